Context: an optimization exercise on an open-source flow, tuned for small area. The choices shown serve that exercise and are no tape-out recipe.
At most, simulation tests tie the RTL to the original design; equivalence was not proved.
Runs are listed by start time; runs that overlapped did not see each other's results, and the first one shown may already differ from the original design.
Not every run is shown, and edits may drop behaviour that the tests do not exercise.
No functional check of the RTL was part of run 1.
Power is estimated from default activity; no workload was simulated.

==> design/flow/design.v <==
module aib_bert_chk #(
parameter [0:0] BERT_BUF_MODE_EN = 1   
)
(
input            clk,                   
input            rstn,                  
input            rx_rst_pulse,          
input            rx_start_pulse,        
input            seed_in_en,            
input      [1:0] rx_sft_nb,             
input      [7:0]   rx_bert_data_in,     
input      [2:0]   rx_ptrn_sel,         
output reg [127:0] rx_bert_data_ff,     
output reg         rbert_running_ff,    
output reg [15:0]  rbert_biterr_cnt_ff  
);
localparam [1:0] NBIT1 = 2'b00;  
localparam [1:0] NBIT2 = 2'b01;  
localparam [1:0] NBIT4 = 2'b10;  
localparam [1:0] NBIT8 = 2'b11;  
localparam [2:0] PRBS7   = 3'b000;  
localparam [2:0] PRBS15  = 3'b001;  
localparam [2:0] PRBS23  = 3'b010;  
localparam [2:0] PRBS31  = 3'b011;  
localparam [2:0] PTRN127 = 3'b100;  
localparam [2:0] PTRN128 = 3'b101;  
integer i;  
reg  [127:0] lfsr_buf_ff;       
reg  [127:0] seed_data_in;      
reg  [127:0] lfsr_buf_next;     
reg  [  7:0] bit_err;           
reg  [  3:0] rxbert_inc_val;    
reg          co2_nc;            
wire [15:0] rbert_biterr_cnt_in;  
wire [15:0] rbert_biterr_nxt;     
wire        co1_cnt;              
wire [7:0] lfsr7_sft1;  
wire [7:0] lfsr7_sft2;  
wire [7:0] lfsr7_sft3;  
wire [7:0] lfsr7_sft4;  
wire [7:0] lfsr7_sft5;  
wire [7:0] lfsr7_sft6;  
wire [7:0] lfsr7_sft7;  
wire [7:0] lfsr7_sft8;  
wire [14:0] lfsr15_sft1;  
wire [14:0] lfsr15_sft2;  
wire [14:0] lfsr15_sft3;  
wire [14:0] lfsr15_sft4;  
wire [14:0] lfsr15_sft5;  
wire [14:0] lfsr15_sft6;  
wire [14:0] lfsr15_sft7;  
wire [14:0] lfsr15_sft8;  
wire [22:0] lfsr23_sft1;  
wire [22:0] lfsr23_sft2;  
wire [22:0] lfsr23_sft3;  
wire [22:0] lfsr23_sft4;  
wire [22:0] lfsr23_sft5;  
wire [22:0] lfsr23_sft6;  
wire [22:0] lfsr23_sft7;  
wire [22:0] lfsr23_sft8;  
wire [30:0] lfsr31_sft1;  
wire [30:0] lfsr31_sft2;  
wire [30:0] lfsr31_sft3;  
wire [30:0] lfsr31_sft4;  
wire [30:0] lfsr31_sft5;  
wire [30:0] lfsr31_sft6;  
wire [30:0] lfsr31_sft7;  
wire [30:0] lfsr31_sft8;  
always @(posedge clk or negedge rstn)
  begin: rbert_running_register
    if(!rstn)  
      begin
        rbert_running_ff <= 1'h0;
      end
    else if(rx_rst_pulse)
      begin
        rbert_running_ff <= 1'h0;
      end
    else if(rx_start_pulse)
      begin
        rbert_running_ff <= 1'b1;
      end
  end  
always @(*)
  begin: seed_data_in_logic
    case(rx_sft_nb[1:0])
      NBIT1:  
        begin
          seed_data_in[127:0] = {rx_bert_data_in[0],
                                 lfsr_buf_ff[127:1]};
        end
      NBIT2:  
        begin
          seed_data_in[127:0] = {rx_bert_data_in[1:0],
                                 lfsr_buf_ff[127:2]};
        end
      NBIT4:  
        begin
          seed_data_in[127:0] = {rx_bert_data_in[3:0],
                                 lfsr_buf_ff[127:4]};
        end
      NBIT8:  
        begin
          seed_data_in[127:0] = {rx_bert_data_in[7:0],
                                 lfsr_buf_ff[127:8]};
        end
    endcase
  end  
assign lfsr7_sft1[7:0] = {(lfsr_buf_ff[121] ^ lfsr_buf_ff[122]),
                           lfsr_buf_ff[127:121]};
assign lfsr7_sft2[7:0] = {(lfsr7_sft1[1] ^ lfsr7_sft1[2]),lfsr7_sft1[7:1]};
assign lfsr7_sft3[7:0] = {(lfsr7_sft2[1] ^ lfsr7_sft2[2]),lfsr7_sft2[7:1]};
assign lfsr7_sft4[7:0] = {(lfsr7_sft3[1] ^ lfsr7_sft3[2]),lfsr7_sft3[7:1]};
assign lfsr7_sft5[7:0] = {(lfsr7_sft4[1] ^ lfsr7_sft4[2]),lfsr7_sft4[7:1]};
assign lfsr7_sft6[7:0] = {(lfsr7_sft5[1] ^ lfsr7_sft5[2]),lfsr7_sft5[7:1]};
assign lfsr7_sft7[7:0] = {(lfsr7_sft6[1] ^ lfsr7_sft6[2]),lfsr7_sft6[7:1]};
assign lfsr7_sft8[7:0] = {(lfsr7_sft7[1] ^ lfsr7_sft7[2]),lfsr7_sft7[7:1]};
assign lfsr15_sft1[14:0] = {(lfsr_buf_ff[113] ^ lfsr_buf_ff[114]),
                             lfsr_buf_ff[127:114]};
assign lfsr15_sft2[14:0] = {(lfsr15_sft1[0] ^ lfsr15_sft1[1]),lfsr15_sft1[14:1]};
assign lfsr15_sft3[14:0] = {(lfsr15_sft2[0] ^ lfsr15_sft2[1]),lfsr15_sft2[14:1]};
assign lfsr15_sft4[14:0] = {(lfsr15_sft3[0] ^ lfsr15_sft3[1]),lfsr15_sft3[14:1]};
assign lfsr15_sft5[14:0] = {(lfsr15_sft4[0] ^ lfsr15_sft4[1]),lfsr15_sft4[14:1]};
assign lfsr15_sft6[14:0] = {(lfsr15_sft5[0] ^ lfsr15_sft5[1]),lfsr15_sft5[14:1]};
assign lfsr15_sft7[14:0] = {(lfsr15_sft6[0] ^ lfsr15_sft6[1]),lfsr15_sft6[14:1]};
assign lfsr15_sft8[14:0] = {(lfsr15_sft7[0] ^ lfsr15_sft7[1]),lfsr15_sft7[14:1]};
assign lfsr23_sft1[22:0] = {(lfsr_buf_ff[105] ^ lfsr_buf_ff[110]),
                             lfsr_buf_ff[127:106]};
assign lfsr23_sft2[22:0] = {(lfsr23_sft1[0] ^ lfsr23_sft1[5]),lfsr23_sft1[22:1]};
assign lfsr23_sft3[22:0] = {(lfsr23_sft2[0] ^ lfsr23_sft2[5]),lfsr23_sft2[22:1]};
assign lfsr23_sft4[22:0] = {(lfsr23_sft3[0] ^ lfsr23_sft3[5]),lfsr23_sft3[22:1]};
assign lfsr23_sft5[22:0] = {(lfsr23_sft4[0] ^ lfsr23_sft4[5]),lfsr23_sft4[22:1]};
assign lfsr23_sft6[22:0] = {(lfsr23_sft5[0] ^ lfsr23_sft5[5]),lfsr23_sft5[22:1]};
assign lfsr23_sft7[22:0] = {(lfsr23_sft6[0] ^ lfsr23_sft6[5]),lfsr23_sft6[22:1]};
assign lfsr23_sft8[22:0] = {(lfsr23_sft7[0] ^ lfsr23_sft7[5]),lfsr23_sft7[22:1]};
assign lfsr31_sft1[30:0] = {(lfsr_buf_ff[97] ^ lfsr_buf_ff[100]),
                             lfsr_buf_ff[127:98]};
assign lfsr31_sft2[30:0] = {(lfsr31_sft1[0] ^ lfsr31_sft1[3]),lfsr31_sft1[30:1]};
assign lfsr31_sft3[30:0] = {(lfsr31_sft2[0] ^ lfsr31_sft2[3]),lfsr31_sft2[30:1]};
assign lfsr31_sft4[30:0] = {(lfsr31_sft3[0] ^ lfsr31_sft3[3]),lfsr31_sft3[30:1]};
assign lfsr31_sft5[30:0] = {(lfsr31_sft4[0] ^ lfsr31_sft4[3]),lfsr31_sft4[30:1]};
assign lfsr31_sft6[30:0] = {(lfsr31_sft5[0] ^ lfsr31_sft5[3]),lfsr31_sft5[30:1]};
assign lfsr31_sft7[30:0] = {(lfsr31_sft6[0] ^ lfsr31_sft6[3]),lfsr31_sft6[30:1]};
assign lfsr31_sft8[30:0] = {(lfsr31_sft7[0] ^ lfsr31_sft7[3]),lfsr31_sft7[30:1]};
always @(*)
  begin: lfsr_buf_next_logic
    lfsr_buf_next[127:0] = lfsr_buf_ff[127:0];
    case(rx_ptrn_sel[2:0])
      PRBS7:  
        begin
          case(rx_sft_nb[1:0])
            NBIT1:  
              begin
                lfsr_buf_next[127:120] = lfsr7_sft1[7:0];
              end
            NBIT2:  
              begin
                lfsr_buf_next[127:120] = lfsr7_sft2[7:0];
              end
            NBIT4:  
              begin
                lfsr_buf_next[127:120] = lfsr7_sft4[7:0];
              end
            NBIT8:  
              begin
                lfsr_buf_next[127:120] = lfsr7_sft8[7:0];
              end
          endcase
        end
      PRBS15:  
        begin
          case(rx_sft_nb[1:0])
            NBIT1:  
              begin
                lfsr_buf_next[127:113] = lfsr15_sft1[14:0];
              end
            NBIT2:  
              begin
                lfsr_buf_next[127:113] = lfsr15_sft2[14:0];
              end
            NBIT4:  
              begin
                lfsr_buf_next[127:113] = lfsr15_sft4[14:0];
              end
            NBIT8:  
              begin
                lfsr_buf_next[127:113] = lfsr15_sft8[14:0];
              end
          endcase
        end
      PRBS23:  
        begin
          case(rx_sft_nb[1:0])
            NBIT1:  
              begin
                lfsr_buf_next[127:105] = lfsr23_sft1[22:0];
              end
            NBIT2:  
              begin
                lfsr_buf_next[127:105] = lfsr23_sft2[22:0];
              end
            NBIT4:  
              begin
                lfsr_buf_next[127:105] = lfsr23_sft4[22:0];
              end
            NBIT8:  
              begin
                lfsr_buf_next[127:105] = lfsr23_sft8[22:0];
              end
          endcase
        end 
      PRBS31:   
        begin
          case(rx_sft_nb[1:0])
            NBIT1:  
              begin
                lfsr_buf_next[127:97] = lfsr31_sft1[30:0];
              end
            NBIT2:  
              begin
                lfsr_buf_next[127:97] = lfsr31_sft2[30:0];
              end
            NBIT4:  
              begin
                lfsr_buf_next[127:97] = lfsr31_sft4[30:0];
              end
            NBIT8:  
              begin
                lfsr_buf_next[127:97] = lfsr31_sft8[30:0];
              end
          endcase
        end
      PTRN127:  
        begin
          case(rx_sft_nb[1:0])
            NBIT1:  
              begin
                lfsr_buf_next[127:1] = { lfsr_buf_ff[1],
                                         lfsr_buf_ff[127:2]  };
              end
            NBIT2:  
              begin
                lfsr_buf_next[127:1] = { lfsr_buf_ff[2:1],
                                         lfsr_buf_ff[127:3] };
              end
            NBIT4:  
              begin
                lfsr_buf_next[127:1] = { lfsr_buf_ff[4:1],
                                         lfsr_buf_ff[127:5] };
              end
            NBIT8:  
              begin
                lfsr_buf_next[127:1] = { lfsr_buf_ff[8:1],
                                         lfsr_buf_ff[127:9] };
              end
          endcase
        end
      PTRN128:  
        begin
          case(rx_sft_nb[1:0])
            NBIT1:  
              begin
                lfsr_buf_next[127:0] = { lfsr_buf_ff[0],
                                         lfsr_buf_ff[127:1]  };
              end
            NBIT2:  
              begin
                lfsr_buf_next[127:0] = { lfsr_buf_ff[1:0],
                                         lfsr_buf_ff[127:2] };
              end
            NBIT4:  
              begin
                lfsr_buf_next[127:0] = { lfsr_buf_ff[3:0],
                                         lfsr_buf_ff[127:4] };
              end
            NBIT8:  
              begin
                lfsr_buf_next[127:0] = { lfsr_buf_ff[7:0],
                                         lfsr_buf_ff[127:8] };
              end
          endcase
        end
      default:  
        begin
          lfsr_buf_next[127:0] = lfsr_buf_ff[127:0];
        end
    endcase
  end  
always @(posedge clk or negedge rstn)
  begin: lfsr_buf_register
    if(!rstn)  
      begin
        lfsr_buf_ff[127:0] <= 128'h0000_0000_0000_0000_0000_0000_0000_0000;
      end
    else if(rx_rst_pulse)
      begin
        lfsr_buf_ff[127:0] <= 128'h0000_0000_0000_0000_0000_0000_0000_0000;
      end
    else if(rbert_running_ff  | rx_start_pulse)
      begin
        lfsr_buf_ff[127:0] <= lfsr_buf_next[127:0] &
                              {31'h7fff_ffff,{97{BERT_BUF_MODE_EN}}};
      end
    else if(seed_in_en)
      begin
        lfsr_buf_ff[127:0] <= seed_data_in[127:0] &
                              {31'h7fff_ffff,{97{BERT_BUF_MODE_EN}}};
      end
  end  
always @(posedge clk or negedge rstn)
  begin: rx_bert_data_register
    if(!rstn)  
      begin
        rx_bert_data_ff[127:0] <= 128'h0000_0000_0000_0000_0000_0000_0000_0000;
      end
    else if(rx_rst_pulse)
      begin
        rx_bert_data_ff[127:0] <= 128'h0000_0000_0000_0000_0000_0000_0000_0000;
      end
    else if(rbert_running_ff  | rx_start_pulse)
      begin
        rx_bert_data_ff[127:0] <= seed_data_in[127:0];
      end
  end  
always @(*)
  begin: bit_err_logic
    bit_err[7:0]     = 8'b00;
    case(rx_sft_nb[1:0])
      NBIT1:  
        begin
          if(rbert_running_ff)
            bit_err[0] = lfsr_buf_ff[127] ^ rx_bert_data_ff[127];
        end
      NBIT2:  
        begin
          if(rbert_running_ff)
            bit_err[1:0] = lfsr_buf_ff[127:126] ^ rx_bert_data_ff[127:126];
        end
      NBIT4:  
        begin
          if(rbert_running_ff)
            bit_err[3:0] = lfsr_buf_ff[127:124] ^ rx_bert_data_ff[127:124];
        end
      NBIT8:  
        begin
          if(rbert_running_ff)
            bit_err[7:0] = lfsr_buf_ff[127:120] ^ rx_bert_data_ff[127:120];
        end
    endcase
  end  
always @(*)
  begin: rxbert_inc_val_logic
    rxbert_inc_val[3:0] = 4'h0;
    for(i=0;i<8;i=i+1)
      begin
        rxbert_inc_val[3:0] = rxbert_inc_val[3:0] + {3'h0,bit_err[i]};
      end
  end  
assign {co1_cnt,rbert_biterr_nxt[15:0]}  = rbert_biterr_cnt_ff[15:0] +
                                          {12'h0,rxbert_inc_val[3:0]};
assign rbert_biterr_cnt_in[15:0] = co1_cnt ? 16'hffff : rbert_biterr_nxt[15:0];
always @(posedge clk or negedge rstn)
  begin: rbert_biterr_cnt_register
    if(!rstn)  
      begin
        rbert_biterr_cnt_ff[15:0] <= {16{1'b0}};
      end
    else if(rx_rst_pulse)
      begin
        rbert_biterr_cnt_ff[15:0] <= {16{1'b0}};
      end
    else if(rbert_running_ff)
      begin
        rbert_biterr_cnt_ff[15:0] <= rbert_biterr_cnt_in[15:0];
      end
  end  
endmodule  
module aib_rx_bert #(
parameter [0:0] BERT_BUF_MODE_EN = 1   
)
(
input         clk,               
input         rstn,              
input [  3:0] rx_rst_pulse,      
input [  3:0] rx_start_pulse,    
input [  3:0] seed_in_en,        
input [  5:0] chk3_lane_sel_ff,  
input [  5:0] chk2_lane_sel_ff,  
input [  5:0] chk1_lane_sel_ff,  
input [  5:0] chk0_lane_sel_ff,  
input [  2:0] chk3_ptrn_sel_ff,  
input [  2:0] chk2_ptrn_sel_ff,  
input [  2:0] chk1_ptrn_sel_ff,  
input [  2:0] chk0_ptrn_sel_ff,  
input [319:0] rx_bert_data_i,    
input         sdr_mode,          
input   [1:0] r_fifo_mode,       
input         m_gen2_mode,       
output reg [ 48:0] rbert_bit_cnt_ff,  
output     [ 15:0] biterr_cnt_chk3,   
output     [ 15:0] biterr_cnt_chk2,   
output     [ 15:0] biterr_cnt_chk1,   
output     [ 15:0] biterr_cnt_chk0,   
output     [127:0] rx_bert3_data,     
output     [127:0] rx_bert2_data,     
output     [127:0] rx_bert1_data,     
output     [127:0] rx_bert0_data,     
output     [  3:0] rbert_running_ff   
);
localparam   FIFO_1X   = 2'b00;        
localparam   FIFO_2X   = 2'b01;        
localparam   FIFO_4X   = 2'b10;        
localparam [1:0] NBIT1 = 2'b00;  
localparam [1:0] NBIT2 = 2'b01;  
localparam [1:0] NBIT4 = 2'b10;  
localparam [1:0] NBIT8 = 2'b11;  
integer i;  
reg [39:0][7:0] rx_bert_lanes;    
reg [ 1:0] rx_sft_nb;             
reg [ 7:0] rx_bert_data_chk0_ff;   
reg [ 7:0] rx_bert_data_chk1_ff;   
reg [ 7:0] rx_bert_data_chk2_ff;   
reg [ 7:0] rx_bert_data_chk3_ff;   
reg [48:0] rbert_bit_cnt_in;
reg        co1_nc;
wire [7:0] rx_bert_data_chk0;    
wire [7:0] rx_bert_data_chk1;    
wire [7:0] rx_bert_data_chk2;    
wire [7:0] rx_bert_data_chk3;    
always @(*)
  begin: rx_sft_nb_logic
    case(r_fifo_mode)
      FIFO_1X:  
        begin
          if(sdr_mode)
            rx_sft_nb[1:0] = 2'b00;  
          else
            rx_sft_nb[1:0] = 2'b01;  
        end
      FIFO_2X:  
        begin
          if(sdr_mode)
            rx_sft_nb[1:0] = 2'b01;  
          else
            rx_sft_nb[1:0] = 2'b10;  
        end
      FIFO_4X:  
        begin
          if(sdr_mode)
            rx_sft_nb[1:0] = 2'b10;  
          else
            rx_sft_nb[1:0] = 2'b11;  
        end
      default:  
        begin
          if(sdr_mode)
            rx_sft_nb[1:0] = 2'b00;  
          else
            rx_sft_nb[1:0] = 2'b01;  
        end
    endcase
  end  
always @(*)
  begin: rx_bert_lanes_logic
    if(m_gen2_mode)  
      begin: rx_bert_lanes_gen2
        for(i=0;i<40;i=i+1)
          begin
            rx_bert_lanes[i] = { rx_bert_data_i[(2*i)+241],
                                 rx_bert_data_i[(2*i)+240],
                                 rx_bert_data_i[(2*i)+161],
                                 rx_bert_data_i[(2*i)+160],
                                 rx_bert_data_i[(2*i)+81],
                                 rx_bert_data_i[(2*i)+80],
                                 rx_bert_data_i[(2*i)+1],
                                 rx_bert_data_i[2*i] };
          end
      end  
    else  
      begin: rx_bert_lanes_gen1
        for(i=0;i<20;i=i+1)
          begin
            if(sdr_mode)  
              begin
                rx_bert_lanes[i] = { rx_bert_data_i[(2*i)+241],  
                                     rx_bert_data_i[(2*i)+240],  
                                     rx_bert_data_i[(2*i)+161],  
                                     rx_bert_data_i[(2*i)+160],  
                                     rx_bert_data_i[(2*i)+81],   
                                     rx_bert_data_i[(2*i)+80],   
                                     rx_bert_data_i[(2*i)+40],
                                     rx_bert_data_i[2*i] };
              end  
            else  
              begin
                rx_bert_lanes[i] = { rx_bert_data_i[(2*i)+241],  
                                     rx_bert_data_i[(2*i)+240],  
                                     rx_bert_data_i[(2*i)+161],  
                                     rx_bert_data_i[(2*i)+160],  
                                     rx_bert_data_i[(2*i)+41],
                                     rx_bert_data_i[(2*i)+40],
                                     rx_bert_data_i[(2*i)+1],
                                     rx_bert_data_i[2*i] };
              end  
          end
        for(i=20;i<40;i=i+1)
          begin
            rx_bert_lanes[i] = { rx_bert_data_i[(2*i)+241],  
                                 rx_bert_data_i[(2*i)+240],  
                                 rx_bert_data_i[(2*i)+161],  
                                 rx_bert_data_i[(2*i)+160],  
                                 rx_bert_data_i[(2*i)+81],   
                                 rx_bert_data_i[(2*i)+80],   
                                 rx_bert_data_i[(2*i)+1],    
                                 rx_bert_data_i[2*i] };      
          end
      end  
  end  
assign rx_bert_data_chk0[7:0] = (chk0_lane_sel_ff[5:0] < 6'd40)      ?
                                 rx_bert_lanes[chk0_lane_sel_ff[5:0] ] :
                                 8'h00;
assign rx_bert_data_chk1[7:0] = (chk1_lane_sel_ff[5:0] < 6'd40)      ?
                                 rx_bert_lanes[chk1_lane_sel_ff[5:0]] :
                                 8'h00;
assign rx_bert_data_chk2[7:0] = (chk2_lane_sel_ff[5:0] < 6'd40)      ?
                                 rx_bert_lanes[chk2_lane_sel_ff[5:0]] :
                                 8'h00;
assign rx_bert_data_chk3[7:0] = (chk3_lane_sel_ff[5:0] < 6'd40)      ?
                                 rx_bert_lanes[chk3_lane_sel_ff[5:0]] :
                                 8'h00;
always @(posedge clk or negedge rstn)
  begin: rx_bert_data_register
    if(!rstn)
      begin
        rx_bert_data_chk0_ff[7:0] <= 8'h0;
        rx_bert_data_chk1_ff[7:0] <= 8'h0;
        rx_bert_data_chk2_ff[7:0] <= 8'h0;
        rx_bert_data_chk3_ff[7:0] <= 8'h0;
      end
    else
      begin
        rx_bert_data_chk0_ff[7:0] <= rx_bert_data_chk0[7:0];
        rx_bert_data_chk1_ff[7:0] <= rx_bert_data_chk1[7:0];
        rx_bert_data_chk2_ff[7:0] <= rx_bert_data_chk2[7:0];
        rx_bert_data_chk3_ff[7:0] <= rx_bert_data_chk3[7:0];
      end
  end  
always @(*)
  begin: rbert_bit_cnt_in_logic
    case(rx_sft_nb[1:0])
      NBIT1:  
        begin
          {co1_nc,rbert_bit_cnt_in[48:0]} = rbert_bit_cnt_ff[48:0] + 49'd1;
        end
      NBIT2:  
        begin
          {co1_nc,rbert_bit_cnt_in[48:0]} = rbert_bit_cnt_ff[48:0] + 49'd2;
        end
      NBIT4:  
        begin
          {co1_nc,rbert_bit_cnt_in[48:0]} = rbert_bit_cnt_ff[48:0] + 49'd4;
        end
      NBIT8:  
        begin
          {co1_nc,rbert_bit_cnt_in[48:0]} = rbert_bit_cnt_ff[48:0] + 49'd8;
        end
    endcase
  end  
always @(posedge clk or negedge rstn)
  begin: rbert_bit_cnt_register
    if(!rstn)  
      begin
        rbert_bit_cnt_ff[48:0] <= {49{1'b0}};
      end
    else if(rx_rst_pulse[3:0] != 4'h0)
      begin
        rbert_bit_cnt_ff[48:0] <= {49{1'b0}};
      end
    else if(rbert_running_ff[3:0] != 4'h0)
      begin
        rbert_bit_cnt_ff[48:0] <= rbert_bit_cnt_in[48:0];
      end
  end  
aib_bert_chk #(.BERT_BUF_MODE_EN (BERT_BUF_MODE_EN))
aib_bert_chk0(
.clk             (clk),            
.rstn            (rstn),           
.rx_rst_pulse    (rx_rst_pulse[0]),   
.rx_start_pulse  (rx_start_pulse[0]), 
.seed_in_en      (seed_in_en[0]),     
.rx_sft_nb       (rx_sft_nb[1:0]), 
.rx_bert_data_in (rx_bert_data_chk0_ff[7:0]),  
.rx_ptrn_sel     (chk0_ptrn_sel_ff[2:0]),      
.rx_bert_data_ff     (rx_bert0_data[127:0]), 
.rbert_running_ff    (rbert_running_ff[0]),     
.rbert_biterr_cnt_ff (biterr_cnt_chk0[15:0])
);
aib_bert_chk #(.BERT_BUF_MODE_EN (BERT_BUF_MODE_EN))
aib_bert_chk1(
.clk             (clk),            
.rstn            (rstn),           
.rx_rst_pulse    (rx_rst_pulse[1]),   
.rx_start_pulse  (rx_start_pulse[1]), 
.seed_in_en      (seed_in_en[1]),     
.rx_sft_nb       (rx_sft_nb[1:0]), 
.rx_bert_data_in (rx_bert_data_chk1_ff[7:0]),  
.rx_ptrn_sel     (chk1_ptrn_sel_ff[2:0]),      
.rx_bert_data_ff     (rx_bert1_data[127:0]), 
.rbert_running_ff    (rbert_running_ff[1]),     
.rbert_biterr_cnt_ff (biterr_cnt_chk1[15:0])
);
aib_bert_chk #(.BERT_BUF_MODE_EN (BERT_BUF_MODE_EN))
aib_bert_chk2(
.clk             (clk),            
.rstn            (rstn),           
.rx_rst_pulse    (rx_rst_pulse[2]),   
.rx_start_pulse  (rx_start_pulse[2]), 
.seed_in_en      (seed_in_en[2]),     
.rx_sft_nb       (rx_sft_nb[1:0]), 
.rx_bert_data_in (rx_bert_data_chk2_ff[7:0]),  
.rx_ptrn_sel     (chk2_ptrn_sel_ff[2:0]),      
.rx_bert_data_ff     (rx_bert2_data[127:0]), 
.rbert_running_ff    (rbert_running_ff[2]),     
.rbert_biterr_cnt_ff (biterr_cnt_chk2[15:0])
);
aib_bert_chk #(.BERT_BUF_MODE_EN (BERT_BUF_MODE_EN))
aib_bert_chk3(
.clk             (clk),            
.rstn            (rstn),           
.rx_rst_pulse    (rx_rst_pulse[3]),   
.rx_start_pulse  (rx_start_pulse[3]), 
.seed_in_en      (seed_in_en[3]),     
.rx_sft_nb       (rx_sft_nb[1:0]), 
.rx_bert_data_in (rx_bert_data_chk3_ff[7:0]),  
.rx_ptrn_sel     (chk3_ptrn_sel_ff[2:0]),      
.rx_bert_data_ff     (rx_bert3_data[127:0]), 
.rbert_running_ff    (rbert_running_ff[3]),     
.rbert_biterr_cnt_ff (biterr_cnt_chk3[15:0])
);
endmodule  
==> design/flow/run.sh <==
#!/bin/bash
# synth_recipe.tcl (not shown) runs the flow's synth.tcl, then flattens the netlist and writes it again
# the make line also repeats each setting of config.mk as NAME=value (left out here)
make -C /OpenROAD-flow-scripts/flow DESIGN_CONFIG=/design/flow/config.mk WORK_HOME=/design/flow/orfs CLKGATE_MAP_FILE= SYNTH_SCRIPT=/design/flow/synth_recipe.tcl finish
==> design/flow/config.mk <==
export PLATFORM = sky130hd
export DESIGN_NAME = aib_rx_bert
export DESIGN_NICKNAME = aib_rx_bert
export VERILOG_FILES = /design/flow/design.v
export SDC_FILE = /design/flow/constraint.sdc
export NUM_CORES = 4
export LEC_CHECK = 0
export CAP_MARGIN = 20
export CORE_MARGIN = 2
export CORE_UTILIZATION = 40
export SLEW_MARGIN = 20
==> design/flow/constraint.sdc <==
create_clock -name core_clock -period 7.5 [get_ports {clk}]
set_input_delay 1.5000 -clock core_clock [delete_from_list [all_inputs] [get_ports {clk}]]
set_output_delay 1.5000 -clock core_clock [all_outputs]
set_load 0.01 [all_outputs]
==> results of run 1 <==
-- sequential cells by signal, indices dropped and copies added (netlist names), 8 cells and up --
name	flops
aib_bert_chk2.rx_bert_data_ff	128
aib_bert_chk0.lfsr_buf_ff	128
rx_bert_data_chk1_ff	8
aib_bert_chk2.lfsr_buf_ff	128
aib_bert_chk3.lfsr_buf_ff	128
rx_bert_data_chk0_ff	8
aib_bert_chk2.rbert_biterr_cnt_ff	16
aib_bert_chk3.rx_bert_data_ff	128
aib_bert_chk0.rbert_biterr_cnt_ff	16
rx_bert_data_chk2_ff	8
rx_bert_data_chk3_ff	8
aib_bert_chk1.lfsr_buf_ff	128
aib_bert_chk1.rbert_biterr_cnt_ff	16
aib_bert_chk1.rx_bert_data_ff	128
rbert_bit_cnt_ff	49
aib_bert_chk3.rbert_biterr_cnt_ff	16
aib_bert_chk0.rx_bert_data_ff	128
-- cells in the final DEF, fill, tap and decap left out, types with 44 or more instances in the layout --
master | Yosys | layout
a211oi_1 | 456 | 456
a21oi_1 | 212 | 211
a31oi_1 | 73 | 73
buf_4 | 19 | 195
clkbuf_16 | 0 | 144
clkdlybuf4s50_1 | 0 | 985
dfrtp_1 | 1173 | 1173
diode_2 | 0 | 44
inv_1 | 84 | 84
mux2_2 | 794 | 794
mux2i_1 | 533 | 533
mux4_2 | 375 | 375
nand2_1 | 776 | 774
nand3_1 | 95 | 95
nand4_1 | 46 | 46
nor2_1 | 343 | 337
nor3_1 | 105 | 105
o21ai_0 | 229 | 226
o22ai_1 | 487 | 487
xnor2_1 | 107 | 107
xor2_1 | 88 | 88
-- power by group through the flow --
stage	logic, mW	clock network (mW)	registers [mW]
2_1_floorplan	3.76	0	8.14
3_3_place_gp	6.27	0	8.54
3_5_place_dp	6.32	0	8.55
4_1_cts	6.35	7.13	8.45
5_1_grt	6.79	7.38	8.59
6_report	6.37	7.00	8.48
-- per-layer routing --
metal / routed length (microns) / vias to the layer above / GRT usage
met3: 23500 / 679 / 0.0519
li1: - / 29800 / -
met5: 81 / - / 0
met1: 119000 / 34900 / 0.381
met2: 150000 / 3544 / 0.498
met4: 20400 / 12 / 0.180
-- Yosys cell counts, drive strengths merged (15+ instances only) --
library cell | n | area share
dfrtp | 1173 | 0.38
mux2 | 794 | 0.11
nand2 | 777 | 0.037
mux2i | 533 | 0.068
clkbuf | 508 | 0.024
o22ai | 487 | 0.039
a211oi | 458 | 0.044
mux4 | 375 | 0.11
nor2 | 346 | 0.017
buf | 295 | 0.018
o21ai | 234 | 0.015
a21oi | 214 | 0.014
nor3 | 109 | 0.0072
xnor2 | 107 | 0.012
nand3 | 97 | 0.0063
xor2 | 88 | 0.0099
inv | 84 | 0.0040
a31oi | 74 | 0.0060
nand4 | 48 | 0.0040
a311oi | 43 | 0.0048
o221ai | 42 | 0.0047
a221oi | 40 | 0.0045
and3 | 40 | 0.0032
o211ai | 38 | 0.0036
a22oi | 36 | 0.0035
ha | 34 | 0.0054
nor2b | 34 | 0.0027
o31ai | 25 | 0.0024
nor4 | 23 | 0.0019
a22o | 22 | 0.0025
nand2b | 21 | 0.0017
a211o | 20 | 0.0022
a21o | 20 | 0.0019
and2 | 20 | 0.0016
fa | 20 | 0.0051
or3 | 19 | 0.0016
a2111oi | 16 | 0.0018
o21a | 15 | 0.0014
-- through the flow --
stage               std cells  TNS (ns)  setup WS [ns]  hold slack [ns]
finish                  10700         0          0.603            0.464
global route            10700         0          0.230            0.490
CTS                     10700         0          0.623            0.470
detailed placement      10400     -4.72         -0.254            0.457
global placement        10400     -2.73         -0.134            0.450
floorplan                7503         0        0.00286            0.507
-- worst paths after layout --
path                                              startpoint                                    end  slack, ns  cells after the start
max in group asynchronous                               rstn      aib_bert_chk0.rx_bert_data_ff[63]       5.29                      2
min in group asynchronous                               rstn                   rbert_bit_cnt_ff[39]       0.76                      1
min reg2reg                aib_bert_chk0.rx_bert_data_ff[63]      aib_bert_chk0.rx_bert_data_ff[63]       0.46                      2
max reg2reg                   aib_bert_chk3.lfsr_buf_ff[126]  aib_bert_chk3.rbert_biterr_cnt_ff[10]       1.37                     19
max                                           r_fifo_mode[0]  aib_bert_chk3.rbert_biterr_cnt_ff[10]       0.60                     24
min                        aib_bert_chk0.rx_bert_data_ff[63]      aib_bert_chk0.rx_bert_data_ff[63]       0.46                      2
-- logic make-up (layout without fill, tap and decap cells) --
family,after synthesis,after routing,share of synthesized area
AO/OA/AOI/OAI,1889,1889,0.164
buffers and inverters,889,1534,0.0470
AND/OR/NAND/NOR,1600,1600,0.0910
adder cells (fa/ha/maj),55,55,0.0107
multiplexers,1702,1702,0.291
other,0,44,0
flip-flops,1173,1173,0.375
XOR/XNOR,195,195,0.0218
-- layout make-up --
type                    instances  area, sq um
well taps                    2542         3180
inverters                      86          323
clock inverters                39          573
diodes                         44          110
flip-flops and latches       1173        29400
clock buffers                 205         4090
repair buffers               1204        11700
fillers                     17800        99900
multi-input cells            5441        45400
-- worst reg2reg max path, cell delays in order, from the launching register on --
cell	delay (ns)
dfrtp_1	0.57
xnor2_1	0.75
o22ai_1	0.15
a211oi_1	0.23
a211oi_1	0.09
ha_1	0.35
inv_1	0.06
fa_1	0.54
inv_1	0.06
fa_1	0.50
fa_1	0.44
inv_1	0.08
fa_1	0.45
fa_1	0.44
nor2b_1	0.12
o21ai_0	0.10
a21boi_0	0.28
nand3_1	0.27
buf_4	0.23
a311oi_1	0.30
==> results.py, run 1 <==
metrics = {
    "yosys": {
        "syn_avg_cell_area_sq_um": 10.4,
        "ys_types": 97,
        "syn_inst": 7503,
        "ys_warn_count": 2,
        "netlist_area_sq_um": 78200,
        "synth_nets": 7931,
        "yosysSeqAreaShare": 0.375,
        "synthFlopType": "dfrtp_1",
        "ys_ff_latch": 1173,
        "synth_edf_count": 0,
        "synthArstFlopShare": 1.00,
    },
    "setup_path": {
        "path_max_fanout": 9,
        "cp-start-kind": "input pin",
        "endpoint_kind": "flip-flop",
        "cp_num_buf_inv": 7,
        "critPathTopFamily": "adder cells",
        "crit_top_cell": "fa_1",
        "path_cells": "clkdlybuf4s50_1 > inv_1 > ha_2 > buf_4 > nor2b_1 > o21ai_4 > o22ai_1 > a211oi_1 > a211oi_1 > ha_1 > inv_1 > fa_1 > inv_1 > fa_1 > fa_1 > inv_1 > fa_1 > fa_1 > nor2b_1 > o21ai_0 > a21boi_0 > nand3_1 > buf_4 > a311oi_1",
        "crit_slowest_cell": "fa_1",
        "required_ns": 8.18,
        "critPathArrivalTime_ns": 7.58,
        "crit_type": "in2reg",
        "critPathMaxStageDelay_ns": 0.54,
    },
    "power_and_ir_drop": {
        "switchingPower_mw": 7.48,
        "clkPwrFrac": 0.320,
        "ir_worst_vdd_mv": 0.257,
        "p_seq_frac": 0.388,
        "p_leak_nw": 38.8,
        "p_int_mw": 14.4,
        "sw_frac_of_total": 0.342,
        "comb_power_share": 0.292,
        "finalPower_mw": 21.9,
        "power.density_nw_per_um2": 231,
    },
    "die": {
        "dieHeight_microns": 446,
        "core_sq_um": 195000,
        "die_x_microns": 446,
        "io_pins": 1003,
        "start_util": 0.402,
        "num_rows": 162,
        "design.die.area_sq_um": 199000,
    },
    "clocking": {
        "cts_max_path_buffers": 3,
        "cts_sinks": 1173,
        "cts_buffers": 138,
        "clkTransAtPathRegs_ns": 0.06,
        "ctsRootBufferMaster": "clkbuf_16",
        "cts_setup_buffers": 0,
        "cts_tree": "yes",
        "post_cts_resized": 0,
        "clk_latency_ns": 0.80,
        "cts_hold_buffers": 0,
        "cts_max_level": 4,
    },
    "global_route": {
        "grt_pass1_wl_microns": 461000,
        "grt_max_degree": 166,
        "overflow": 0,
        "grt_pass1_vias": 67100,
        "groute.usage.overall": 0.305,
        "antenna_found_initial": 66,
    },
    "timing": {
        "finalMaxSlewViolations": 0,
        "setup_viol": 0,
        "finalClockSkew_ns": 0.0478,
        "min_period_ns": 6.90,
        "rsz0062_at_grt": "no",
        "fmax_ghz": 0.145,
        "slew_headroom": 0.214,
        "tightestPinTransition_ns": 1.18,
        "hold_viol_final": 0,
        "finalCritPeriodShare": 0.920,
    },
    "worst_hold_path": {
        "hp-class": "reg2reg",
    },
    "placement": {
        "port_buffers": 1002,
        "place_hpwl_microns": 227000,
        "gp_congestion": 0.961,
        "place_area_sq_um": 89900,
    },
    "layout": {
        "fin_util": 0.487,
        "nNetsFinal": 8472,
        "final_area_sq_um": 94700,
        "area_delta_synth_final_pct": 21.1,
        "drive_above_1_share": 0.205,
    },
    "drt": {
        "dr.pass1.iters": 9,
        "first_iter_violations": 6999,
        "wirelength_microns": 313000,
        "drc_errors": 0,
        "via_per_inst": 6.42,
        "ant_nets": 0,
        "wl_per_cell_microns": 29.1,
        "num_vias": 68900,
    },
    "run": {
        "max-cap-violations": 0,
    },
    "outcome": {
        "status": "finished clean",
    },
}
==> run 2: changes to the inputs <==
==> design/flow/design.v (replaced) <==
module aib_bert_chk #(
parameter [0:0] BERT_BUF_MODE_EN = 1   
)
(
input            clk,                   
input            rstn,                  
input            rx_rst_pulse,          
input            rx_start_pulse,        
input            seed_in_en,            
input      [1:0] rx_sft_nb,             
input      [7:0] rx_bert_data_in,       
input      [2:0] rx_ptrn_sel,           
output reg [127:0] rx_bert_data_ff,     
output reg         rbert_running_ff,    
output reg [15:0]  rbert_biterr_cnt_ff  
);
localparam [1:0] NBIT1 = 2'b00;
localparam [1:0] NBIT2 = 2'b01;
localparam [1:0] NBIT4 = 2'b10;
localparam [1:0] NBIT8 = 2'b11;
localparam [2:0] PRBS7   = 3'b000;
localparam [2:0] PRBS15  = 3'b001;
localparam [2:0] PRBS23  = 3'b010;
localparam [2:0] PRBS31  = 3'b011;
localparam [2:0] PTRN127 = 3'b100;
localparam [2:0] PTRN128 = 3'b101;
integer i;
reg  [127:0] lfsr_buf_ff;
reg  [127:0] seed_data_in;
reg  [  7:0] top_next;       
reg  [  7:0] bit_err;
reg  [  3:0] rxbert_inc_val;
wire [7:0] d = rx_bert_data_in;
wire [127:0] L = lfsr_buf_ff;
wire en  = rbert_running_ff | rx_start_pulse;   
wire rst = rx_rst_pulse;
always @(posedge clk or negedge rstn)
  if(!rstn)             rbert_running_ff <= 1'b0;
  else if(rst)          rbert_running_ff <= 1'b0;
  else if(rx_start_pulse) rbert_running_ff <= 1'b1;
always @(*)
  case(rx_sft_nb)
    NBIT1: seed_data_in = {d[0],   L[127:1]};
    NBIT2: seed_data_in = {d[1:0], L[127:2]};
    NBIT4: seed_data_in = {d[3:0], L[127:4]};
    default: seed_data_in = {d[7:0], L[127:8]};
  endcase
wire [7:0]  p7_1  = {L[121]^L[122], L[127:121]};
wire [7:0]  p7_2  = {p7_1[1]^p7_1[2], p7_1[7:1]};
wire [7:0]  p7_3  = {p7_2[1]^p7_2[2], p7_2[7:1]};
wire [7:0]  p7_4  = {p7_3[1]^p7_3[2], p7_3[7:1]};
wire [7:0]  p7_5  = {p7_4[1]^p7_4[2], p7_4[7:1]};
wire [7:0]  p7_6  = {p7_5[1]^p7_5[2], p7_5[7:1]};
wire [7:0]  p7_7  = {p7_6[1]^p7_6[2], p7_6[7:1]};
wire [7:0]  p7_8  = {p7_7[1]^p7_7[2], p7_7[7:1]};
wire [14:0] p15_1 = {L[113]^L[114], L[127:114]};
wire [14:0] p15_2 = {p15_1[0]^p15_1[1], p15_1[14:1]};
wire [14:0] p15_3 = {p15_2[0]^p15_2[1], p15_2[14:1]};
wire [14:0] p15_4 = {p15_3[0]^p15_3[1], p15_3[14:1]};
wire [14:0] p15_5 = {p15_4[0]^p15_4[1], p15_4[14:1]};
wire [14:0] p15_6 = {p15_5[0]^p15_5[1], p15_5[14:1]};
wire [14:0] p15_7 = {p15_6[0]^p15_6[1], p15_6[14:1]};
wire [14:0] p15_8 = {p15_7[0]^p15_7[1], p15_7[14:1]};
wire [22:0] p23_1 = {L[105]^L[110], L[127:106]};
wire [22:0] p23_2 = {p23_1[0]^p23_1[5], p23_1[22:1]};
wire [22:0] p23_3 = {p23_2[0]^p23_2[5], p23_2[22:1]};
wire [22:0] p23_4 = {p23_3[0]^p23_3[5], p23_3[22:1]};
wire [22:0] p23_5 = {p23_4[0]^p23_4[5], p23_4[22:1]};
wire [22:0] p23_6 = {p23_5[0]^p23_5[5], p23_5[22:1]};
wire [22:0] p23_7 = {p23_6[0]^p23_6[5], p23_6[22:1]};
wire [22:0] p23_8 = {p23_7[0]^p23_7[5], p23_7[22:1]};
wire [30:0] p31_1 = {L[97]^L[100], L[127:98]};
wire [30:0] p31_2 = {p31_1[0]^p31_1[3], p31_1[30:1]};
wire [30:0] p31_3 = {p31_2[0]^p31_2[3], p31_2[30:1]};
wire [30:0] p31_4 = {p31_3[0]^p31_3[3], p31_3[30:1]};
wire [30:0] p31_5 = {p31_4[0]^p31_4[3], p31_4[30:1]};
wire [30:0] p31_6 = {p31_5[0]^p31_5[3], p31_5[30:1]};
wire [30:0] p31_7 = {p31_6[0]^p31_6[3], p31_6[30:1]};
wire [30:0] p31_8 = {p31_7[0]^p31_7[3], p31_7[30:1]};
wire [7:0] r127_1 = {L[1],     L[127:121]};
wire [7:0] r127_2 = {L[2:1],   L[127:122]};
wire [7:0] r127_4 = {L[4:1],   L[127:124]};
wire [7:0] r127_8 = L[8:1];
wire [7:0] r128_1 = {L[0],     L[127:121]};
wire [7:0] r128_2 = {L[1:0],   L[127:122]};
wire [7:0] r128_4 = {L[3:0],   L[127:124]};
wire [7:0] r128_8 = L[7:0];
always @(*)
  begin
    top_next = L[127:120];
    case(rx_ptrn_sel)
      PRBS7:
        case(rx_sft_nb)
          NBIT1: top_next = p7_1;
          NBIT2: top_next = p7_2;
          NBIT4: top_next = p7_4;
          default: top_next = p7_8;
        endcase
      PRBS15:
        case(rx_sft_nb)
          NBIT1: top_next = p15_1[14:7];
          NBIT2: top_next = p15_2[14:7];
          NBIT4: top_next = p15_4[14:7];
          default: top_next = p15_8[14:7];
        endcase
      PRBS23:
        case(rx_sft_nb)
          NBIT1: top_next = p23_1[22:15];
          NBIT2: top_next = p23_2[22:15];
          NBIT4: top_next = p23_4[22:15];
          default: top_next = p23_8[22:15];
        endcase
      PRBS31:
        case(rx_sft_nb)
          NBIT1: top_next = p31_1[30:23];
          NBIT2: top_next = p31_2[30:23];
          NBIT4: top_next = p31_4[30:23];
          default: top_next = p31_8[30:23];
        endcase
      PTRN127:
        case(rx_sft_nb)
          NBIT1: top_next = r127_1;
          NBIT2: top_next = r127_2;
          NBIT4: top_next = r127_4;
          default: top_next = r127_8;
        endcase
      PTRN128:
        case(rx_sft_nb)
          NBIT1: top_next = r128_1;
          NBIT2: top_next = r128_2;
          NBIT4: top_next = r128_4;
          default: top_next = r128_8;
        endcase
      default: top_next = L[127:120];
    endcase
  end
wire sh0   = (rx_ptrn_sel == PTRN128);
wire sh1   = (rx_ptrn_sel == PTRN127) | sh0;
wire sh97  = (rx_ptrn_sel == PRBS31)  | sh1;
wire sh105 = (rx_ptrn_sel == PRBS23)  | sh97;
wire sh113 = (rx_ptrn_sel == PRBS15)  | sh105;
wire seed_ld = ~en & seed_in_en;
wire ld0   = (en & sh0)   | seed_ld;
wire ld1   = (en & sh1)   | seed_ld;
wire ld97  = (en & sh97)  | seed_ld;
wire ld105 = (en & sh105) | seed_ld;
wire ld113 = (en & sh113) | seed_ld;
wire [4:0] f1 = {ld113, ld105, ld97, ld1, ld0} & {5{~rst}};
wire [4:0] f0 = ~{ld113, ld105, ld97, ld1, ld0} & {5{~rst}};
wire e1 = en & ~rst;
wire e0 = ~en & ~rst;
wire [119:0] lo_lfsr_d;
wire [119:0] lo_rx_d;
genvar g;
generate
  for(g=0;g<120;g=g+1)
    begin: g_bit
      localparam integer GRP = (g == 0) ? 0 : (g < 97) ? 1 : (g < 105) ? 2 :
                               (g < 113) ? 3 : 4;
      aib_bert_bit #(.MASK ((g > 96) | BERT_BUF_MODE_EN)) u_bit (
        .l1 (L[g+1]), .l2 (L[g+2]), .l4 (L[g+4]), .l8 (L[g+8]),
        .lq (L[g]), .xq (rx_bert_data_ff[g]), .k (rx_sft_nb),
        .e1 (e1), .e0 (e0), .f1 (f1[GRP]), .f0 (f0[GRP]),
        .xd (lo_rx_d[g]), .ld (lo_lfsr_d[g]));
    end
endgenerate
always @(posedge clk or negedge rstn)
  if(!rstn)
    lfsr_buf_ff <= 128'h0;
  else
    begin
      lfsr_buf_ff[119:0]   <= lo_lfsr_d;
      lfsr_buf_ff[127:120] <= rst ? 8'h0 :
                              en  ? top_next :
                              seed_in_en ? seed_data_in[127:120] :
                              lfsr_buf_ff[127:120];
    end
always @(posedge clk or negedge rstn)
  if(!rstn)
    rx_bert_data_ff <= 128'h0;
  else
    begin
      rx_bert_data_ff[119:0]   <= lo_rx_d;
      rx_bert_data_ff[127:120] <= rst ? 8'h0 :
                                  en  ? seed_data_in[127:120] :
                                  rx_bert_data_ff[127:120];
    end
always @(*)
  begin
    bit_err = 8'h0;
    if(rbert_running_ff)
      case(rx_sft_nb)
        NBIT1: bit_err[0]   = L[127]     ^ rx_bert_data_ff[127];
        NBIT2: bit_err[1:0] = L[127:126] ^ rx_bert_data_ff[127:126];
        NBIT4: bit_err[3:0] = L[127:124] ^ rx_bert_data_ff[127:124];
        default: bit_err[7:0] = L[127:120] ^ rx_bert_data_ff[127:120];
      endcase
  end
always @(*)
  begin
    rxbert_inc_val = 4'h0;
    for(i=0;i<8;i=i+1)
      rxbert_inc_val = rxbert_inc_val + {3'h0,bit_err[i]};
  end
wire [16:0] err_sum = {1'b0,rbert_biterr_cnt_ff} + {13'h0,rxbert_inc_val};
always @(posedge clk or negedge rstn)
  if(!rstn)
    rbert_biterr_cnt_ff <= 16'h0;
  else if(rst)
    rbert_biterr_cnt_ff <= 16'h0;
  else if(rbert_running_ff)
    rbert_biterr_cnt_ff <= err_sum[16] ? 16'hffff : err_sum[15:0];
endmodule  
module aib_bert_bit #(parameter [0:0] MASK = 1) (
input       l1, l2, l4, l8,    
input       lq, xq,            
input [1:0] k,                 
input       e1, e0,            
input       f1, f0,            
output      xd, ld
);
reg s;
always @(*)
  case(k)
    2'b00: s = l1;
    2'b01: s = l2;
    2'b10: s = l4;
    default: s = l8;
  endcase
assign xd = (s & e1) | (xq & e0);
assign ld = (s & MASK & f1) | (lq & f0);
endmodule
module aib_rx_bert #(
parameter [0:0] BERT_BUF_MODE_EN = 1   
)
(
input         clk,
input         rstn,
input [  3:0] rx_rst_pulse,
input [  3:0] rx_start_pulse,
input [  3:0] seed_in_en,
input [  5:0] chk3_lane_sel_ff,
input [  5:0] chk2_lane_sel_ff,
input [  5:0] chk1_lane_sel_ff,
input [  5:0] chk0_lane_sel_ff,
input [  2:0] chk3_ptrn_sel_ff,
input [  2:0] chk2_ptrn_sel_ff,
input [  2:0] chk1_ptrn_sel_ff,
input [  2:0] chk0_ptrn_sel_ff,
input [319:0] rx_bert_data_i,
input         sdr_mode,
input   [1:0] r_fifo_mode,
input         m_gen2_mode,
output reg [ 48:0] rbert_bit_cnt_ff,
output     [ 15:0] biterr_cnt_chk3,
output     [ 15:0] biterr_cnt_chk2,
output     [ 15:0] biterr_cnt_chk1,
output     [ 15:0] biterr_cnt_chk0,
output     [127:0] rx_bert3_data,
output     [127:0] rx_bert2_data,
output     [127:0] rx_bert1_data,
output     [127:0] rx_bert0_data,
output     [  3:0] rbert_running_ff
);
integer i;
reg [1:0] rx_sft_nb;
always @(*)
  case(r_fifo_mode)
    2'b01:   rx_sft_nb = sdr_mode ? 2'b01 : 2'b10;
    2'b10:   rx_sft_nb = sdr_mode ? 2'b10 : 2'b11;
    default: rx_sft_nb = sdr_mode ? 2'b00 : 2'b01;
  endcase
reg [319:0] lanes;
always @(*)
  for(i=0;i<40;i=i+1)
    begin
      lanes[8*i+0] = rx_bert_data_i[2*i];
      lanes[8*i+1] = (!m_gen2_mode && i<20 && sdr_mode)  ? rx_bert_data_i[2*i+40] :
                                                           rx_bert_data_i[2*i+1];
      lanes[8*i+2] = (!m_gen2_mode && i<20 && !sdr_mode) ? rx_bert_data_i[2*i+40] :
                                                           rx_bert_data_i[2*i+80];
      lanes[8*i+3] = (!m_gen2_mode && i<20 && !sdr_mode) ? rx_bert_data_i[2*i+41] :
                                                           rx_bert_data_i[2*i+81];
      lanes[8*i+4] = rx_bert_data_i[2*i+160];
      lanes[8*i+5] = rx_bert_data_i[2*i+161];
      lanes[8*i+6] = rx_bert_data_i[2*i+240];
      lanes[8*i+7] = rx_bert_data_i[2*i+241];
    end
wire [39:0] oh0, oh1, oh2, oh3;
aib_lane_dec u_dec0 (.sel (chk0_lane_sel_ff), .oh (oh0));
aib_lane_dec u_dec1 (.sel (chk1_lane_sel_ff), .oh (oh1));
aib_lane_dec u_dec2 (.sel (chk2_lane_sel_ff), .oh (oh2));
aib_lane_dec u_dec3 (.sel (chk3_lane_sel_ff), .oh (oh3));
reg [319:0] lanes_t;
always @(*)
  for(i=0;i<320;i=i+1)
    lanes_t[40*(i%8)+(i/8)] = lanes[i];
wire [7:0] pick0, pick1, pick2, pick3;
genvar g;
generate
  for(g=0;g<8;g=g+1)
    begin: g_pick
      aib_lane_pick u_p0 (.d (lanes_t[40*g +: 40]), .oh (oh0), .y (pick0[g]));
      aib_lane_pick u_p1 (.d (lanes_t[40*g +: 40]), .oh (oh1), .y (pick1[g]));
      aib_lane_pick u_p2 (.d (lanes_t[40*g +: 40]), .oh (oh2), .y (pick2[g]));
      aib_lane_pick u_p3 (.d (lanes_t[40*g +: 40]), .oh (oh3), .y (pick3[g]));
    end
endgenerate
reg [7:0] rx_bert_data_chk0_ff;
reg [7:0] rx_bert_data_chk1_ff;
reg [7:0] rx_bert_data_chk2_ff;
reg [7:0] rx_bert_data_chk3_ff;
always @(posedge clk or negedge rstn)
  if(!rstn)
    begin
      rx_bert_data_chk0_ff <= 8'h0;
      rx_bert_data_chk1_ff <= 8'h0;
      rx_bert_data_chk2_ff <= 8'h0;
      rx_bert_data_chk3_ff <= 8'h0;
    end
  else
    begin
      rx_bert_data_chk0_ff <= pick0;
      rx_bert_data_chk1_ff <= pick1;
      rx_bert_data_chk2_ff <= pick2;
      rx_bert_data_chk3_ff <= pick3;
    end
wire [3:0] cnt_inc = 4'd1 << rx_sft_nb;
always @(posedge clk or negedge rstn)
  if(!rstn)
    rbert_bit_cnt_ff <= 49'h0;
  else if(rx_rst_pulse != 4'h0)
    rbert_bit_cnt_ff <= 49'h0;
  else if(rbert_running_ff != 4'h0)
    rbert_bit_cnt_ff <= rbert_bit_cnt_ff + {45'h0, cnt_inc};
aib_bert_chk #(.BERT_BUF_MODE_EN (BERT_BUF_MODE_EN))
aib_bert_chk0(
.clk             (clk),
.rstn            (rstn),
.rx_rst_pulse    (rx_rst_pulse[0]),
.rx_start_pulse  (rx_start_pulse[0]),
.seed_in_en      (seed_in_en[0]),
.rx_sft_nb       (rx_sft_nb),
.rx_bert_data_in (rx_bert_data_chk0_ff),
.rx_ptrn_sel     (chk0_ptrn_sel_ff),
.rx_bert_data_ff     (rx_bert0_data),
.rbert_running_ff    (rbert_running_ff[0]),
.rbert_biterr_cnt_ff (biterr_cnt_chk0)
);
aib_bert_chk #(.BERT_BUF_MODE_EN (BERT_BUF_MODE_EN))
aib_bert_chk1(
.clk             (clk),
.rstn            (rstn),
.rx_rst_pulse    (rx_rst_pulse[1]),
.rx_start_pulse  (rx_start_pulse[1]),
.seed_in_en      (seed_in_en[1]),
.rx_sft_nb       (rx_sft_nb),
.rx_bert_data_in (rx_bert_data_chk1_ff),
.rx_ptrn_sel     (chk1_ptrn_sel_ff),
.rx_bert_data_ff     (rx_bert1_data),
.rbert_running_ff    (rbert_running_ff[1]),
.rbert_biterr_cnt_ff (biterr_cnt_chk1)
);
aib_bert_chk #(.BERT_BUF_MODE_EN (BERT_BUF_MODE_EN))
aib_bert_chk2(
.clk             (clk),
.rstn            (rstn),
.rx_rst_pulse    (rx_rst_pulse[2]),
.rx_start_pulse  (rx_start_pulse[2]),
.seed_in_en      (seed_in_en[2]),
.rx_sft_nb       (rx_sft_nb),
.rx_bert_data_in (rx_bert_data_chk2_ff),
.rx_ptrn_sel     (chk2_ptrn_sel_ff),
.rx_bert_data_ff     (rx_bert2_data),
.rbert_running_ff    (rbert_running_ff[2]),
.rbert_biterr_cnt_ff (biterr_cnt_chk2)
);
aib_bert_chk #(.BERT_BUF_MODE_EN (BERT_BUF_MODE_EN))
aib_bert_chk3(
.clk             (clk),
.rstn            (rstn),
.rx_rst_pulse    (rx_rst_pulse[3]),
.rx_start_pulse  (rx_start_pulse[3]),
.seed_in_en      (seed_in_en[3]),
.rx_sft_nb       (rx_sft_nb),
.rx_bert_data_in (rx_bert_data_chk3_ff),
.rx_ptrn_sel     (chk3_ptrn_sel_ff),
.rx_bert_data_ff     (rx_bert3_data),
.rbert_running_ff    (rbert_running_ff[3]),
.rbert_biterr_cnt_ff (biterr_cnt_chk3)
);
endmodule  
module aib_lane_dec (
input  [5:0]  sel,
output [39:0] oh
);
genvar g;
generate
  for(g=0;g<40;g=g+1)
    begin: g_oh
      assign oh[g] = (sel == g);
    end
endgenerate
endmodule
module aib_lane_pick (
input  [39:0] d,
input  [39:0] oh,
output        y
);
assign y = |(d & oh);
endmodule
--- a/design/flow/config.mk
+++ b/design/flow/config.mk
@@ -10,2 +10,4 @@
 export CORE_UTILIZATION = 40
 export SLEW_MARGIN = 20
+export SYNTH_HIERARCHICAL = 1
+export SYNTH_MINIMUM_KEEP_SIZE = 0
==> results.py, run 2 <==
metrics = {
    "outcome": {
        "status": "finished clean",
    },
    "timing": {
        "min_period_ns": 6.43,
        "finalMaxSlewViolations": 0,
        "setup_viol": 0,
        "finalClockSkew_ns": 0.0486,
        "fmax_ghz": 0.155,
        "finalCritPeriodShare": 0.858,
        "tightestPinTransition_ns": 1.29,
        "slew_headroom": 0.137,
        "hold_viol_final": 0,
        "rsz0062_at_grt": "no",
        "fin_setup_tns_ns": 0,
    },
    "drt": {
        "drc_errors": 0,
        "num_vias": 62900,
        "via_per_inst": 6.84,
        "wirelength_microns": 315000,
        "wl_per_cell_microns": 34.2,
        "first_iter_violations": 8115,
        "dr.pass1.iters": 7,
        "ant_nets": 0,
    },
    "power_and_ir_drop": {
        "ir_worst_vdd_mv": 0.193,
        "p_leak_nw": 35.0,
        "power.density_nw_per_um2": 179,
    },
    "worst_hold_path": {
        "hold_path_depth": 1,
        "hp-class": "reg2reg",
        "min_from": "aib_bert_chk3.rx_bert_data_ff[53]",
        "hold_end": "aib_bert_chk3.rx_bert_data_ff[53]",
    },
    "yosys": {
        "yosys.area.top_type": "dfrtp_1",
        "synth_xor_xnor_area_share": 0.0244,
        "synthArstFlopShare": 1.00,
        "synth.top_cell.area_share": 0.420,
        "synth_nets": 6067,
        "ys_types": 86,
        "synth_compound_area_frac": 0.248,
        "syn_inst": 5641,
        "yosysSeqAreaShare": 0.420,
        "synthFlopType": "dfrtp_1",
        "ys_warn_count": 9,
        "synthTopCellsByArea": "dfrtp_1 42%, mux4_2 17%, a22o_1 12%",
        "syn_avg_cell_area_sq_um": 12.4,
        "netlist_area_sq_um": 69900,
        "synthSimpleGateAreaFrac": 0.0895,
        "synthTopCellsByCount": "1173 x dfrtp_1, 996 x a22o_1, 568 x a22oi_1",
        "ys_ff_latch": 1173,
        "synthAdderAreaFrac": 0.0116,
        "yosysMostFrequentCell": "dfrtp_1",
        "synth_top_family_by_area": "compound AO/OA/AOI/OAI gates",
        "synth_edf_count": 0,
        "synthMuxAreaShare": 0.189,
    },
    "setup_path": {
        "required_ns": 8.19,
        "critPathTopFamily": "adder cells",
        "endpoint_kind": "flip-flop",
        "crit_top_cell": "fa_1",
        "crit_slowest_cell": "clkdlybuf4s50_1",
        "timing.rr.start": "aib_bert_chk0.lfsr_buf_ff[127]",
        "path_max_fanout": 12,
        "cp_num_buf_inv": 7,
        "path_cells": "clkdlybuf4s50_1 > inv_6 > ha_4 > nor2_1 > o22ai_4 > buf_4 > mux4_2 > and2_4 > fa_1 > inv_1 > fa_1 > inv_1 > fa_1 > inv_2 > fa_2 > inv_2 > fa_2 > a21o_1 > a21o_1 > and3_2 > o21ai_1 > a221oi_2",
        "reg2reg_slack_ns": 2.29,
        "critPathArrivalTime_ns": 7.12,
        "crit_type": "in2reg",
        "cp-start-kind": "input pin",
        "r2r_end": "aib_bert_chk0.rbert_biterr_cnt_ff[5]",
        "startpoint": "r_fifo_mode[0]",
        "r2r_cells": 17,
        "critPathMaxStageDelay_ns": 0.59,
    },
    "layout": {
        "multi_input_area_sq_um": 39700,
        "final_common_cell": "dfrtp_1",
        "final_area_sq_um": 88000,
        "area_delta_synth_final_pct": 25.9,
        "register_area_sq_um": 29400,
        "fillers": 15500,
        "final_cell_mix": "1171 x dfrtp_1, 997 x clkdlybuf4s50_1, 996 x a22o_1",
        "drive_above_1_share": 0.164,
        "nNetsFinal": 7147,
    },
    "die": {
        "design.die.area_sq_um": 178000,
        "num_rows": 153,
        "core_sq_um": 174000,
        "die_x_microns": 422,
        "dieHeight_microns": 422,
        "start_util": 0.402,
        "io_pins": 1003,
    },
    "placement": {
        "gp_congestion": 1.04,
        "place_area_sq_um": 83300,
        "port_buffers": 1002,
        "place_hpwl_microns": 232000,
    },
    "clocking": {
        "cts_hold_buffers": 0,
        "clkTransAtPathRegs_ns": 0.06,
        "ctsRootBufferMaster": "clkbuf_16",
        "cts_tree": "yes",
        "cts_sinks": 1173,
        "cts_setup_buffers": 0,
        "cts_max_level": 4,
        "cts_buffers": 136,
        "cts_max_path_buffers": 3,
        "post_cts_resized": 0,
        "clk_latency_ns": 0.78,
    },
    "global_route": {
        "overflow": 0,
        "grt_pass1_wl_microns": 456000,
        "grt_pass1_vias": 62000,
        "groute.usage.overall": 0.345,
        "antenna_found_initial": 76,
        "grt_max_degree": 165,
    },
    "run": {
        "max-cap-violations": 0,
    },
}
## run 2: cell count changes after synthesis, moves of 182 or more
cell	before	now
o22ai_1	487	21
mux2i_1	533	44
a22o_1	22	996
a211oi_1	456	70
nand2_1	776	137
a22oi_1	36	568
mux2_2	794	76
o21ai_0	229	47
clkbuf_1	507	79
## run 2: per-module statistics from Yosys, one instance, submodules excluded, excerpt
| module | area (sq um) | copies in the design | flops+latches | cells inside |
|---|---|---|---|---|
| aib_lane_pick | 195 | 32 | 0 | 26 |
| aib_rx_bert | 4410 | 1 | 81 | 421 |
| aib_lane_dec | 285 | 4 | 0 | 57 |
## run 2: stage by stage
stage	std cells	utilization	power [mW]	worst slack, ns	hold slack [ns]
2_1_floorplan	5641	-	8.09	-12.91	0.512
3_3_place_gp	8907	0.479	9.05	0.400	0.493
3_5_place_dp	8907	0.479	9.05	0.323	0.496
4_1_cts	9144	0.505	15.9	1.15	0.510
5_1_grt	9188	0.506	16.3	0.878	0.518
6_report	9198	0.506	15.8	1.07	0.504
## run 2: cell families (layout without fill, tap and decap cells)
logic type	Yosys count	in the layout
AOI/OAI and AO/OA	2141	2141
muxes	648	648
buffers and inverters	247	1426
DFF	1173	1173
xor gates and xnor gates	195	195
adders and majority gates	52	52
other	0	53
and+or+nand+nor	1185	1185
## run 2: final cells by class
type	count	share of cell area
Antenna cell	53	0.00151
Clock buffer	191	0.0452
Clock inverter	46	0.00629
Inverter	74	0.00321
Multi-Input combinational cell	4221	0.451
Sequential cell	1173	0.334
Tap cell	2325	0.0331
Timing Repair Buffer	1115	0.126
## run 2: worst reg2reg max path: stages, from the launching register on
cell and delay [ns]:
dfrtp_1 0.75, xor2_1 0.27, mux4_2 0.52, and2_4 0.18, fa_1 0.52, inv_1 0.05
fa_1 0.49, inv_1 0.05, fa_1 0.49, inv_2 0.04, fa_2 0.37, inv_2 0.07
fa_2 0.21, a21o_1 0.11, a21o_1 0.28, and3_2 0.31, o21ai_1 0.09, a221oi_2 0.31
## run 2: worst max-delay path by stage
stage	end	cells after the start
detailed placement	aib_bert_chk0.rbert_biterr_cnt_ff[5]	22
floorplan	aib_bert_chk0.rbert_biterr_cnt_ff[12]	22
finish	aib_bert_chk0.rbert_biterr_cnt_ff[5]	22
global placement	aib_bert_chk0.rbert_biterr_cnt_ff[12]	22
CTS	aib_bert_chk0.rbert_biterr_cnt_ff[5]	22
global route	aib_bert_chk0.rbert_biterr_cnt_ff[14]	22
## run 2: per-layer routing
| layer | track usage | vias to the layer above | wire [microns] |
|---|---|---|---|
| li1 | - | 26000 | - |
| met1 | 0.423 | 32400 | 116000 |
| met2 | 0.539 | 3704 | 146000 |
| met3 | 0.0694 | 876 | 24200 |
| met4 | 0.262 | 24 | 28600 |
| met5 | 0 | - | 144 |
## run 2: report_power, final
part,total [mW],switching (mW),internal [mW]
clock,6.78,2.85,3.93
combinational,2.39,1.51,0.875
sequential,6.59,0.177,6.41
total,15.8,4.54,11.2
==> run 3: changes to the inputs <==
==> design/flow/design.v (replaced) <==
module aib_bert_chk #(
parameter [0:0] BERT_BUF_MODE_EN = 1   
)
(
input            clk,                   
input            rstn,                  
input            rx_rst_pulse,          
input            rx_start_pulse,        
input            seed_in_en,            
input      [1:0] rx_sft_nb,             
input      [7:0] rx_bert_data_in,       
input      [2:0] rx_ptrn_sel,           
output reg [127:0] rx_bert_data_ff,     
output reg         rbert_running_ff,    
output reg [15:0]  rbert_biterr_cnt_ff  
);
localparam [2:0] PRBS7   = 3'b000;
localparam [2:0] PRBS15  = 3'b001;
localparam [2:0] PRBS23  = 3'b010;
localparam [2:0] PRBS31  = 3'b011;
localparam [2:0] PTRN127 = 3'b100;
localparam [2:0] PTRN128 = 3'b101;
reg  [127:0] lfsr_buf_ff;
wire [127:0] L = lfsr_buf_ff;
wire [7:0]   d = rx_bert_data_in;
wire en  = rbert_running_ff | rx_start_pulse;   
wire rst = rx_rst_pulse;
always @(posedge clk or negedge rstn)
  if(!rstn)               rbert_running_ff <= 1'b0;
  else if(rst)            rbert_running_ff <= 1'b0;
  else if(rx_start_pulse) rbert_running_ff <= 1'b1;
wire [7:0] n7, n15, n23, n31;
wire s8 = L[121] ^ L[122];
assign n7  = {L[121] ^ L[123], L[127] ^ s8, L[127:122] ^ L[126:121]};
assign n15 = L[120:113] ^ L[121:114];
assign n23 = L[112:105] ^ L[117:110];
assign n31 = L[104:97]  ^ L[107:100];
wire [6:0] isel = {~en,
                   {6{en}} & {(rx_ptrn_sel == PTRN128), (rx_ptrn_sel == PTRN127),
                              (rx_ptrn_sel == PRBS31),  (rx_ptrn_sel == PRBS23),
                              (rx_ptrn_sel == PRBS15),  (rx_ptrn_sel == PRBS7)}};
wire [7:0] inc;
genvar g;
generate
  for(g=0;g<8;g=g+1)
    begin: g_inc
      wire na, nb;
      aib_aoi222 u_a (.a1 (n7[g]),  .a2 (isel[0]), .b1 (n15[g]),  .b2 (isel[1]),
                      .c1 (n23[g]), .c2 (isel[2]), .y (na));
      aib_aoi222 u_b (.a1 (n31[g]), .a2 (isel[3]), .b1 (L[g+1]),  .b2 (isel[4]),
                      .c1 (L[g]),   .c2 (isel[5]), .y (nb));
      aib_inc_or u_o (.na (na), .nb (nb), .d (d[g]), .dsel (isel[6]), .y (inc[g]));
    end
endgenerate
wire ptrn_ok = ~(rx_ptrn_sel[2] & rx_ptrn_sel[1]);            
wire sh0   = (rx_ptrn_sel == PTRN128);
wire sh1   = (rx_ptrn_sel == PTRN127) | sh0;
wire sh97  = (rx_ptrn_sel == PRBS31)  | sh1;
wire sh105 = (rx_ptrn_sel == PRBS23)  | sh97;
wire sh113 = (rx_ptrn_sel == PRBS15)  | sh105;
wire seed_ld = ~en & seed_in_en;
wire [5:0] ld = {(en & ptrn_ok), (en & sh113), (en & sh105), (en & sh97),
                 (en & sh1), (en & sh0)} | {6{seed_ld}};
wire [5:0] f1 = ld & {6{~rst}};
wire [5:0] f0 = ~ld & {6{~rst}};
wire e1 = en & ~rst;
wire e0 = ~en & ~rst;
function integer grp;
  input integer b;
  grp = (b == 0) ? 0 : (b < 97) ? 1 : (b < 105) ? 2 : (b < 113) ? 3 :
        (b < 120) ? 4 : 5;
endfunction
wire [135:0] el = {inc, L};    
wire [135:0] ex = {d, L};      
wire [127:0] lfsr_d;
wire [127:0] rx_d;
generate
  for(g=0;g<128;g=g+1)
    begin: g_bit
      if(g < 120)
        begin: g_lo
          aib_bert_bit #(.MASK ((g > 96) | BERT_BUF_MODE_EN)) u_bit (
            .l1 (L[g+1]), .l2 (L[g+2]), .l4 (L[g+4]), .l8 (L[g+8]),
            .lq (L[g]), .xq (rx_bert_data_ff[g]), .k (rx_sft_nb),
            .e1 (e1), .e0 (e0), .f1 (f1[grp(g)]), .f0 (f0[grp(g)]),
            .xd (rx_d[g]), .ld (lfsr_d[g]));
        end
      else
        begin: g_hi
          aib_bert_bit2 u_bit (
            .l1 (el[g+1]), .l2 (el[g+2]), .l4 (el[g+4]), .l8 (el[g+8]),
            .x1 (ex[g+1]), .x2 (ex[g+2]), .x4 (ex[g+4]), .x8 (ex[g+8]),
            .lq (L[g]), .xq (rx_bert_data_ff[g]), .k (rx_sft_nb),
            .e1 (e1), .e0 (e0), .f1 (f1[5]), .f0 (f0[5]),
            .xd (rx_d[g]), .ld (lfsr_d[g]));
        end
    end
endgenerate
always @(posedge clk or negedge rstn)
  if(!rstn) lfsr_buf_ff <= 128'h0;
  else      lfsr_buf_ff <= lfsr_d;
always @(posedge clk or negedge rstn)
  if(!rstn) rx_bert_data_ff <= 128'h0;
  else      rx_bert_data_ff <= rx_d;
wire [7:0] kmask = (rx_sft_nb == 2'b00) ? 8'h01 :
                   (rx_sft_nb == 2'b01) ? 8'h03 :
                   (rx_sft_nb == 2'b10) ? 8'h0f : 8'hff;
wire [7:0] bit_err;
genvar j;
generate
  for(j=0;j<8;j=j+1)
    begin: g_err
      assign bit_err[j] = kmask[j] & rbert_running_ff &
                           (L[127-j] ^ rx_bert_data_ff[127-j]);
    end
endgenerate
wire [15:0] err_d;
aib_bert_errcnt u_errcnt (
  .cnt (rbert_biterr_cnt_ff), .bit_err (bit_err),
  .run (rbert_running_ff), .rst (rst), .cnt_d (err_d));
always @(posedge clk or negedge rstn)
  if(!rstn) rbert_biterr_cnt_ff <= 16'h0;
  else      rbert_biterr_cnt_ff <= err_d;
endmodule  
module aib_bert_bit #(parameter [0:0] MASK = 1) (
input       l1, l2, l4, l8,    
input       lq, xq,            
input [1:0] k,                 
input       e1, e0,            
input       f1, f0,            
output      xd, ld
);
reg s;
always @(*)
  case(k)
    2'b00: s = l1;
    2'b01: s = l2;
    2'b10: s = l4;
    default: s = l8;
  endcase
assign xd = (s & e1) | (xq & e0);
assign ld = (s & MASK & f1) | (lq & f0);
endmodule
module aib_bert_bit2 (
input       l1, l2, l4, l8,
input       x1, x2, x4, x8,
input       lq, xq,
input [1:0] k,
input       e1, e0,
input       f1, f0,
output      xd, ld
);
reg sl, sx;
always @(*)
  case(k)
    2'b00: begin sl = l1; sx = x1; end
    2'b01: begin sl = l2; sx = x2; end
    2'b10: begin sl = l4; sx = x4; end
    default: begin sl = l8; sx = x8; end
  endcase
assign xd = (sx & e1) | (xq & e0);
assign ld = (sl & f1) | (lq & f0);
endmodule
module aib_bert_errcnt (
input  [15:0] cnt,
input  [7:0]  bit_err,
input         run,
input         rst,
output [15:0] cnt_d
);
wire s1, s2, s3, s5, c1, c2, c3, c4, c5, c6, c7;
wire [15:0] sum;
wire [16:4] cy;
aib_fa u_fa1 (.a (bit_err[0]), .b (bit_err[1]), .c (bit_err[2]), .s (s1), .co (c1));
aib_fa u_fa2 (.a (bit_err[3]), .b (bit_err[4]), .c (bit_err[5]), .s (s2), .co (c2));
aib_fa u_fa3 (.a (bit_err[6]), .b (bit_err[7]), .c (cnt[0]),     .s (s3), .co (c3));
aib_fa u_fa4 (.a (s1), .b (s2), .c (s3), .s (sum[0]), .co (c4));
aib_fa u_fa5 (.a (c1), .b (c2), .c (c3), .s (s5), .co (c5));
aib_fa u_fa6 (.a (cnt[1]), .b (c4), .c (s5), .s (sum[1]), .co (c6));
aib_fa u_fa7 (.a (cnt[2]), .b (c5), .c (c6), .s (sum[2]), .co (c7));
aib_ha u_ha3 (.a (cnt[3]), .b (c7), .s (sum[3]), .co (cy[4]));
genvar g;
generate
  for(g=4;g<16;g=g+1)
    begin: g_inc
      aib_ha u_ha (.a (cnt[g]), .b (cy[g]), .s (sum[g]), .co (cy[g+1]));
    end
endgenerate
wire nrst = ~rst;
generate
  for(g=0;g<16;g=g+1)
    begin: g_out
      aib_o21a u_o (.a1 (sum[g]), .a2 (cy[16]), .b1 (nrst), .y (cnt_d[g]));
    end
endgenerate
endmodule
module aib_fa (
input  a, b, c,
output s, co
);
assign {co, s} = a + b + c;
endmodule
module aib_ha (
input  a, b,
output s, co
);
assign {co, s} = a + b;
endmodule
module aib_inc_or (
input  na, nb, d, dsel,
output y
);
assign y = ~(na & nb & ~(d & dsel));
endmodule
module aib_rx_bert #(
parameter [0:0] BERT_BUF_MODE_EN = 1   
)
(
input         clk,
input         rstn,
input [  3:0] rx_rst_pulse,
input [  3:0] rx_start_pulse,
input [  3:0] seed_in_en,
input [  5:0] chk3_lane_sel_ff,
input [  5:0] chk2_lane_sel_ff,
input [  5:0] chk1_lane_sel_ff,
input [  5:0] chk0_lane_sel_ff,
input [  2:0] chk3_ptrn_sel_ff,
input [  2:0] chk2_ptrn_sel_ff,
input [  2:0] chk1_ptrn_sel_ff,
input [  2:0] chk0_ptrn_sel_ff,
input [319:0] rx_bert_data_i,
input         sdr_mode,
input   [1:0] r_fifo_mode,
input         m_gen2_mode,
output reg [ 48:0] rbert_bit_cnt_ff,
output     [ 15:0] biterr_cnt_chk3,
output     [ 15:0] biterr_cnt_chk2,
output     [ 15:0] biterr_cnt_chk1,
output     [ 15:0] biterr_cnt_chk0,
output     [127:0] rx_bert3_data,
output     [127:0] rx_bert2_data,
output     [127:0] rx_bert1_data,
output     [127:0] rx_bert0_data,
output     [  3:0] rbert_running_ff
);
integer i;
reg [1:0] rx_sft_nb;
always @(*)
  case(r_fifo_mode)
    2'b01:   rx_sft_nb = sdr_mode ? 2'b01 : 2'b10;
    2'b10:   rx_sft_nb = sdr_mode ? 2'b10 : 2'b11;
    default: rx_sft_nb = sdr_mode ? 2'b00 : 2'b01;
  endcase
wire g1_sdr = ~m_gen2_mode & sdr_mode;
wire g1_ddr = ~m_gen2_mode & ~sdr_mode;
wire [319:0] lanes;
genvar g;
generate
  for(g=0;g<40;g=g+1)
    begin: g_lane
      assign lanes[8*g+0] = rx_bert_data_i[2*g];
      assign lanes[8*g+4] = rx_bert_data_i[2*g+160];
      assign lanes[8*g+5] = rx_bert_data_i[2*g+161];
      assign lanes[8*g+6] = rx_bert_data_i[2*g+240];
      assign lanes[8*g+7] = rx_bert_data_i[2*g+241];
      if(g < 20)
        begin: g_gen1
          aib_ao22 u_b1 (.a1 (rx_bert_data_i[2*g+40]), .a2 (g1_sdr),
                         .b1 (rx_bert_data_i[2*g+1]),  .b2 (~g1_sdr),
                         .y (lanes[8*g+1]));
          aib_ao22 u_b2 (.a1 (rx_bert_data_i[2*g+40]), .a2 (g1_ddr),
                         .b1 (rx_bert_data_i[2*g+80]), .b2 (~g1_ddr),
                         .y (lanes[8*g+2]));
          aib_ao22 u_b3 (.a1 (rx_bert_data_i[2*g+41]), .a2 (g1_ddr),
                         .b1 (rx_bert_data_i[2*g+81]), .b2 (~g1_ddr),
                         .y (lanes[8*g+3]));
        end
      else
        begin: g_gen2
          assign lanes[8*g+1] = rx_bert_data_i[2*g+1];
          assign lanes[8*g+2] = rx_bert_data_i[2*g+80];
          assign lanes[8*g+3] = rx_bert_data_i[2*g+81];
        end
    end
endgenerate
wire [39:0] oh0, oh1, oh2, oh3;
aib_lane_dec u_dec0 (.sel (chk0_lane_sel_ff), .oh (oh0));
aib_lane_dec u_dec1 (.sel (chk1_lane_sel_ff), .oh (oh1));
aib_lane_dec u_dec2 (.sel (chk2_lane_sel_ff), .oh (oh2));
aib_lane_dec u_dec3 (.sel (chk3_lane_sel_ff), .oh (oh3));
wire [319:0] lanes_t;
generate
  for(g=0;g<320;g=g+1)
    begin: g_t
      assign lanes_t[40*(g%8)+(g/8)] = lanes[g];
    end
endgenerate
wire [7:0] pick0, pick1, pick2, pick3;
generate
  for(g=0;g<8;g=g+1)
    begin: g_pick
      aib_lane_pick u_p0 (.d (lanes_t[40*g +: 40]), .oh (oh0), .y (pick0[g]));
      aib_lane_pick u_p1 (.d (lanes_t[40*g +: 40]), .oh (oh1), .y (pick1[g]));
      aib_lane_pick u_p2 (.d (lanes_t[40*g +: 40]), .oh (oh2), .y (pick2[g]));
      aib_lane_pick u_p3 (.d (lanes_t[40*g +: 40]), .oh (oh3), .y (pick3[g]));
    end
endgenerate
reg [7:0] rx_bert_data_chk0_ff;
reg [7:0] rx_bert_data_chk1_ff;
reg [7:0] rx_bert_data_chk2_ff;
reg [7:0] rx_bert_data_chk3_ff;
always @(posedge clk or negedge rstn)
  if(!rstn)
    begin
      rx_bert_data_chk0_ff <= 8'h0;
      rx_bert_data_chk1_ff <= 8'h0;
      rx_bert_data_chk2_ff <= 8'h0;
      rx_bert_data_chk3_ff <= 8'h0;
    end
  else
    begin
      rx_bert_data_chk0_ff <= pick0;
      rx_bert_data_chk1_ff <= pick1;
      rx_bert_data_chk2_ff <= pick2;
      rx_bert_data_chk3_ff <= pick3;
    end
wire [48:0] bit_cnt_d;
aib_bit_cnt u_bit_cnt (
  .cnt (rbert_bit_cnt_ff), .nb (rx_sft_nb), .run (|rbert_running_ff),
  .rst (|rx_rst_pulse), .cnt_d (bit_cnt_d));
always @(posedge clk or negedge rstn)
  if(!rstn) rbert_bit_cnt_ff <= 49'h0;
  else      rbert_bit_cnt_ff <= bit_cnt_d;
aib_bert_chk #(.BERT_BUF_MODE_EN (BERT_BUF_MODE_EN))
aib_bert_chk0(
.clk             (clk),
.rstn            (rstn),
.rx_rst_pulse    (rx_rst_pulse[0]),
.rx_start_pulse  (rx_start_pulse[0]),
.seed_in_en      (seed_in_en[0]),
.rx_sft_nb       (rx_sft_nb),
.rx_bert_data_in (rx_bert_data_chk0_ff),
.rx_ptrn_sel     (chk0_ptrn_sel_ff),
.rx_bert_data_ff     (rx_bert0_data),
.rbert_running_ff    (rbert_running_ff[0]),
.rbert_biterr_cnt_ff (biterr_cnt_chk0)
);
aib_bert_chk #(.BERT_BUF_MODE_EN (BERT_BUF_MODE_EN))
aib_bert_chk1(
.clk             (clk),
.rstn            (rstn),
.rx_rst_pulse    (rx_rst_pulse[1]),
.rx_start_pulse  (rx_start_pulse[1]),
.seed_in_en      (seed_in_en[1]),
.rx_sft_nb       (rx_sft_nb),
.rx_bert_data_in (rx_bert_data_chk1_ff),
.rx_ptrn_sel     (chk1_ptrn_sel_ff),
.rx_bert_data_ff     (rx_bert1_data),
.rbert_running_ff    (rbert_running_ff[1]),
.rbert_biterr_cnt_ff (biterr_cnt_chk1)
);
aib_bert_chk #(.BERT_BUF_MODE_EN (BERT_BUF_MODE_EN))
aib_bert_chk2(
.clk             (clk),
.rstn            (rstn),
.rx_rst_pulse    (rx_rst_pulse[2]),
.rx_start_pulse  (rx_start_pulse[2]),
.seed_in_en      (seed_in_en[2]),
.rx_sft_nb       (rx_sft_nb),
.rx_bert_data_in (rx_bert_data_chk2_ff),
.rx_ptrn_sel     (chk2_ptrn_sel_ff),
.rx_bert_data_ff     (rx_bert2_data),
.rbert_running_ff    (rbert_running_ff[2]),
.rbert_biterr_cnt_ff (biterr_cnt_chk2)
);
aib_bert_chk #(.BERT_BUF_MODE_EN (BERT_BUF_MODE_EN))
aib_bert_chk3(
.clk             (clk),
.rstn            (rstn),
.rx_rst_pulse    (rx_rst_pulse[3]),
.rx_start_pulse  (rx_start_pulse[3]),
.seed_in_en      (seed_in_en[3]),
.rx_sft_nb       (rx_sft_nb),
.rx_bert_data_in (rx_bert_data_chk3_ff),
.rx_ptrn_sel     (chk3_ptrn_sel_ff),
.rx_bert_data_ff     (rx_bert3_data),
.rbert_running_ff    (rbert_running_ff[3]),
.rbert_biterr_cnt_ff (biterr_cnt_chk3)
);
endmodule  
module aib_lane_dec (
input  [5:0]  sel,
output [39:0] oh
);
wire [5:0] seln;
wire [7:0] lo_n;
wire [4:0] hi_n;
genvar g;
generate
  for(g=0;g<6;g=g+1)
    begin: g_inv
      aib_inv u_i (.a (sel[g]), .y (seln[g]));
    end
  for(g=0;g<8;g=g+1)
    begin: g_lo
      aib_nand3 u_n (.a (g & 1 ? sel[0] : seln[0]), .b (g & 2 ? sel[1] : seln[1]),
                     .c (g & 4 ? sel[2] : seln[2]), .y (lo_n[g]));
    end
  for(g=0;g<5;g=g+1)
    begin: g_hi
      aib_nand3 u_n (.a (g & 1 ? sel[3] : seln[3]), .b (g & 2 ? sel[4] : seln[4]),
                     .c (g & 4 ? sel[5] : seln[5]), .y (hi_n[g]));
    end
  for(g=0;g<40;g=g+1)
    begin: g_oh
      aib_nor2 u_o (.a (lo_n[g%8]), .b (hi_n[g/8]), .y (oh[g]));
    end
endgenerate
endmodule
module aib_lane_pick (
input  [39:0] d,
input  [39:0] oh,
output        y
);
wire [13:0] n;
genvar g;
generate
  for(g=0;g<13;g=g+1)
    begin: g_t
      aib_aoi222 u_t (.a1 (d[3*g]),   .a2 (oh[3*g]),
                      .b1 (d[3*g+1]), .b2 (oh[3*g+1]),
                      .c1 (d[3*g+2]), .c2 (oh[3*g+2]), .y (n[g]));
    end
endgenerate
assign n[13] = ~(d[39] & oh[39]);
assign y = ~&n;
endmodule
module aib_aoi222 (
input  a1, a2, b1, b2, c1, c2,
output y
);
assign y = ~((a1 & a2) | (b1 & b2) | (c1 & c2));
endmodule
module aib_ao22 (
input  a1, a2, b1, b2,
output y
);
assign y = (a1 & a2) | (b1 & b2);
endmodule
module aib_bit_cnt (
input  [48:0] cnt,
input  [1:0]  nb,
input         run,
input         rst,
output [48:0] cnt_d
);
wire [3:0] inc = run ? (4'd1 << nb) : 4'd0;
wire [4:0] lo  = {1'b0, cnt[3:0]} + {1'b0, inc};
assign cnt_d[3:0] = lo[3:0] & {4{~rst}};
wire [49:4] cy;       
assign cy[4] = lo[4];
genvar g;
generate
  for(g=4;g<49;g=g+1)
    begin: g_stage
      if(g % 2 == 0)
        begin: g_e
          aib_cnt_stage_e u_s (.q (cnt[g]), .c (cy[g]), .rst (rst),
                               .d (cnt_d[g]), .cn (cy[g+1]));
        end
      else
        begin: g_o
          aib_cnt_stage_o u_s (.q (cnt[g]), .c (cy[g]), .rst (rst),
                               .d (cnt_d[g]), .cn (cy[g+1]));
        end
    end
endgenerate
endmodule
module aib_cnt_stage_e (
input  q, c, rst,
output d, cn
);
wire x;
aib_xnor2 u_x (.a (q), .b (c), .y (x));
aib_nor2  u_d (.a (rst), .b (x), .y (d));
aib_nand2 u_c (.a (q), .b (c), .y (cn));
endmodule
module aib_cnt_stage_o (
input  q, c, rst,
output d, cn
);
wire x, qn;
aib_xor2  u_x (.a (q), .b (c), .y (x));
aib_nor2  u_d (.a (rst), .b (x), .y (d));
aib_inv   u_i (.a (q), .y (qn));
aib_nor2  u_c (.a (c), .b (qn), .y (cn));
endmodule
module aib_nand2 (input a, b, output y); assign y = ~(a & b); endmodule
module aib_nor2  (input a, b, output y); assign y = ~(a | b); endmodule
module aib_inv   (input a, output y); assign y = ~a; endmodule
module aib_nand3 (input a, b, c, output y); assign y = ~(a & b & c); endmodule
module aib_xor2  (input a, b, output y); assign y = a ^ b; endmodule
module aib_xnor2 (input a, b, output y); assign y = ~(a ^ b); endmodule
module aib_o21a  (input a1, a2, b1, output y); assign y = (a1 | a2) & b1; endmodule
==> design/flow/flow/run.sh (new file) <==
#!/bin/bash
# Standard layout, except: the port buffers use the smallest buffer cell, and
# the clock tree uses clkbuf_4 buffers without dummy loads.
set -o pipefail
bash standard.sh \
  "BUFFER_PORTS_ARGS=-buffer_cell sky130_fd_sc_hd__buf_1" \
  "CTS_ARGS=-sink_clustering_enable -repair_clock_nets -buf_list sky130_fd_sc_hd__clkbuf_4 -dont_use_dummy_load" \
  finish > standard.log 2>&1
==> design/flow/standard.sh (new file) <==
#!/bin/bash
# synth_recipe.tcl (not shown) runs the flow's synth.tcl, then flattens the netlist and writes it again
# the make line also repeats each setting of config.mk as NAME=value (left out here)
make -C /OpenROAD-flow-scripts/flow DESIGN_CONFIG=/design/flow/config.mk WORK_HOME=/design/flow/orfs CLKGATE_MAP_FILE= SYNTH_SCRIPT=/design/flow/synth_recipe.tcl "${@:-finish}"
removed: design/flow/run.sh
==> results.py, run 3 <==
metrics = {
    "layout": {
        "final_common_cell": "dfrtp_1",
        "stdcell_count": 8133,
        "final_cell_mix": "1173 x dfrtp_1, 1084 x a22o_1, 1001 x buf_1",
        "nNetsFinal": 6427,
        "fillers": 14600,
        "fin_util": 0.473,
        "multi_input_area_sq_um": 35000,
        "drive_above_1_share": 0.190,
        "area_delta_synth_final_pct": 17.4,
        "register_area_sq_um": 29400,
    },
    "setup_path": {
        "crit_type": "reg2reg",
        "cp-start-kind": "flip-flop",
        "critPathArrivalTime_ns": 7.86,
        "crit_slowest_cell": "or4_1",
        "critPathMaxStageDelay_ns": 0.67,
        "crit_cells": 52,
        "path_max_fanout": 4,
        "critPathTopFamily": "simple AND/OR/NAND/NOR gates",
        "endpoint_kind": "flip-flop",
        "r2r_cells": 52,
        "cp_num_buf_inv": 2,
        "required_ns": 8.64,
    },
    "yosys": {
        "synth_nets": 4983,
        "syn_inst": 4514,
        "netlist_area_sq_um": 63900,
        "ys_warn_count": 10,
        "syn_avg_cell_area_sq_um": 14.2,
    },
    "timing": {
        "slew_headroom": 0.169,
        "finalMaxSlewViolations": 0,
        "hold_viol_final": 0,
        "setup_slack_ns": 0.788,
        "setup_viol": 0,
        "rsz0062_at_grt": "no",
        "min_period_ns": 6.71,
        "fmax_ghz": 0.149,
        "finalClockSkew_ns": 0.0799,
        "tightestPinTransition_ns": 1.24,
        "finalCritPeriodShare": 0.895,
    },
    "clocking": {
        "post_cts_resized": 0,
        "cts_hold_buffers": 0,
        "ctsRootBufferMaster": "clkbuf_4",
        "clkTransAtPathRegs_ns": 0.07,
        "cts_sinks": 1173,
        "cts_buffers": 342,
        "cts_tree": "yes",
        "cts_max_level": 5,
        "cts_setup_buffers": 0,
        "cts_max_path_buffers": 4,
        "clk_latency_ns": 1.37,
    },
    "drt": {
        "drc_errors": 0,
        "via_per_inst": 7.16,
        "wl_per_cell_microns": 36.5,
        "first_iter_violations": 10400,
        "num_vias": 58300,
        "wirelength_microns": 297000,
        "ant_nets": 0,
        "dr.pass1.iters": 17,
    },
    "placement": {
        "place_hpwl_microns": 221000,
        "dp_cells": 7683,
        "dp_worst_setup_slack_ns": -0.520,
        "gp_congestion": 1.01,
        "port_buffers": 1002,
    },
    "die": {
        "io_pins": 1003,
        "die_x_microns": 404,
        "num_rows": 146,
        "design.die.area_sq_um": 163000,
        "dieHeight_microns": 404,
        "core_sq_um": 159000,
        "start_util": 0.403,
    },
    "power_and_ir_drop": {
        "finalPower_mw": 12.8,
        "power.density_nw_per_um2": 170,
        "ir_worst_vdd_mv": 0.149,
        "p_leak_nw": 31.7,
    },
    "global_route": {
        "overflow": 0,
        "grt_pass1_vias": 55600,
        "grtUsageMet3": 0.139,
        "grt_max_degree": 171,
        "groute.usage.overall": 0.354,
        "met1_usage": 0.470,
        "antenna_found_initial": 197,
        "grt.busiest_layer": "met2",
        "grt_util_met2": 0.495,
        "grt_pass1_wl_microns": 418000,
    },
    "worst_hold_path": {
        "hp-class": "in2async",
    },
    "outcome": {
        "status": "finished clean",
    },
    "run": {
        "max-cap-violations": 0,
    },
}
==> run 3: metal layers <==
metal | vias up | part of all wire
met4 | 112 | 0.057
met2 | 4174 | 0.43
met1 | 29900 | 0.38
li1 | 23200 | -
met5 | - | 0.0024
met3 | 890 | 0.13
==> run 3: final timing paths <==
check / from / endpoint / slack, ns
setup / recovery: aib_bert_chk1.rbert_running_ff / rbert_bit_cnt_ff[47] / 0.79
hold / removal: rstn / aib_bert_chk2.lfsr_buf_ff[77] / 0.28
setup reg to reg: aib_bert_chk1.rbert_running_ff / rbert_bit_cnt_ff[47] / 0.79
hold reg to reg: aib_bert_chk3.rx_bert_data_ff[64] / aib_bert_chk3.rx_bert_data_ff[64] / 0.50
max in group asynchronous: rstn / aib_bert_chk3.lfsr_buf_ff[77] / 5.63
min in group core_clock: aib_bert_chk3.rx_bert_data_ff[64] / aib_bert_chk3.rx_bert_data_ff[64] / 0.50
==> run 3: area by class of cell <==
| type | instances | share of cell area |
|---|---|---|
| Inverter | 75 | 0.00392 |
| Antenna cell | 105 | 0.00350 |
| Tap cell | 2072 | 0.0346 |
| Sequential cell | 1173 | 0.391 |
| Timing Repair Buffer | 1124 | 0.0658 |
| Clock buffer | 342 | 0.0342 |
| Multi-Input combinational cell | 3242 | 0.467 |
==> run 3: stage by stage <==
stage | hold WS (ns) | cell area (sq um) | setup TNS, ns
CTS | 0.148 | 74600 | 0
finish | 0.277 | 75000 | 0
floorplan | 0.480 | 64700 | -
detailed placement | 0.495 | 72100 | -8.48
global placement | 0.491 | 72000 | -2.85
global route | 0.220 | 74900 | 0
==> run 3: report_power, final <==
| group | total, mW | internal [mW] | switching [mW] |
|---|---|---|---|
| registers | 6.47 | 6.38 | 0.0888 |
| clock network | 4.67 | 2.07 | 2.60 |
| logic | 1.65 | 0.482 | 1.17 |
| total | 12.8 | 8.92 | 3.86 |
==> run 4: changes to the inputs <==
--- a/design/flow/config.mk
+++ b/design/flow/config.mk
@@ -8,5 +8,5 @@
 export CAP_MARGIN = 20
 export CORE_MARGIN = 2
-export CORE_UTILIZATION = 40
+export CORE_UTILIZATION = 55
 export SLEW_MARGIN = 20
 export SYNTH_HIERARCHICAL = 1
==> results.py, run 4 <==
metrics = {
    "die": {
        "io_pins": 1003,
        "design.die.area_sq_um": 119000,
        "core_sq_um": 116000,
        "die_x_microns": 345,
        "num_rows": 125,
        "dieHeight_microns": 345,
        "start_util": 0.552,
    },
    "timing": {
        "setup_viol": 0,
        "fmax_ghz": 0.147,
        "finalClockSkew_ns": 0.127,
        "min_period_ns": 6.82,
        "finalCritPeriodShare": 0.909,
        "finalMaxSlewViolations": 0,
        "hold_ws_ns": 0.316,
        "tightestPinTransition_ns": 1.16,
        "slew_headroom": 0.226,
        "hold_viol_final": 0,
    },
    "setup_path": {
        "crit_slowest_cell": "ha_2",
        "cp-start-kind": "input pin",
        "critPathMaxStageDelay_ns": 0.22,
        "crit_top_cell": "nor2_2",
        "path_max_fanout": 5,
        "r2r_cells": 52,
        "required_ns": 8.59,
        "crit_type": "in2reg",
        "reg2reg_slack_ns": 0.70,
        "endpoint_kind": "flip-flop",
        "timing.rr.start": "aib_bert_chk0.rbert_running_ff",
        "r2r_end": "rbert_bit_cnt_ff[48]",
        "critPathTopFamily": "simple AND/OR/NAND/NOR gates",
        "cp_num_buf_inv": 2,
        "critPathArrivalTime_ns": 7.91,
    },
    "power_and_ir_drop": {
        "clkPwrFrac": 0.357,
        "p_leak_nw": 31.6,
        "switchingPower_mw": 3.70,
        "p_int_mw": 8.83,
        "p_seq_frac": 0.514,
        "ir_worst_vdd_mv": 0.138,
        "sw_frac_of_total": 0.295,
        "comb_power_share": 0.129,
        "power.density_nw_per_um2": 169,
    },
    "clocking": {
        "clk_latency_ns": 1.34,
        "clkTransAtPathRegs_ns": 0.06,
        "cts_max_path_buffers": 4,
        "cts_max_level": 5,
        "ctsRootBufferMaster": "clkbuf_4",
        "cts_hold_buffers": 0,
        "cts_tree": "yes",
        "cts_sinks": 1173,
        "cts_buffers": 326,
    },
    "yosys": {
        "syn_avg_cell_area_sq_um": 14.2,
        "ys_warn_count": 10,
        "syn_inst": 4514,
        "netlist_area_sq_um": 63900,
        "synth_nets": 4983,
    },
    "layout": {
        "drive_above_1_share": 0.188,
        "final_common_cell": "dfrtp_1",
        "fin_util": 0.642,
        "fillers": 9178,
        "final_area_sq_um": 74300,
        "stdcell_count": 7621,
        "nNetsFinal": 6406,
        "final_cell_mix": "1173 x dfrtp_1, 1084 x a22o_1, 1000 x buf_1",
        "area_delta_synth_final_pct": 16.2,
    },
    "global_route": {
        "groute.usage.overall": 0.441,
        "grt_pass1_vias": 54900,
        "antenna_found_initial": 198,
        "grt_pass1_wl_microns": 382000,
        "grt_max_degree": 161,
        "overflow": 0,
    },
    "drt": {
        "via_per_inst": 7.61,
        "first_iter_violations": 10800,
        "ant_nets": 0,
        "drc_errors": 0,
        "wl_per_cell_microns": 35.3,
        "num_vias": 58000,
        "wirelength_microns": 269000,
        "dr.pass1.iters": 19,
    },
    "worst_hold_path": {
        "hp-class": "in2async",
    },
    "run": {
        "max-cap-violations": 0,
    },
    "placement": {
        "place_hpwl_microns": 200000,
        "gp_congestion": 1.08,
        "dp_cells": 7129,
        "port_buffers": 1002,
        "place_area_sq_um": 71300,
    },
    "outcome": {
        "status": "finished clean",
    },
}
## run 4: layout make-up
cell class                 count  area, sq um  area share
antenna                      162          405     0.00546
clock buffer                 326         2450      0.0330
inverter                      75          294     0.00396
multi-input combinational   3242        35000       0.472
sequential                  1173        29400       0.395
tap                         1524         1910      0.0257
timing repair buffer        1119         4810      0.0648
## run 4: power by group through the flow
stage | clock [mW] | combinational [mW] | sequential [mW]
finish | 4.47 | 1.62 | 6.44
global placement | 0 | 1.54 | 6.55
detailed placement | 0 | 1.56 | 6.55
global route | 4.85 | 1.70 | 6.44
floorplan | 0 | 1.03 | 6.53
CTS | 4.52 | 1.56 | 6.44
## run 4: worst max-delay path by stage
| stage | from | endpoint | slack, ns | cells after the start |
|---|---|---|---|---|
| 6_report | r_fifo_mode[0] | rbert_bit_cnt_ff[48] | 0.68 | 56 |
| 5_1_grt | r_fifo_mode[0] | rbert_bit_cnt_ff[48] | -0.01 | 56 |
| 4_1_cts | r_fifo_mode[0] | rbert_bit_cnt_ff[48] | 0.54 | 56 |
| 3_5_place_dp | r_fifo_mode[0] | rbert_bit_cnt_ff[48] | -0.76 | 56 |
| 3_3_place_gp | r_fifo_mode[0] | rbert_bit_cnt_ff[48] | -0.54 | 56 |
| 2_1_floorplan | r_fifo_mode[0] | rbert_bit_cnt_ff[48] | -15.14 | 54 |
## run 4: per-stage QoR
step	setup slack, ns	setup TNS, ns	total power, mW
finish	0.683	0	12.5
global route	-0.0113	-0.0113	13.0
CTS	0.536	0	12.5
detailed placement	-0.760	-15.42	8.11
global placement	-0.542	-7.01	8.10
floorplan	-15.14	-	7.56
## run 4: per-layer routing
metal | wire length (microns) | up-vias | track usage | part of all wire
met5 | 648 | - | 0.00441 | 0.0024
met4 | 18300 | 104 | 0.279 | 0.068
met3 | 40700 | 934 | 0.191 | 0.15
met2 | 117000 | 4656 | 0.616 | 0.43
met1 | 92600 | 29200 | 0.564 | 0.34
li1 | - | 23100 | - | -
## run 4: what timing repair did
item                                    in CTS  in global routing
buffers inserted                             0                  2
endpoints found under the setup margin       0                  3
gates resized for setup                      0                 11
==> run 5: changes to the inputs <==
--- a/design/flow/config.mk
+++ b/design/flow/config.mk
@@ -8,5 +8,5 @@
 export CAP_MARGIN = 20
 export CORE_MARGIN = 2
-export CORE_UTILIZATION = 55
+export CORE_UTILIZATION = 62
 export SLEW_MARGIN = 20
 export SYNTH_HIERARCHICAL = 1
==> results.py, run 5 <==
metrics = {
    "outcome": {
        "status": "finished clean",
    },
    "drt": {
        "ant_nets": 0,
        "first_iter_violations": 14000,
        "num_vias": 59900,
        "wirelength_microns": 269000,
        "wl_per_cell_microns": 36.0,
        "dr.pass1.iters": 20,
        "via_per_inst": 8.01,
        "drc_errors": 0,
    },
    "clocking": {
        "cts_max_path_buffers": 4,
        "cts_tree": "yes",
        "cts_max_level": 5,
        "cts_sinks": 1173,
        "clk_latency_ns": 1.29,
        "ctsRootBufferMaster": "clkbuf_4",
        "cts_hold_buffers": 0,
        "cts_buffers": 315,
        "clkTransAtPathRegs_ns": 0.07,
    },
    "layout": {
        "multi_input_area_sq_um": 35100,
        "fin_util": 0.726,
        "fillers": 6838,
        "area_delta_synth_final_pct": 16.0,
        "drive_above_1_share": 0.188,
        "final_common_cell": "dfrtp_1",
        "nNetsFinal": 6391,
        "final_cell_mix": "1173 x dfrtp_1, 1084 x a22o_1, 1000 x buf_1",
        "register_area_sq_um": 29400,
        "stdcell_count": 7477,
    },
    "setup_path": {
        "crit_top_cell": "nand2_2",
        "required_ns": 8.56,
        "crit_type": "in2reg",
        "critPathArrivalTime_ns": 8.17,
        "cp-start-kind": "input pin",
        "endpoint_kind": "flip-flop",
        "path_max_fanout": 3,
        "critPathMaxStageDelay_ns": 0.22,
        "crit_slowest_cell": "ha_2",
    },
    "placement": {
        "port_buffers": 1002,
        "place_hpwl_microns": 198000,
        "dp_cells": 6964,
        "gp_congestion": 1.09,
    },
    "timing": {
        "finalClockSkew_ns": 0.156,
        "finalCritPeriodShare": 0.948,
        "finalMaxSlewViolations": 0,
        "fmax_ghz": 0.141,
        "tightestPinTransition_ns": 1.20,
        "hold_viol_final": 0,
        "setup_viol": 0,
        "min_period_ns": 7.11,
        "slew_headroom": 0.195,
    },
    "yosys": {
        "synth_nets": 4983,
        "netlist_area_sq_um": 63900,
        "syn_inst": 4514,
        "syn_avg_cell_area_sq_um": 14.2,
        "ys_warn_count": 10,
    },
    "global_route": {
        "antenna_found_initial": 210,
        "groute.usage.overall": 0.499,
        "grt_max_degree": 156,
        "grt_pass1_wl_microns": 389000,
        "overflow": 0,
        "grt_pass1_vias": 56900,
    },
    "power_and_ir_drop": {
        "p_leak_nw": 31.5,
        "ir_worst_vdd_mv": 0.150,
        "power.density_nw_per_um2": 168,
    },
    "run": {
        "max-cap-violations": 0,
    },
    "die": {
        "num_rows": 117,
        "die_x_microns": 325,
        "start_util": 0.626,
        "core_sq_um": 102000,
        "design.die.area_sq_um": 106000,
        "io_pins": 1003,
        "dieHeight_microns": 325,
    },
    "worst_hold_path": {
        "hp-class": "in2async",
    },
}
## run 5: cell count changes in the layout (fill, tap and decap cells not counted), moves of 8 or more
| cell | previous run | this run |
|---|---|---|
| diode_2 | 162 | 189 |
| clkbuf_4 | 327 | 317 |
| buf_4 | 104 | 96 |
| nor2_2 | 20 | 12 |
| nand2_2 | 4 | 14 |
| nand2_1 | 87 | 77 |
| nor2_4 | 11 | 20 |
## run 5: cell type report
class	count	area share
multi-input cells	3242	0.474
flip-flops and latches	1173	0.396
diodes	189	0.00638
well taps	1368	0.0231
inverters	75	0.00397
clock buffers	315	0.0319
repair buffers	1115	0.0650
## run 5: repair_timing
action,in CTS,in global routing
setup buffers,0,6
setup endpoints to repair,0,5
resized for setup,0,33
endpoints found under the hold margin,0,0
## run 5: worst paths after layout
kind	from	end	slack, ns	cells after the start
worst max-delay path	r_fifo_mode[0]	rbert_bit_cnt_ff[48]	0.39	58
worst min-delay path	rstn	aib_bert_chk1.lfsr_buf_ff[67]	0.35	1
worst min register to register	aib_bert_chk1.rx_bert_data_ff[51]	aib_bert_chk1.rx_bert_data_ff[51]	0.50	1
worst max register to register	aib_bert_chk1.rbert_running_ff	rbert_bit_cnt_ff[48]	0.41	53
max in group asynchronous	rstn	aib_bert_chk0.rx_bert_data_ff[94]	5.31	3
min in group core_clock	aib_bert_chk1.rx_bert_data_ff[51]	aib_bert_chk1.rx_bert_data_ff[51]	0.50	1
## run 5: critical path: cells and delay by family
kind	cells	cell delay [ns]
and+or+nand+nor	47	4.85
adders and majority gates	3	0.63
xor gates and xnor gates	1	0.14
AOI/OAI and AO/OA	3	0.35
buffers and inverters	4	0.62
## run 5: report_power, final
group	internal (mW)	switching, mW	total (mW)
registers	6.37	0.0754	6.45
logic	0.479	1.13	1.61
clock network	1.91	2.50	4.41
## run 5: per-stage QoR
stage | worst slack (ns) | instance area (sq um) | total power, mW | hold slack, ns | setup TNS (ns)
2_1_floorplan | -15.14 | 64700 | 7.56 | 0.480 | -
3_3_place_gp | -0.634 | 71000 | 8.07 | 0.490 | -5.35
3_5_place_dp | -0.986 | 71000 | 8.09 | 0.495 | -21.00
4_1_cts | 0.230 | 73400 | 12.4 | 0.298 | 0
5_1_grt | -0.0373 | 74000 | 12.8 | 0.313 | -0.0373
6_report | 0.388 | 74100 | 12.5 | 0.354 | 0
## run 5: metal layers
| layer | global-route usage | vias up | wire length (microns) |
|---|---|---|---|
| li1 | - | 23100 | - |
| met2 | 0.692 | 5595 | 114000 |
| met5 | 0.00725 | - | 782 |
| met1 | 0.624 | 29700 | 88700 |
| met3 | 0.225 | 1309 | 42300 |
| met4 | 0.354 | 98 | 23900 |
==> run 6: changes to the inputs <==
--- a/design/flow/config.mk
+++ b/design/flow/config.mk
@@ -8,5 +8,5 @@
 export CAP_MARGIN = 20
 export CORE_MARGIN = 2
-export CORE_UTILIZATION = 62
+export CORE_UTILIZATION = 70
 export SLEW_MARGIN = 20
 export SYNTH_HIERARCHICAL = 1
==> results.py, run 6 <==
metrics = {
    "outcome": {
        "status": "aborted with a tool error",
        "failing_step": "global routing (5_1_grt)",
        "error": "[ERROR GRT-0232] Routing congestion too high. Check the congestion heatmap in the GUI.",
    },
    "yosys": {
        "syn_inst": 4514,
        "syn_avg_cell_area_sq_um": 14.2,
        "ys_warn_count": 10,
        "synth_nets": 4983,
        "netlist_area_sq_um": 63900,
    },
    "timing": {
        "grt-worst-endpoint": "rbert_bit_cnt_ff[47]$_DFF_PN0_/D",
        "worst_path_end_type": "sequential cell input",
    },
    "die": {
        "io_pins": 1003,
        "die_x_microns": 306,
        "dieHeight_microns": 306,
        "start_util": 0.708,
        "num_rows": 110,
    },
    "global_route": {
        "overflow": 146,
        "antenna_found_initial": 240,
        "groute.usage.overall": 0.812,
        "grt_max_degree": 174,
    },
    "clocking": {
        "cts_max_level": 5,
        "ctsRootBufferMaster": "clkbuf_4",
        "cts_buffers": 312,
        "cts_max_path_buffers": 4,
        "cts_sinks": 1173,
    },
    "placement": {
        "place_hpwl_microns": 207000,
        "dp_worst_setup_slack_ns": -1.68,
        "place_area_sq_um": 70700,
        "dp_cells": 6770,
        "port_buffers": 1002,
        "gp_congestion": 1.12,
    },
}
-- run 6: repair_timing --
action	CTS
pin swaps	18
buffers inserted	10
hold buffers	0
endpoints found under the setup margin	9
resized for setup	27
-- run 6: power groups by stage --
stage	Clock, mW	Combinational, mW	Sequential (mW)
3_5_place_dp	0	1.54	6.55
4_1_cts	4.41	1.56	6.44
3_3_place_gp	0	1.50	6.55
2_1_floorplan	0	1.03	6.53
-- run 6: how the worst max path moves through the flow --
stage	startpoint	end	slack, ns
3_5_place_dp	r_fifo_mode[0]	rbert_bit_cnt_ff[47]	-1.68
2_1_floorplan	r_fifo_mode[0]	rbert_bit_cnt_ff[48]	-15.14
4_1_cts	r_fifo_mode[0]	rbert_bit_cnt_ff[48]	0.009
3_3_place_gp	r_fifo_mode[0]	rbert_bit_cnt_ff[48]	-1.13
-- run 6: layer usage --
| layer | GRT overflow | global-route usage |
|---|---|---|
| met5 | 2 | 0.444 |
| met3 | 11 | 0.703 |
| met1 | 4 | 0.822 |
| met2 | 62 | 0.934 |
| met4 | 67 | 0.783 |

static timing again, ports no longer ideal:
How much do the figures lean on ideal ports? The routed layouts below were timed once more, with nothing changed but the port constraints. Step 1 assumes that a clkbuf_16 drives the clock port and a buf_2 every other input. Step 2, shift: input delay + t, output delay - t, t = (earliest + latest rising clock arrival at the registers) / 2. This alone moves slack from input paths to output paths. Slacks: ideal / step 1 / step 2; pairs: ideal / step 1.
| run | t, ns | slack for setup (ns) | worst hold slack (ns) | worst setup path after step 2 | pins driven straight from the clock port |
|---|---|---|---|---|---|
| run 1 | 0.869 | 0.603 / 0.600 / -0.269 | 0.464 / 0.464 / 0.464 | input to register | 1 |
| run 2 | 0.849 | 1.068 / 1.107 / 0.258 | 0.504 / 0.504 / 0.504 | input to register | 1 |
| run 3 | 1.407 | 0.788 / 0.788 / -0.575 | 0.277 / 0.234 / 0.501 | input to register | 1 |
| run 4 | 1.358 | 0.683 / 0.697 / -0.612 | 0.316 / 0.254 / 0.502 | input to register | 1 |
| run 5 | 1.298 | 0.388 / 0.407 / -0.847 | 0.354 / 0.287 / 0.503 | input to register | 1 |
Met with ideal ports but missed after step 2: setup timing in run 1, run 3, run 4 and run 5. For run 3, which loses most, drivers alone change the setup slack by 0.000 ns; drivers and shift together by -1.363 ns.
